This is an optimization exercise on Yosys and OpenROAD, whose aim is small area and a short achievable clock period, not a production implementation.
At most, simulation tests tie the RTL to the original design; equivalence was not proved.
Order is by start time. A run may have started before the one above it ended, and the first run may already hold edits.
The series may have gaps, and a smaller design here may also do less where the tests do not look.
No functional check of the RTL was part of run 2. No driver is modelled on the clock port, so clocking that relies on it looks cheaper here than on a real chip.

### flow/run.sh
#!/bin/bash
# synth_recipe.tcl (not shown) runs the flow's synth.tcl, then flattens the netlist and writes it again
# the make line also repeats each setting of config.mk as NAME=value (left out here)
make -C /OpenROAD-flow-scripts/flow DESIGN_CONFIG=/design/flow/config.mk WORK_HOME=/design/flow/orfs CLKGATE_MAP_FILE= SYNTH_SCRIPT=/design/flow/synth_recipe.tcl finish
### flow/constraint.sdc
create_clock -name core_clock -period 6.5 [get_ports {clk}]
set_input_delay 1.3000 -clock core_clock [delete_from_list [all_inputs] [get_ports {clk}]]
set_output_delay 1.3000 -clock core_clock [all_outputs]
set_load 0.01 [all_outputs]
### flow/config.mk
export PLATFORM = sky130hd
export DESIGN_NAME = fifo_queue
export DESIGN_NICKNAME = fifo_queue
export VERILOG_FILES = /design/flow/design.v
export SDC_FILE = /design/flow/constraint.sdc
export NUM_CORES = 4
export LEC_CHECK = 0
export CAP_MARGIN = 40
export CORE_MARGIN = 2
export CORE_UTILIZATION = 35
export SLEW_MARGIN = 30
### flow/design.v
`default_nettype none
module fifo_queue #(
    parameter int FIFO_DATA_WIDTH = 16,
    parameter int FIFO_DEPTH = 128
)(
    input wire clk,
    input wire clk_en,
    input wire sync_rst,
    input wire wr_en,
    input wire [FIFO_DATA_WIDTH-1:0] data_in,
    input wire rd_en,
    output reg [FIFO_DATA_WIDTH-1:0] data_out,
    output reg full,
    output reg empty
);
localparam int PTR_WIDTH = $clog2(FIFO_DEPTH);
reg [PTR_WIDTH:0] wr_ptr, rd_ptr;
wire empty_msb_cmp = wr_ptr[PTR_WIDTH] ^ rd_ptr[PTR_WIDTH];
wire low_empty_chk = wr_ptr[PTR_WIDTH-1:0] == rd_ptr[PTR_WIDTH-1:0];
wire full_chk = low_empty_chk && empty_msb_cmp;
wire empty_chk = low_empty_chk && !empty_msb_cmp;
wire wr_ptr_update = sync_rst || (clk_en & wr_en & !full_chk);
wire [PTR_WIDTH:0] wr_ptr_next = sync_rst ? 0 : wr_ptr + 1;
always_ff @(posedge clk) begin : update_wr_ptr
    if (wr_ptr_update) wr_ptr <= wr_ptr_next;
end
logic [FIFO_DEPTH-1:0] wr_dec;
always_comb begin : decode
    wr_dec = 0;
    wr_dec[wr_ptr[PTR_WIDTH-1:0]] = 1'b1;
end
wire [FIFO_DATA_WIDTH-1:0] fifo_read [FIFO_DEPTH];
genvar fifo_idx;
generate
    for (fifo_idx = 0; fifo_idx < FIFO_DEPTH; fifo_idx = fifo_idx + 1) begin : gen_queue
        reg [FIFO_DATA_WIDTH-1:0] fifo_entry;
        wire [FIFO_DATA_WIDTH-1:0] fifo_entry_data = sync_rst ? 0 : data_in;
        wire write_trigger = sync_rst || (clk_en & wr_dec[fifo_idx] & wr_en & !full_chk);
        always_ff @(posedge clk) begin : update_entries
            if (write_trigger) fifo_entry <= fifo_entry_data;
        end
        assign fifo_read[fifo_idx] = fifo_entry;
    end
endgenerate
wire rd_ptr_update = sync_rst || (clk_en & rd_en & !empty_chk);
wire [PTR_WIDTH:0] rd_ptr_next = sync_rst ? 0 : rd_ptr + 1;
always_ff @(posedge clk) begin : read_fifo
    if (rd_ptr_update) begin
        data_out <= fifo_read[rd_ptr[PTR_WIDTH-1:0]];
        rd_ptr <= rd_ptr_next;
    end
end
assign full = full_chk;
assign empty = empty_chk;
endmodule
`default_nettype wire
==> impl_metrics.env, run 1 <==
export IMPL_cp_data_arrival_time_ns=5.91
export IMPL_rsz0062_at_grt="no"
export IMPL_ys_top_cells_by_area="edfxtp_1, a22oi_1, a22o_1, a221oi_1, nand4_1"
export IMPL_cp_top_family="simple AND/OR/NAND/NOR gates"
export IMPL_grt_util_all_layers_pct=41.8
export IMPL_r2r_start="rd_ptr[6]"
export IMPL_hold_buffers=0
export IMPL_synth_edf_count=2080
export IMPL_synth_seq_area_share_pct=80.4
export IMPL_fin_tns_setup_ns=0
export IMPL_cp_max_fo=15
export IMPL_tightest_slew_ns=1.24
export IMPL_startpoint_type="flop"
export IMPL_crit_cells=11
export IMPL_syn_num_nets=4413
export IMPL_cts_root_buf="clkbuf_16"
export IMPL_numPortBuffers=38
export IMPL_wl_per_cell_microns=59.3
export IMPL_drt_iter0_markers=15600
export IMPL_cts_sinks=2080
export IMPL_overflow=0
export IMPL_clock_path_buffers=3
export IMPL_rows=172
export IMPL_hold_depth=1
export IMPL_fp_dieW_microns=475
export IMPL_cts_tree="built"
export IMPL_insertion_delay_ns=0.93
export IMPL_period_needed_ns=5.23
export IMPL_place_hpwl_mm=313
export IMPL_die_y_microns=475
export IMPL_die_area_sq_um=226000
export IMPL_hold_class="flop to flop"
export IMPL_outcome="complete, no violations"
export IMPL_routed_via_density=7.36
export IMPL_initial_core_util_pct=35.3
export IMPL_finalNetCount=4901
export IMPL_clock_fmax_mhz=191
export IMPL_grt_pass1_wl_mm=590
export IMPL_drv_cap=0
export IMPL_cts_clk_slew_worst_paths_ns=0.07
export IMPL_synth_top_cell_area_share_pct=80.4
export IMPL_hold_viol=0
export IMPL_fillers=19300
export IMPL_syn_inst=4384
export IMPL_relSlewSlack_pct=17.1
export IMPL_drive_gt1_share_pct=20.9
export IMPL_yosysWarnings=3
export IMPL_reg2reg_depth=11
export IMPL_cts_htree_levels=4
export IMPL_dr_pass1_iters=7
export IMPL_ys_ff_latch=2080
export IMPL_drc=0
export IMPL_avgSynthCellArea_sq_um=17.7
export IMPL_multiInputGateArea_sq_um=15500
export IMPL_seq_area_sq_um=62500
export IMPL_slew_viol_final=0
export IMPL_cp_required_ns=7.17
export IMPL_area_growth_pct=20.9
export IMPL_path_class="flop to flop"
export IMPL_endpoint_kind="flop"
export IMPL_vias=59600
export IMPL_post_cts_resized=0
export IMPL_postCtsSetupBuffers=0
export IMPL_pin_count=39
export IMPL_antenna_found_initial=99
export IMPL_path_cells="buf_4, buf_4, nand2b_1, nor2_2, buf_4, a22oi_1, nand4_1, nor4_4, buf_4, nand4_1, a2111o_1"
export IMPL_place_congestion=1.10
export IMPL_grt_max_degree=129
export IMPL_min_from="gen_queue[0].fifo_entry[14]"
export IMPL_fin_crit_sh_pct=80.5
export IMPL_ys_types=69
export IMPL_synthFlopType="edfxtp_1"
export IMPL_grt_pass1_vias=50700
export IMPL_cpMaxStageDelayCell="nor4_4"
export IMPL_setup_viol=0
export IMPL_cts_buffers=213
export IMPL_finalWirelength_mm=480
export IMPL_synthArstFlopShare_pct=0
export IMPL_postRouteAntennaNets=0
export IMPL_cpPeakStageDelay_ns=0.89
export IMPL_skew_ns=0.110
export IMPL_startpoint="rd_ptr[6]"
export IMPL_cp_common_cell="buf_4"
export IMPL_syn_area_sq_um=77700
export IMPL_yosys_area_top_type="edfxtp_1"
export IMPL_core_region_area_sq_um=220000
export IMPL_critPathBufInv=4
-- cell type report --
class	instances	area share, %
Antenna cell	89	0.237
Clock buffer	256	5.89
Clock inverter	144	1.65
Inverter	14	0.0559
Multi-Input combinational cell	2047	16.4
Sequential cell	2080	66.4
Tap cell	2958	3.94
Timing Repair Buffer	516	5.34
-- final timing paths --
| kind | to | slack, ns |
|---|---|---|
| max | data_out[2] | 1.27 |
| min | data_out[14] | 0.54 |
| min reg2reg | data_out[14] | 0.54 |
| max reg2reg | data_out[2] | 1.27 |
-- worst register-to-register path, cell delays in order, from the launching register on --
cell	delay, ns
edfxtp_1	0.63
buf_4	0.31
buf_4	0.21
nand2b_1	0.70
nor2_2	0.31
buf_4	0.37
a22oi_1	0.37
nand4_1	0.64
nor4_4	0.90
buf_4	0.22
nand4_1	0.10
a2111o_1	0.30
-- synthesized netlist by cell type (all sizes together), types with 6 or more instances --
master and number:
nand4bb 8, ha 8, or4b 7, a2111o 11, nand3 63, and3 56, nor3 62, nand3b 6
a22oi 652, nand4b 10, o32ai 6, or4 27, a21oi 30, a31o 18, xor2 10, a2111oi 19
o21ai 15, buf 45, a21o 68, nand2b 13, and2 12, nor4bb 7, nand4 124, clkbuf 198
o21bai 43, xnor2 7, a22o 145, mux2i 18, and4 11, or3 7, inv 13, a221oi 122
nor2 151, a221o 6, nand2 150, edfxtp 2080, nor2b 34, nor4 44, a32oi 11, a222oi 7
-- per-layer routing --
metal  wire length, microns  vias up  GRT usage [%]
li1                       -    19500              -
met2                 185000     7746           54.5
met3                  90700     2100           25.3
met4                  48300       70           33.2
met1                 156000    30200           48.9
met5                    675        -          0.426
-- cell families after synthesis --
kind of cell    count (synthesis)  synth area share (%)
flops                        2080                  80.4
compound gates               1192                  12.0
simple gates                  807                  5.61
buf+inv                       257                  1.37
mux                            23                 0.304
xor+xnor                       17                 0.192
fa+ha+maj                       8                 0.129
-- flip-flops by register name (all words and copies together), names as in the netlist --
register and flops:
data_out 16, gen_queue.fifo_entry 2048, rd_ptr 8, wr_ptr 8
-- placed cells by master, fill, tap and decap left out, types with 37 or more instances in the layout --
master	instances
edfxtp_1	2080
a22oi_1	651
buf_4	377
clkbuf_16	215
nand2_1	150
a22o_1	145
nand4_1	124
a221oi_1	121
diode_2	89
nor2_2	74
nand3_1	63
nor2_1	56
and3_1	55
clkinv_1	52
nor3_1	42
clkbuf_1	41
buf_12	41
clkinv_2	39
nor4_1	37
clkdlybuf4s50_1	37
-- per-stage QoR --
step                cell area [sq um]  cells  util (%)  hold slack, ns  setup slack, ns
CTS                             93600   8003      42.5           0.537             1.64
global route                    93800   8023      42.6           0.542             1.48
global placement                85100   7534      38.7           0.516            0.463
detailed placement              86500   7603      39.3           0.527             1.59
finish                          94000   8104      42.7           0.545             1.27
floorplan                       77700   4384         -           0.504            0.853
Power of run 1 is not shown: the default activity estimate is doubtful for this run.
==> run 2, diff against run 1 <==
==> flow/design.v (replaced) <==
`default_nettype none
module fifo_queue #(
    parameter int FIFO_DATA_WIDTH = 16,
    parameter int FIFO_DEPTH = 128
)(
    input wire clk,
    input wire clk_en,
    input wire sync_rst,
    input wire wr_en,
    input wire [FIFO_DATA_WIDTH-1:0] data_in,
    input wire rd_en,
    output reg [FIFO_DATA_WIDTH-1:0] data_out,
    output reg full,
    output reg empty
);
localparam int PTR_WIDTH = $clog2(FIFO_DEPTH);
reg [PTR_WIDTH-1:0] head_idx;
wire shift = clk_en & wr_en & ~full;
wire wr_acc = shift & ~sync_rst;
wire rd_take = clk_en & rd_en & ~empty;
wire rd_acc = rd_take & ~sync_rst;
reg [FIFO_DATA_WIDTH-1:0] mem [FIFO_DEPTH];
always_ff @(posedge clk) begin : update_storage
    if (shift) begin
        mem[0] <= data_in;
        for (int i = 1; i < FIFO_DEPTH; i++) mem[i] <= mem[i-1];
    end
end
always_ff @(posedge clk) begin : read_head
    if (rd_take) data_out <= mem[head_idx];
end
wire head_is_0 = head_idx == 0;
wire head_is_top2 = head_idx == PTR_WIDTH'(FIFO_DEPTH - 2);
always_ff @(posedge clk) begin : update_count
    if (sync_rst) begin
        head_idx <= PTR_WIDTH'(FIFO_DEPTH - 1);
        empty <= 1'b1;
        full <= 1'b0;
    end else if (wr_acc & ~rd_acc) begin
        head_idx <= head_idx + 1'b1;
        empty <= 1'b0;
        full <= head_is_top2;
    end else if (rd_acc & ~wr_acc) begin
        head_idx <= head_idx - 1'b1;
        empty <= head_is_0;
        full <= 1'b0;
    end
end
endmodule
`default_nettype wire
==> run 2 against run 1 <==
Critical endpoint is now data_out[12]; largest cell class unchanged; sequential cell count is 7 lower; core utilization down 1.4 points; first-iteration DRC count shrank 4.6%; synthesized area down 2.4%; critical path type unchanged.
==> impl_metrics.env, run 2 <==
export IMPL_outcome="complete, no violations"
export IMPL_area_growth_pct=17.0
export IMPL_dr_pass1_iters=7
export IMPL_setup_viol=0
export IMPL_cp_max_fo=27
export IMPL_hold_viol=0
export IMPL_post_dp_cell_area_sq_um=81900
export IMPL_cpMaxStageDelayCell="dfxtp_4"
export IMPL_relSlewSlack_pct=29.9
export IMPL_wl_per_cell_microns=47.4
export IMPL_cp_data_arrival_time_ns=5.27
export IMPL_path_cells="buf_4, nand4bb_1, nor2_4, buf_4, nor3_1, nand4_1, nor4_4, buf_4, buf_4, nand3_1, nand4_1"
export IMPL_skew_ns=0.0661
export IMPL_finalNetCount=4390
export IMPL_synth_most_common_cell="edfxtp_1"
export IMPL_period_needed_ns=4.68
export IMPL_yosysWarnings=2
export IMPL_hold_class="flop to flop"
export IMPL_regMostFlops="mem"
export IMPL_cts_buffers=203
export IMPL_cts_root_buf="clkbuf_16"
export IMPL_postRouteAntennaNets=0
export IMPL_avgSynthCellArea_sq_um=18.5
export IMPL_fin_tns_setup_ns=0
export IMPL_insertion_delay_ns=0.89
export IMPL_cts_clk_slew_worst_paths_ns=0.07
export IMPL_pin_count=39
export IMPL_core_region_area_sq_um=215000
export IMPL_yosys_area_top_type="edfxtp_1"
export IMPL_place_congestion=1.02
export IMPL_grt_pass1_vias=46500
export IMPL_rsz0062_at_grt="no"
export IMPL_slew_viol_final=0
export IMPL_hold_buffers=0
export IMPL_synthFlopType="edfxtp_1"
export IMPL_rows=170
export IMPL_drive_gt1_share_pct=14.9
export IMPL_overflow=0
export IMPL_ys_top_cells_by_area="edfxtp_1, a22oi_1, a221oi_1, a22o_1, nand4_1"
export IMPL_reg_largest_list="mem x2048, data_out x16, head_idx x7"
export IMPL_cpPeakStageDelay_ns=0.81
export IMPL_place_hpwl_mm=229
export IMPL_final_cell_mix="edfxtp_1, a22oi_1, clkbuf_16"
export IMPL_synthTopCellsByCount="edfxtp_1, a22oi_1, a221oi_1, nand4_1, a22o_1"
export IMPL_cts_sinks=2073
export IMPL_startpoint_type="flop"
export IMPL_fp_dieW_microns=470
export IMPL_drv_cap=0
export IMPL_synth_seq_area_share_pct=81.9
export IMPL_drt_iter0_markers=14800
export IMPL_ys_ff_latch=2073
export IMPL_drc=0
export IMPL_vias=53000
export IMPL_grt_max_degree=148
export IMPL_grt_util_all_layers_pct=30.8
export IMPL_path_class="flop to flop"
export IMPL_endpoint_kind="flop"
export IMPL_die_y_microns=470
export IMPL_syn_area_sq_um=75900
export IMPL_synth_top_cell_area_share_pct=81.7
export IMPL_clock_path_buffers=3
export IMPL_syn_num_nets=4126
export IMPL_finalWirelength_mm=353
export IMPL_cp_common_cell="buf_4"
export IMPL_final_common_cell="edfxtp_1"
export IMPL_grt_pass1_wl_mm=449
export IMPL_fillers=18900
export IMPL_cts_tree="built"
export IMPL_fin_crit_sh_pct=72.0
export IMPL_numPortBuffers=38
export IMPL_tightest_slew_ns=1.05
export IMPL_routed_via_density=7.12
export IMPL_postCtsSetupBuffers=0
export IMPL_cts_htree_levels=4
export IMPL_syn_inst=4099
export IMPL_die_area_sq_um=221000
export IMPL_post_cts_resized=0
export IMPL_ys_types=76
export IMPL_synth_edf_count=2064
export IMPL_cp_required_ns=7.09
export IMPL_clock_fmax_mhz=214
export IMPL_fin_area_sq_um=88800
export IMPL_largest_reg_flops=2048
export IMPL_initial_core_util_pct=35.3
export IMPL_antenna_found_initial=52
export IMPL_synthArstFlopShare_pct=0
==> run 2: logic make-up (layout without fill, tap and decap cells) <==
logic type / Yosys count / count (layout) / synth area share (%)
other: 0 / 75 / 0
multiplexers: 62 / 62 / 0.833
AO/OA/AOI/OAI: 1010 / 1010 / 10.5
adder cells (fa/ha/maj): 6 / 6 / 0.0989
XOR/XNOR: 7 / 7 / 0.0808
buffers and inverters: 205 / 639 / 1.27
flip-flops: 2073 / 2073 / 81.9
AND/OR/NAND/NOR: 736 / 736 / 5.29
==> run 2: cell type report <==
| type | instances | area, sq um | area share [%] |
|---|---|---|---|
| clock inverters | 129 | 1290 | 1.46 |
| well taps | 2838 | 3550 | 4.00 |
| repair buffers | 257 | 2640 | 2.97 |
| flip-flops and latches | 2073 | 62200 | 70.0 |
| multi-input cells | 1821 | 13600 | 15.4 |
| inverters | 7 | 26.3 | 0.0296 |
| clock buffers | 246 | 5260 | 5.93 |
| diodes | 75 | 188 | 0.211 |
==> run 2: path summary, 6_finish.rpt <==
path	start	end	slack, ns	depth (start not counted)
worst max-delay path	head_idx[2]	data_out[12]	1.82	11
worst min register to register	mem[36][8]	mem[37][8]	0.39	0
worst max register to register	head_idx[2]	data_out[12]	1.82	11
worst min-delay path	mem[36][8]	mem[37][8]	0.39	0
==> run 2: critical path: cells and delay by family, from the launching register on <==
kind,cells,cell delay (ns)
buf+inv,4,1.54
flops,1,0.81
simple gates,7,1.99
==> run 2: metal layers <==
metal,track usage (%),up-vias,routed length [microns]
li1,-,18100,-
met1,39.0,26300,115000
met2,41.3,6875,140000
met3,14.9,1764,67400
met4,20.3,31,30000
met5,1.17,-,301
==> run 2: per-stage QoR <==
stage,setup slack (ns),instances,hold slack [ns],utilization [%]
6_report,1.82,7446,0.394,41.3
5_1_grt,2.03,7374,0.413,41.2
4_1_cts,1.94,7366,0.391,41.1
3_5_place_dp,1.99,6991,0.428,38.1
3_3_place_gp,1.99,6974,0.426,37.9
2_1_floorplan,-25.45,4099,0.417,-
Power of run 2 is not shown: the default activity estimate is doubtful for this run.
==> run 3, diff against run 2 <==
--- a/flow/design.v
+++ b/flow/design.v
@@ -13,8 +13,10 @@
     output reg full,
     output reg empty
 );
-localparam int PTR_WIDTH = $clog2(FIFO_DEPTH);
-reg [PTR_WIDTH-1:0] head_idx;
+localparam int LO = 8;
+localparam int HI = FIFO_DEPTH / LO;
+reg [LO-1:0] head_lo;
+reg [HI-1:0] head_hi;
 wire shift = clk_en & wr_en & ~full;
 wire wr_acc = shift & ~sync_rst;
 wire rd_take = clk_en & rd_en & ~empty;
@@ -26,22 +28,35 @@
         for (int i = 1; i < FIFO_DEPTH; i++) mem[i] <= mem[i-1];
     end
 end
+logic [FIFO_DATA_WIDTH-1:0] head_data;
+always_comb begin : read_mux
+    logic [FIFO_DATA_WIDTH-1:0] grp;
+    head_data = '0;
+    for (int h = 0; h < HI; h++) begin
+        grp = '0;
+        for (int l = 0; l < LO; l++) grp = grp | ({FIFO_DATA_WIDTH{head_lo[l]}} & mem[h*LO+l]);
+        head_data = head_data | ({FIFO_DATA_WIDTH{head_hi[h]}} & grp);
+    end
+end
 always_ff @(posedge clk) begin : read_head
-    if (rd_take) data_out <= mem[head_idx];
+    if (rd_take) data_out <= head_data;
 end
-wire head_is_0 = head_idx == 0;
-wire head_is_top2 = head_idx == PTR_WIDTH'(FIFO_DEPTH - 2);
+wire head_is_0 = head_lo[0] & head_hi[0];
+wire head_is_top2 = head_lo[LO-2] & head_hi[HI-1];
 always_ff @(posedge clk) begin : update_count
     if (sync_rst) begin
-        head_idx <= PTR_WIDTH'(FIFO_DEPTH - 1);
+        head_lo <= LO'(1) << (LO - 1);
+        head_hi <= HI'(1) << (HI - 1);
         empty <= 1'b1;
         full <= 1'b0;
     end else if (wr_acc & ~rd_acc) begin
-        head_idx <= head_idx + 1'b1;
+        head_lo <= {head_lo[LO-2:0], head_lo[LO-1]};
+        if (head_lo[LO-1]) head_hi <= {head_hi[HI-2:0], head_hi[HI-1]};
         empty <= 1'b0;
         full <= head_is_top2;
     end else if (rd_acc & ~wr_acc) begin
-        head_idx <= head_idx - 1'b1;
+        head_lo <= {head_lo[0], head_lo[LO-1:1]};
+        if (head_lo[0]) head_hi <= {head_hi[0], head_hi[HI-1:1]};
         empty <= head_is_0;
         full <= 1'b0;
     end
--- a/flow/config.mk
+++ b/flow/config.mk
@@ -7,5 +7,6 @@
 export LEC_CHECK = 0
 export CAP_MARGIN = 40
 export CORE_MARGIN = 2
-export CORE_UTILIZATION = 35
+export CORE_UTILIZATION = 55
+export SETUP_SLACK_MARGIN = 3.7
 export SLEW_MARGIN = 30
==> run 3 against run 2 <==
Hold slack better by 0.045 ns; register-to-register slack better by 1.9 ns; critical path depth down 10; sequential cell count increased by 17; still clean on timing, DRC and antenna; maximum frequency rose by 60%; die area shrank 37%.
==> impl_metrics.env, run 3 <==
export IMPL_outcome="complete, no violations"
export IMPL_regMostFlops="mem"
export IMPL_startpoint_type="flop"
export IMPL_syn_area_sq_um=75200
export IMPL_path_cells="buf_6"
export IMPL_cts_sinks=2090
export IMPL_reg_largest_list="mem x2048, data_out x16, head_hi x16"
export IMPL_seq_area_sq_um=62500
export IMPL_cpMaxStageDelayCell="edfxtp_1"
export IMPL_skew_ns=0.0209
export IMPL_tightest_slew_ns=0.937
export IMPL_cts_buffers=203
export IMPL_final_common_cell="edfxtp_1"
export IMPL_hold_buffers=0
export IMPL_avgSynthCellArea_sq_um=19.7
export IMPL_grt_pass1_vias=40900
export IMPL_finalWirelength_mm=182
export IMPL_core_region_area_sq_um=136000
export IMPL_diodes=0
export IMPL_crit_path_end="data_out[11]"
export IMPL_drc=0
export IMPL_reg2reg_depth=5
export IMPL_synthArstFlopShare_pct=0
export IMPL_r2r_slack_ns=3.72
export IMPL_finalNetCount=3929
export IMPL_multiInputGateArea_sq_um=11200
export IMPL_largest_reg_flops=2048
export IMPL_drv_cap=0
export IMPL_dr_pass1_iters=6
export IMPL_ys_ff_latch=2090
export IMPL_ys_top_cells_by_area="edfxtp_1, a22oi_1, a41oi_1, buf_6, dfxtp_1"
export IMPL_relSlewSlack_pct=37.5
export IMPL_synth_most_common_cell="edfxtp_1"
export IMPL_routed_via_density=6.98
export IMPL_reg2reg_to="data_out[12]"
export IMPL_synth_edf_count=2064
export IMPL_clock_path_buffers=3
export IMPL_fillers=9306
export IMPL_insertion_delay_ns=0.83
export IMPL_vias=40800
export IMPL_yosysWarnings=2
export IMPL_cp_required_ns=5.20
export IMPL_critPathBufInv=1
export IMPL_antenna_found_initial=7
export IMPL_grt_util_all_layers_pct=25.5
export IMPL_postRouteAntennaNets=0
export IMPL_synthTopCellsByCount="edfxtp_1, a22oi_1, a41oi_1, buf_2, clkbuf_1"
export IMPL_die_y_microns=374
export IMPL_cts_tree="built"
export IMPL_cpPeakStageDelay_ns=0.59
export IMPL_period_needed_ns=2.92
export IMPL_area_growth_pct=11.7
export IMPL_cp_data_arrival_time_ns=1.62
export IMPL_yosys_area_top_type="edfxtp_1"
export IMPL_synth_seq_area_share_pct=83.1
export IMPL_cp_top_family="flip-flops"
export IMPL_setup_viol=0
export IMPL_drt_iter0_markers=5885
export IMPL_die_area_sq_um=140000
export IMPL_drive_gt1_share_pct=10.8
export IMPL_rows=135
export IMPL_crit_cells=1
export IMPL_initial_core_util_pct=55.5
export IMPL_final_cell_mix="edfxtp_1, a22oi_1, clkbuf_16"
export IMPL_hold_viol=0
export IMPL_rsz0062_at_grt="yes"
export IMPL_clock_fmax_mhz=343
export IMPL_grt_max_degree=176
export IMPL_place_hpwl_mm=93.2
export IMPL_wl_per_cell_microns=31.2
export IMPL_grt_pass1_wl_mm=267
export IMPL_fp_dieW_microns=374
export IMPL_synth_top_cell_area_share_pct=82.4
export IMPL_cts_root_buf="clkbuf_16"
export IMPL_numPortBuffers=38
export IMPL_syn_num_nets=3843
export IMPL_syn_inst=3821
export IMPL_cp_max_fo=1
export IMPL_synthFlopType="edfxtp_1"
export IMPL_fin_tns_setup_ns=0
export IMPL_cts_clk_slew_worst_paths_ns=0.06
export IMPL_fin_crit_sh_pct=44.9
export IMPL_endpoint_kind="primary output"
export IMPL_overflow=0
export IMPL_path_class="flop to primary output"
export IMPL_ys_types=28
export IMPL_whs_ns=0.439
export IMPL_place_congestion=0.808
export IMPL_hold_depth=0
export IMPL_slew_viol_final=0
export IMPL_pin_count=39
export IMPL_cts_htree_levels=4
export IMPL_hold_class="flop to flop"
export IMPL_r2r_start="head_lo[1]"
export IMPL_startpoint="data_out[11]"
==> run 3: cell count changes after synthesis, sizes merged, moves of 38 or more <==
cell     change
a22oi      +450
buf        +103
nand2      -130
nand4       -58
nor4        -57
nand3       -81
a2111oi     +53
a41oi      +192
nor2       -109
clkbuf      -38
nor3        -57
a22o       -137
a221oi     -152
==> run 3: cell type report <==
cell class / count / area share [%]
sequential: 2090 / 74.4
multi-input combinational: 1457 / 13.4
clock buffer: 265 / 6.54
tap: 1781 / 2.65
timing repair buffer: 143 / 2.02
clock inverter: 105 / 0.947
inverter: 12 / 0.0581
==> run 3: stage by stage <==
stage	instance area (sq um)	utilization, %	instances	worst slack (ns)
global route	84000	62.0	5853	3.50
global placement	77300	57.0	5466	1.61
detailed placement	77500	57.2	5476	1.83
CTS	83900	61.8	5849	3.53
finish	84000	62.0	5853	3.58
floorplan	75200	-	3821	-25.45
==> run 3: kinds of logic (layout without fill, tap and decap cells) <==
kind of cell               count (synthesis)  count (layout)  share of synthesized area, %
AOI/OAI and AO/OA                       1309            1310                          13.5
adders and majority gates                  1               1                        0.0166
buffers and inverters                    275             525                          2.17
DFF                                     2090            2090                          83.1
muxes                                     22              22                         0.293
and+or+nand+nor                          124             124                         0.900
==> run 3: routing by layer <==
metal	GRT usage (%)	up-vias	part of all wire, %
met1	39.0	21300	42
met3	5.04	317	9.9
met2	37.4	2472	45
li1	-	16800	-
met5	0	-	0.0071
met4	8.01	2	2.6
==> run 3: worst min-delay path by stage <==
stage | start | endpoint | slack, ns
4_1_cts | mem[113][4] | mem[114][4] | 0.44
3_3_place_gp | mem[5][6] | mem[6][6] | 0.43
2_1_floorplan | mem[99][0] | mem[100][0] | 0.43
3_5_place_dp | mem[81][13] | mem[82][13] | 0.43
5_1_grt | mem[84][11] | mem[85][11] | 0.44
6_report | mem[84][11] | mem[85][11] | 0.44
==> run 3: timing repair <==
| item | 4_1_cts | 5_1_grt |
|---|---|---|
| hold endpoints to repair | 0 | 0 |
| endpoints found under the setup margin | 50 | 52 |
| setup buffers | 2 | 2 |
| gates resized for setup | 94 | 35 |
| cloned | 1 | 2 |
| pin swaps | 1 | 4 |
Power of run 3 is not shown: the default activity estimate is doubtful for this run.
==> run 4, diff against run 3 <==
--- a/flow/config.mk
+++ b/flow/config.mk
@@ -7,6 +7,8 @@
 export LEC_CHECK = 0
 export CAP_MARGIN = 40
 export CORE_MARGIN = 2
-export CORE_UTILIZATION = 55
+export CORE_UTILIZATION = 70
+export CTS_CLUSTER_DIAMETER = 100
+export CTS_CLUSTER_SIZE = 30
 export SETUP_SLACK_MARGIN = 3.7
 export SLEW_MARGIN = 30
==> run 4 against run 3 <==
Wire length fell by 5.6%; die area shrank 21%; core utilization grew 12 points; setup slack better by 0.10 ns; critical path depth grew 8; design area is 5.5% lower; global-route usage rose by 4.7 points; maximum frequency grew 3.6%; hold slack better by 0.0056 ns; synthesized cell count is the same.
==> impl_metrics.env, run 4 <==
export IMPL_outcome="complete, no violations"
export IMPL_critPathBufInv=3
export IMPL_setup_viol=0
export IMPL_insertion_delay_ns=0.70
export IMPL_syn_area_sq_um=75200
export IMPL_regMostFlops="mem"
export IMPL_fin_cells=5195
export IMPL_largest_reg_flops=2048
export IMPL_cts_tree="built"
export IMPL_yosys_area_top_type="edfxtp_1"
export IMPL_fin_tns_setup_ns=0
export IMPL_path_cells="clkdlybuf4s15_1, nor3_2, ha_4, buf_8, nand2_2, a21oi_4, buf_12, nor2_1, a211o_1"
export IMPL_post_dp_cell_area_sq_um=76800
export IMPL_ys_top_cells_by_area="edfxtp_1, a22oi_1, a41oi_1, buf_6, dfxtp_1"
export IMPL_ys_types=28
export IMPL_synth_seq_area_share_pct=83.1
export IMPL_drive_gt1_share_pct=5.79
export IMPL_cts_htree_levels=3
export IMPL_finalNetCount=3798
export IMPL_grt_util_all_layers_pct=30.2
export IMPL_fin_area_sq_um=79400
export IMPL_drv_cap=0
export IMPL_cp_max_fo=26
export IMPL_rsz0062_at_grt="yes"
export IMPL_die_y_microns=332
export IMPL_finalWirelength_mm=172
export IMPL_hold_class="flop to flop"
export IMPL_skew_ns=0.0258
export IMPL_place_congestion=0.823
export IMPL_yosysWarnings=2
export IMPL_area_growth_pct=5.56
export IMPL_initial_core_util_pct=70.5
export IMPL_postRouteAntennaNets=0
export IMPL_cts_root_buf="clkbuf_16"
export IMPL_cts_clk_slew_worst_paths_ns=0.11
export IMPL_avgSynthCellArea_sq_um=19.7
export IMPL_synthArstFlopShare_pct=0
export IMPL_path_class="input pin to flop"
export IMPL_ys_ff_latch=2090
export IMPL_reg_largest_list="mem x2048, data_out x16, head_hi x16"
export IMPL_clock_path_buffers=3
export IMPL_wl_per_cell_microns=33.1
export IMPL_vias=39800
export IMPL_grt_pass1_wl_mm=250
export IMPL_tightest_slew_ns=0.980
export IMPL_synthTopCellsByCount="edfxtp_1, a22oi_1, a41oi_1, buf_2, clkbuf_1"
export IMPL_cpMaxStageDelayCell="clkdlybuf4s15_1"
export IMPL_synth_edf_count=2064
export IMPL_pin_count=39
export IMPL_final_cell_mix="edfxtp_1, a22oi_1, a41oi_1"
export IMPL_synthFlopType="edfxtp_1"
export IMPL_syn_num_nets=3843
export IMPL_whs_ns=0.445
export IMPL_drt_iter0_markers=6365
export IMPL_fin_crit_sh_pct=43.3
export IMPL_die_area_sq_um=110000
export IMPL_relSlewSlack_pct=34.7
export IMPL_clock_fmax_mhz=355
export IMPL_fp_dieW_microns=332
export IMPL_antenna_found_initial=5
export IMPL_place_inst=5078
export IMPL_endpoint_kind="flop"
export IMPL_grt_max_degree=210
export IMPL_overflow=0
export IMPL_cp_data_arrival_time_ns=3.42
export IMPL_period_needed_ns=2.82
export IMPL_routed_via_density=7.65
export IMPL_drc=0
export IMPL_place_hpwl_mm=86.4
export IMPL_cp_top_family="buffers and inverters"
export IMPL_rows=120
export IMPL_final_common_cell="edfxtp_1"
export IMPL_hold_viol=0
export IMPL_numPortBuffers=38
export IMPL_startpoint_type="input pin"
export IMPL_dr_pass1_iters=5
export IMPL_cts_buffers=79
export IMPL_cp_required_ns=7.10
export IMPL_grt_pass1_vias=39100
export IMPL_synth_most_common_cell="edfxtp_1"
export IMPL_hold_buffers=0
export IMPL_core_region_area_sq_um=107000
export IMPL_synth_top_cell_area_share_pct=82.4
export IMPL_cpPeakStageDelay_ns=0.46
export IMPL_slew_viol_final=0
export IMPL_cts_sinks=2090
export IMPL_syn_inst=3821
[run 4: cell type report]
class | instances | area [sq um]
timing repair buffer | 136 | 1780
inverter | 12 | 45.0
sequential | 2090 | 62500
fill | 5884 | 27300
tap | 1403 | 1760
multi-input combinational | 1457 | 11200
antenna | 7 | 17.5
clock buffer | 89 | 2060
clock inverter | 1 | 11.3
[run 4: final timing paths]
| path | startpoint | endpoint | slack (ns) | cells after the start |
|---|---|---|---|---|
| setup / recovery | sync_rst | head_hi[15] | 3.68 | 9 |
| hold / removal | mem[77][9] | mem[78][9] | 0.44 | 0 |
| setup reg to reg | head_lo[3] | data_out[5] | 3.70 | 6 |
| hold reg to reg | mem[77][9] | mem[78][9] | 0.44 | 0 |
[run 4: metrics by stage]
stage          utilization (%)  worst slack (ns)
6_report                  74.4              3.68
5_1_grt                   74.4              3.57
4_1_cts                   74.0              3.63
3_5_place_dp              72.0              2.31
3_3_place_gp              71.9              1.83
2_1_floorplan                -            -25.45
[run 4: kinds of logic after synthesis]
| kind of cell | share of synthesized area [%] |
|---|---|
| flip-flops | 83.1 |
| AO/OA/AOI/OAI | 13.5 |
| buffers and inverters | 2.17 |
| AND/OR/NAND/NOR | 0.900 |
| multiplexers | 0.293 |
| adder cells (fa/ha/maj) | 0.0166 |
[run 4: worst reg2reg max path: cells and delay by family, from the launching register on]
family	cells	cell delay [ns]
buffers and inverters	2	0.82
DFF	1	0.57
and+or+nand+nor	1	0.10
AOI/OAI and AO/OA	3	1.04
[run 4: metal layers]
layer / track usage (%) / part of all wire [%] / routed length, microns
met1: 45.5 / 39 / 67100
met2: 46.8 / 47 / 81700
met3: 5.03 / 10 / 17800
met4: 9.02 / 3.2 / 5570
met5: 0 / 0 / 0
[run 4: what timing repair did]
item / in CTS / in global routing
resized for setup: 53 / 18
gates cloned: 1 / 5
endpoints found under the setup margin: 1951 / 243
setup buffers: 5 / 5
pin swaps: 3 / 0
Power of run 4 is not shown: the default activity estimate is doubtful for this run.
==> run 5, diff against run 4 <==
==> flow/design.v (replaced) <==
`default_nettype none
module fifo_queue #(
    parameter int FIFO_DATA_WIDTH = 16,
    parameter int FIFO_DEPTH = 128
)(
    input wire clk,
    input wire clk_en,
    input wire sync_rst,
    input wire wr_en,
    input wire [FIFO_DATA_WIDTH-1:0] data_in,
    input wire rd_en,
    output reg [FIFO_DATA_WIDTH-1:0] data_out,
    output reg full,
    output reg empty
);
localparam int CHAIN = FIFO_DEPTH + 1;
localparam int LO = 8;
localparam int HI = (CHAIN + LO - 1) / LO;
wire wr_acc = clk_en & wr_en & ~full & ~sync_rst;
wire rd_acc = clk_en & rd_en & ~empty & ~sync_rst;
wire rd_take = clk_en & rd_en & ~empty;
reg pending;
reg [FIFO_DATA_WIDTH-1:0] stage;
reg [FIFO_DATA_WIDTH-1:0] mem [FIFO_DEPTH];
always_ff @(posedge clk) begin : update_stage
    pending <= wr_acc;
    if (wr_acc) stage <= data_in;
end
always_ff @(posedge clk) begin : update_storage
    if (pending) begin
        mem[0] <= stage;
        for (int i = 1; i < FIFO_DEPTH; i++) mem[i] <= mem[i-1];
    end
end
reg [LO-1:0] head_lo;
reg [HI-1:0] head_hi;
logic [FIFO_DATA_WIDTH-1:0] head_data;
always_comb begin : read_mux
    logic [FIFO_DATA_WIDTH-1:0] grp;
    logic [FIFO_DATA_WIDTH-1:0] ent;
    head_data = '0;
    for (int l = 0; l < LO; l++) begin
        grp = '0;
        for (int h = 0; h < HI; h++) begin
            if (h * LO + l < CHAIN) begin
                ent = (h * LO + l == 0) ? stage : mem[h * LO + l - 1];
                grp = grp | ({FIFO_DATA_WIDTH{head_hi[h]}} & ent);
            end
        end
        head_data = head_data | ({FIFO_DATA_WIDTH{head_lo[l]}} & grp);
    end
end
reg [FIFO_DATA_WIDTH-1:0] out_hold_n;
always_ff @(posedge clk) begin : read_head
    if (rd_take) out_hold_n <= ~head_data;
    data_out <= rd_take ? head_data : ~out_hold_n;
end
wire [LO-1:0] lo_inc = {head_lo[LO-2:0], head_lo[LO-1]};
wire [LO-1:0] lo_dec = {head_lo[0], head_lo[LO-1:1]};
wire [HI-1:0] hi_inc = head_lo[LO-1] ? {head_hi[HI-2:0], head_hi[HI-1]} : head_hi;
wire [HI-1:0] hi_dec = head_lo[0] ? {head_hi[0], head_hi[HI-1:1]} : head_hi;
wire idx_0 = head_lo[0] & head_hi[0];
wire idx_1 = head_lo[1] & head_hi[0];
wire idx_126 = head_lo[6] & head_hi[15];
wire idx_127 = head_lo[7] & head_hi[15];
wire count_is_1 = pending ? idx_0 : idx_1;
wire count_is_127 = pending ? idx_126 : idx_127;
always_ff @(posedge clk) begin : update_index
    if (sync_rst) begin
        head_lo <= LO'(1);
        head_hi <= HI'(1);
    end else if (pending & ~rd_acc) begin
        head_lo <= lo_inc;
        head_hi <= hi_inc;
    end else if (~pending & rd_acc) begin
        head_lo <= lo_dec;
        head_hi <= hi_dec;
    end
end
always_ff @(posedge clk) begin : update_flags
    if (sync_rst) begin
        empty <= 1'b1;
        full <= 1'b0;
    end else if (wr_acc & ~rd_acc) begin
        empty <= 1'b0;
        full <= count_is_127;
    end else if (rd_acc & ~wr_acc) begin
        empty <= count_is_1;
        full <= 1'b0;
    end
end
endmodule
`default_nettype wire
--- a/flow/config.mk
+++ b/flow/config.mk
@@ -8,7 +8,7 @@
 export CAP_MARGIN = 40
 export CORE_MARGIN = 2
 export CORE_UTILIZATION = 70
-export CTS_CLUSTER_DIAMETER = 100
-export CTS_CLUSTER_SIZE = 30
-export SETUP_SLACK_MARGIN = 3.7
+export CTS_CLUSTER_DIAMETER = 80
+export CTS_CLUSTER_SIZE = 25
+export SETUP_SLACK_MARGIN = 4.0
 export SLEW_MARGIN = 30
==> run 5 against run 4 <==
Clock-buffer cell count rose by 81; synthesized cell count down 0.18%; critical path type unchanged; clock skew is 0.0011 ns lower; sequential cell count grew 34; hold slack worse by 0.017 ns; critical path depth is 1 higher.
==> impl_metrics.env, run 5 <==
export IMPL_vias=41800
export IMPL_grt_pass1_vias=40000
export IMPL_wl_per_cell_microns=37.9
export IMPL_relSlewSlack_pct=39.1
export IMPL_skew_ns=0.0247
export IMPL_synth_most_common_cell="edfxtp_1"
export IMPL_clock_fmax_mhz=385
export IMPL_tightest_slew_ns=0.914
export IMPL_finalWirelength_mm=202
export IMPL_die_y_microns=334
export IMPL_fin_crit_sh_pct=39.9
export IMPL_ys_top_cells_by_area="edfxtp_1, a22o_1, a221oi_1, a22oi_1, dfxtp_1"
export IMPL_rows=121
export IMPL_cts_clk_slew_worst_paths_ns=0.10
export IMPL_drv_cap=0
export IMPL_fin_tns_setup_ns=0
export IMPL_routed_via_density=7.83
export IMPL_syn_num_nets=3837
export IMPL_seq_area_sq_um=63400
export IMPL_final_common_cell="edfxtp_1"
export IMPL_reg_largest_list="mem x2048, head_hi x17"
export IMPL_synthFlopType="edfxtp_1"
export IMPL_cts_tree="built"
export IMPL_yosys_area_top_type="edfxtp_1"
export IMPL_hold_depth=1
export IMPL_core_region_area_sq_um=108000
export IMPL_clock_path_buffers=3
export IMPL_synth_seq_area_share_pct=83.2
export IMPL_cts_root_buf="clkbuf_16"
export IMPL_largest_reg_flops=2048
export IMPL_cp_max_fo=8
export IMPL_finalNetCount=3871
export IMPL_die_area_sq_um=111000
export IMPL_synthArstFlopShare_pct=0
export IMPL_postRouteAntennaNets=0
export IMPL_area_growth_pct=8.69
export IMPL_insertion_delay_ns=0.72
export IMPL_cts_buffers=94
export IMPL_grt_pass1_wl_mm=277
export IMPL_ys_ff_latch=2124
export IMPL_ys_types=39
export IMPL_cts_htree_levels=3
export IMPL_setup_viol=0
export IMPL_place_hpwl_mm=106
export IMPL_cp_data_arrival_time_ns=3.21
export IMPL_final_cell_mix="edfxtp_1, a22o_1, a221oi_1"
export IMPL_slew_viol_final=0
export IMPL_hold_viol=0
export IMPL_syn_area_sq_um=76200
export IMPL_drt_iter0_markers=8063
export IMPL_rsz0062_at_grt="yes"
export IMPL_period_needed_ns=2.60
export IMPL_pin_count=39
export IMPL_dr_pass1_iters=7
export IMPL_syn_inst=3814
export IMPL_r2r_slack_ns=3.97
export IMPL_hold_class="flop to flop"
export IMPL_fillers=5861
export IMPL_yosysWarnings=2
export IMPL_cp_required_ns=7.11
export IMPL_multiInputGateArea_sq_um=11700
export IMPL_grt_max_degree=208
export IMPL_numPortBuffers=38
export IMPL_drive_gt1_share_pct=9.59
export IMPL_antenna_found_initial=5
export IMPL_drc=0
export IMPL_cts_sinks=2124
export IMPL_startpoint_type="input pin"
export IMPL_endpoint_kind="flop"
export IMPL_synth_edf_count=2080
export IMPL_hold_buffers=0
export IMPL_initial_core_util_pct=70.3
export IMPL_regMostFlops="mem"
export IMPL_avgSynthCellArea_sq_um=20.0
export IMPL_path_class="input pin to flop"
export IMPL_reg2reg_depth=9
export IMPL_overflow=0
export IMPL_place_congestion=0.870
export IMPL_grt_util_all_layers_pct=35.0
export IMPL_fp_dieW_microns=334
export IMPL_synthTopCellsByCount="edfxtp_1, a22o_1, a221oi_1, a22oi_1, buf_2"
export IMPL_synth_top_cell_area_share_pct=82.0
export IMPL_outcome="complete, no violations"
[run 5: cell type report]
type / count / area share (%)
Clock buffer: 170 / 3.26
Tap cell: 1414 / 2.14
Antenna cell: 5 / 0.0151
Inverter: 3 / 0.0166
Sequential cell: 2124 / 76.6
Multi-Input combinational cell: 1425 / 14.1
Timing Repair Buffer: 200 / 3.82
[run 5: timing repair]
item | in CTS | in global routing
setup buffers | 42 | 32
pin swaps | 9 | 19
cloned | 17 | 4
gates resized for setup | 183 | 41
endpoints found under the setup margin | 966 | 438
endpoints found under the hold margin | 0 | 0
[run 5: layer usage]
metal  track usage (%)  vias up  part of all wire, %
met2              53.4     3490                   46
met5                 0        -                0.011
met3              7.75      513                   14
met4              13.5        4                  4.1
met1              50.6    21300                   36
li1                  -    16600                    -
[run 5: final timing paths]
kind                   from      endpoint
max                sync_rst    head_hi[1]
min reg2reg  out_hold_n[14]  data_out[14]
min          out_hold_n[14]  data_out[14]
max reg2reg         pending    head_hi[1]
[run 5: logic make-up after synthesis]
logic type               count (synthesis)  synth area share [%]
AND/OR/NAND/NOR                        247                  1.92
AO/OA/AOI/OAI                         1144                  12.7
flip-flops                            2124                  83.2
multiplexers                            31                 0.407
adder cells (fa/ha/maj)                  2                0.0328
buffers and inverters                  266                  1.82
[run 5: critical path: stages]
cell	delay, ns
buf_8	0.10
buf_12	0.12
or3_4	0.39
ha_4	0.19
buf_12	0.12
buf_12	0.12
nand2_1	0.24
a21oi_4	0.17
buf_12	0.18
a211oi_2	0.27
[run 5: metrics by stage]
stage | instances | setup slack (ns) | utilization (%) | hold slack, ns | cell area (sq um)
2_1_floorplan | 3814 | -10.07 | - | 0.404 | 76200
3_3_place_gp | 5056 | 2.21 | 71.6 | 0.414 | 77600
3_5_place_dp | 5069 | 2.12 | 71.9 | 0.414 | 77900
4_1_cts | 5298 | 3.96 | 75.7 | 0.426 | 82100
5_1_grt | 5336 | 3.88 | 76.4 | 0.442 | 82800
6_report | 5341 | 3.90 | 76.4 | 0.428 | 82800
Power of run 5 is not shown: the default activity estimate is doubtful for this run.
==> run 6, diff against run 5 <==
--- a/flow/design.v
+++ b/flow/design.v
@@ -16,15 +16,14 @@
 localparam int CHAIN = FIFO_DEPTH + 1;
 localparam int LO = 8;
 localparam int HI = (CHAIN + LO - 1) / LO;
-wire wr_acc = clk_en & wr_en & ~full & ~sync_rst;
-wire rd_acc = clk_en & rd_en & ~empty & ~sync_rst;
-wire rd_take = clk_en & rd_en & ~empty;
+wire wr_go = clk_en & wr_en & ~full;
+wire rd_go = clk_en & rd_en & ~empty;
 reg pending;
 reg [FIFO_DATA_WIDTH-1:0] stage;
 reg [FIFO_DATA_WIDTH-1:0] mem [FIFO_DEPTH];
 always_ff @(posedge clk) begin : update_stage
-    pending <= wr_acc;
-    if (wr_acc) stage <= data_in;
+    pending <= wr_go & ~sync_rst;
+    if (wr_go) stage <= data_in;
 end
 always_ff @(posedge clk) begin : update_storage
     if (pending) begin
@@ -52,8 +51,8 @@
 end
 reg [FIFO_DATA_WIDTH-1:0] out_hold_n;
 always_ff @(posedge clk) begin : read_head
-    if (rd_take) out_hold_n <= ~head_data;
-    data_out <= rd_take ? head_data : ~out_hold_n;
+    if (rd_go) out_hold_n <= ~head_data;
+    data_out <= rd_go ? head_data : ~out_hold_n;
 end
 wire [LO-1:0] lo_inc = {head_lo[LO-2:0], head_lo[LO-1]};
 wire [LO-1:0] lo_dec = {head_lo[0], head_lo[LO-1:1]};
@@ -65,28 +64,26 @@
 wire idx_127 = head_lo[7] & head_hi[15];
 wire count_is_1 = pending ? idx_0 : idx_1;
 wire count_is_127 = pending ? idx_126 : idx_127;
+wire [LO-1:0] lo_if_rd = pending ? head_lo : lo_dec;
+wire [LO-1:0] lo_if_nrd = pending ? lo_inc : head_lo;
+wire [HI-1:0] hi_if_rd = pending ? head_hi : hi_dec;
+wire [HI-1:0] hi_if_nrd = pending ? hi_inc : head_hi;
 always_ff @(posedge clk) begin : update_index
     if (sync_rst) begin
         head_lo <= LO'(1);
         head_hi <= HI'(1);
-    end else if (pending & ~rd_acc) begin
-        head_lo <= lo_inc;
-        head_hi <= hi_inc;
-    end else if (~pending & rd_acc) begin
-        head_lo <= lo_dec;
-        head_hi <= hi_dec;
+    end else begin
+        head_lo <= rd_go ? lo_if_rd : lo_if_nrd;
+        head_hi <= rd_go ? hi_if_rd : hi_if_nrd;
     end
 end
 always_ff @(posedge clk) begin : update_flags
     if (sync_rst) begin
         empty <= 1'b1;
         full <= 1'b0;
-    end else if (wr_acc & ~rd_acc) begin
-        empty <= 1'b0;
-        full <= count_is_127;
-    end else if (rd_acc & ~wr_acc) begin
-        empty <= count_is_1;
-        full <= 1'b0;
+    end else begin
+        empty <= ~wr_go & (empty | (rd_go & count_is_1));
+        full <= ~rd_go & (full | (wr_go & count_is_127));
     end
 end
 endmodule
==> run 6 against run 5 <==
Clock-buffer cell count is 4 lower; sequential cell count unchanged; die area shrank 0.33%; critical path depth shrank 8; non-clock buffer count is 35 lower; still clean on timing, DRC and antenna; wire length down 1.6%; synthesized area is 0.33% lower; design area down 1.1%.
==> impl_metrics.env, run 6 <==
export IMPL_drive_gt1_share_pct=8.28
export IMPL_drc=0
export IMPL_r2r_slack_ns=3.78
export IMPL_synth_edf_count=2080
export IMPL_wl_per_cell_microns=37.6
export IMPL_place_congestion=0.878
export IMPL_outcome="complete, no violations"
export IMPL_cpMaxStageDelayCell="dfxtp_4"
export IMPL_synth_top_cell_area_share_pct=82.3
export IMPL_ys_top_cells_by_area="edfxtp_1, a22o_1, a221oi_1, a22oi_1, dfxtp_1"
export IMPL_die_area_sq_um=111000
export IMPL_fp_dieW_microns=333
export IMPL_cts_sinks=2124
export IMPL_place_hpwl_mm=105
export IMPL_largest_reg_flops=2048
export IMPL_period_needed_ns=2.72
export IMPL_syn_inst=3824
export IMPL_crit_path_end="mem[10][0]"
export IMPL_tightest_slew_ns=0.998
export IMPL_yosysWarnings=2
export IMPL_dr_pass1_iters=6
export IMPL_grt_util_all_layers_pct=34.5
export IMPL_avgSynthCellArea_sq_um=19.9
export IMPL_initial_core_util_pct=70.7
export IMPL_cp_common_cell="buf_16"
export IMPL_cts_tree="built"
export IMPL_cts_htree_levels=3
export IMPL_setup_viol=0
export IMPL_syn_num_nets=3845
export IMPL_final_common_cell="edfxtp_1"
export IMPL_drv_cap=0
export IMPL_hold_viol=0
export IMPL_fillers=5776
export IMPL_numPortBuffers=38
export IMPL_rsz0062_at_grt="yes"
export IMPL_regMostFlops="mem"
export IMPL_path_class="flop to flop"
export IMPL_reg2reg_depth=2
export IMPL_routed_via_density=7.90
export IMPL_relSlewSlack_pct=33.5
export IMPL_path_cells="buf_16, buf_16"
export IMPL_vias=41900
export IMPL_reg_largest_list="mem x2048, head_hi x17"
export IMPL_cts_clk_slew_worst_paths_ns=0.10
export IMPL_synth_seq_area_share_pct=83.4
export IMPL_startpoint="pending"
export IMPL_cpPeakStageDelay_ns=0.69
export IMPL_grt_pass1_wl_mm=274
export IMPL_whs_ns=0.411
export IMPL_slew_viol_final=0
export IMPL_synthTopCellsByCount="edfxtp_1, a22o_1, a221oi_1, a22oi_1, buf_2"
export IMPL_final_cell_mix="edfxtp_1, a22o_1, a221oi_1"
export IMPL_cp_max_fo=184
export IMPL_cts_root_buf="clkbuf_16"
export IMPL_insertion_delay_ns=0.72
export IMPL_cts_buffers=94
export IMPL_ys_ff_latch=2124
export IMPL_area_growth_pct=7.88
export IMPL_overflow=0
export IMPL_synthArstFlopShare_pct=0
export IMPL_finalNetCount=3837
export IMPL_cp_data_arrival_time_ns=3.06
export IMPL_fin_crit_sh_pct=41.8
export IMPL_core_region_area_sq_um=107000
export IMPL_finalWirelength_mm=199
export IMPL_ys_types=40
export IMPL_syn_area_sq_um=75900
export IMPL_endpoint_kind="flop"
export IMPL_grt_pass1_vias=39700
export IMPL_die_y_microns=333
export IMPL_pin_count=39
export IMPL_fin_tns_setup_ns=0
export IMPL_clock_fmax_mhz=368
export IMPL_clock_path_buffers=3
export IMPL_synthFlopType="edfxtp_1"
export IMPL_grt_max_degree=207
export IMPL_reg2reg_to="mem[10][0]"
export IMPL_postRouteAntennaNets=0
export IMPL_rows=120
export IMPL_yosys_area_top_type="edfxtp_1"
export IMPL_cp_required_ns=6.84
export IMPL_final_util_pct=76.3
export IMPL_r2r_start="pending"
export IMPL_startpoint_type="flop"
export IMPL_skew_ns=0.0238
export IMPL_post_dp_cell_area_sq_um=77700
export IMPL_drt_iter0_markers=8057
export IMPL_synth_most_common_cell="edfxtp_1"
export IMPL_fin_area_sq_um=81900
export IMPL_hold_class="flop to flop"
export IMPL_antenna_found_initial=5
==> run 6: how the worst min path moves through the flow <==
stage | from | endpoint | cells after the start
2_1_floorplan | out_hold_n[0] | data_out[0] | 1
3_3_place_gp | out_hold_n[13] | data_out[13] | 1
3_5_place_dp | out_hold_n[13] | data_out[13] | 1
4_1_cts | out_hold_n[13] | data_out[13] | 1
5_1_grt | out_hold_n[13] | data_out[13] | 1
6_report | out_hold_n[13] | data_out[13] | 1
==> run 6: final cells by class <==
| cell class | count | area [sq um] | area share [%] |
|---|---|---|---|
| clock buffer | 166 | 2640 | 3.23 |
| multi-input combinational | 1429 | 11500 | 14.0 |
| sequential | 2124 | 63500 | 77.5 |
| antenna | 6 | 15.0 | 0.0183 |
| tap | 1403 | 1760 | 2.14 |
| timing repair buffer | 165 | 2520 | 3.08 |
| inverter | 2 | 15.0 | 0.0183 |
| clock inverter | 1 | 8.76 | 0.0107 |
==> run 6: cell families after synthesis <==
group / after synthesis / share of synthesized area, %
DFF: 2124 / 83.4
AOI/OAI and AO/OA: 1148 / 12.8
and+or+nand+nor: 273 / 1.99
buffers and inverters: 271 / 1.69
muxes: 8 / 0.109
==> run 6: worst max-delay path: cells and delay by family, from the launching register on <==
| kind | cells | cell delay, ns |
|---|---|---|
| buffers and inverters | 2 | 1.28 |
| flip-flops | 1 | 0.69 |
==> run 6: routing by layer <==
layer  GRT usage [%]  vias up  part of all wire, %
met1            50.6    21200                   36
met4            13.0        2                  4.0
li1                -    16500                    -
met3            7.30      539                   14
met5               0        -               0.0075
met2            52.5     3608                   47
==> run 6: metrics by stage <==
step | std cells | setup slack, ns
finish | 5296 | 3.78
global route | 5290 | 3.75
CTS | 5252 | 3.81
detailed placement | 5059 | 2.32
global placement | 5048 | 2.23
floorplan | 3824 | -9.49
==> run 6: timing repair <==
| action | in CTS | in global routing |
|---|---|---|
| pin swaps | 1 | 8 |
| setup buffers | 19 | 30 |
| setup endpoints to repair | 1234 | 818 |
| hold buffers | 0 | 0 |
| cloned | 7 | 7 |
| resized for setup | 178 | 38 |
Power of run 6 is not shown: the default activity estimate is doubtful for this run.
==> run 7, diff against run 6 <==
==> flow/flow/run.sh (new file) <==
#!/bin/bash
set -euo pipefail
# synthesis exactly as the standard flow runs it
bash standard.sh synth > synth.log 2>&1
export BUFFER_PORTS_ARGS="-buffer_cell sky130_fd_sc_hd__buf_4"
export CTS_ARGS="-sink_clustering_enable -repair_clock_nets -sink_clustering_size 25 -sink_clustering_max_diameter 80 -dont_use_dummy_load"
bash standard.sh finish > layout.log 2>&1
==> flow/standard.sh (new file) <==
#!/bin/bash
# synth_recipe.tcl (not shown) runs the flow's synth.tcl, then flattens the netlist and writes it again
# the make line also repeats each setting of config.mk as NAME=value (left out here)
make -C /OpenROAD-flow-scripts/flow DESIGN_CONFIG=/design/flow/config.mk WORK_HOME=/design/flow/orfs CLKGATE_MAP_FILE= SYNTH_SCRIPT=/design/flow/synth_recipe.tcl "${@:-finish}"
removed: flow/run.sh
==> run 7 against run 6 <==
Still clean; setup slack gained 0.19 ns; clock-buffer cell count shrank 72; wire length grew 0.28%; non-clock buffer count shrank 19; die area is the same; critical endpoint is now head_hi[4]; largest cell class unchanged.
==> impl_metrics.env, run 7 <==
export IMPL_grt_util_all_layers_pct=34.7
export IMPL_area_growth_pct=7.41
export IMPL_setup_viol=0
export IMPL_rsz0062_at_grt="yes"
export IMPL_synthTopCellsByCount="edfxtp_1, a22o_1, a221oi_1, a22oi_1, buf_2"
export IMPL_final_common_cell="edfxtp_1"
export IMPL_syn_area_sq_um=75900
export IMPL_cpMaxStageDelayCell="buf_4"
export IMPL_relSlewSlack_pct=44.8
export IMPL_hold_class="flop to flop"
export IMPL_cpPeakStageDelay_ns=0.46
export IMPL_rows=120
export IMPL_routed_via_density=7.98
export IMPL_reg_largest_list="mem x2048, head_hi x17"
export IMPL_slew_viol_final=0
export IMPL_antenna_found_initial=2
export IMPL_place_congestion=0.877
export IMPL_clock_fmax_mhz=396
export IMPL_drive_gt1_share_pct=8.83
export IMPL_cts_clk_slew_worst_paths_ns=0.10
export IMPL_endpoint_kind="flop"
export IMPL_cts_htree_levels=3
export IMPL_clock_path_buffers=3
export IMPL_ys_top_cells_by_area="edfxtp_1, a22o_1, a221oi_1, a22oi_1, dfxtp_1"
export IMPL_synth_most_common_cell="edfxtp_1"
export IMPL_insertion_delay_ns=0.72
export IMPL_wl_per_cell_microns=38.4
export IMPL_grt_pass1_wl_mm=275
export IMPL_cts_buffers=94
export IMPL_outcome="complete, no violations"
export IMPL_fp_dieW_microns=333
export IMPL_drc=0
export IMPL_dr_pass1_iters=7
export IMPL_cts_sinks=2124
export IMPL_core_region_area_sq_um=107000
export IMPL_synth_top_cell_area_share_pct=82.3
export IMPL_synthFlopType="edfxtp_1"
export IMPL_whs_ns=0.416
export IMPL_cp_required_ns=7.11
export IMPL_overflow=0
export IMPL_vias=41500
export IMPL_pin_count=39
export IMPL_cts_tree="built"
export IMPL_grt_max_degree=201
export IMPL_final_cell_mix="edfxtp_1, a22o_1, a221oi_1"
export IMPL_drv_cap=0
export IMPL_fin_tns_setup_ns=0
export IMPL_hold_depth=1
export IMPL_syn_num_nets=3845
export IMPL_cp_data_arrival_time_ns=3.13
export IMPL_ys_ff_latch=2124
export IMPL_synthArstFlopShare_pct=0
export IMPL_drt_iter0_markers=7397
export IMPL_synth_edf_count=2080
export IMPL_die_y_microns=333
export IMPL_tightest_slew_ns=0.829
export IMPL_finalNetCount=3818
export IMPL_cp_max_fo=40
export IMPL_finalWirelength_mm=200
export IMPL_ys_types=40
export IMPL_crit_cells=7
export IMPL_place_hpwl_mm=105
export IMPL_path_cells="buf_4, nand3b_1, buf_12, inv_4, buf_4, nand2_1, a311oi_1"
export IMPL_numPortBuffers=38
export IMPL_synth_seq_area_share_pct=83.4
export IMPL_cp_common_cell="buf_4"
export IMPL_cp_top_family="buffers and inverters"
export IMPL_postRouteAntennaNets=0
export IMPL_yosysWarnings=2
export IMPL_yosys_area_top_type="edfxtp_1"
export IMPL_initial_core_util_pct=70.7
export IMPL_startpoint_type="input pin"
export IMPL_largest_reg_flops=2048
export IMPL_regMostFlops="mem"
export IMPL_path_class="input pin to flop"
export IMPL_hold_viol=0
export IMPL_avgSynthCellArea_sq_um=19.9
export IMPL_reg2reg_depth=7
export IMPL_skew_ns=0.0287
export IMPL_critPathBufInv=4
export IMPL_grt_pass1_vias=39500
export IMPL_period_needed_ns=2.53
export IMPL_hold_buffers=0
export IMPL_fin_crit_sh_pct=38.9
export IMPL_die_area_sq_um=111000
export IMPL_syn_inst=3824
export IMPL_cts_root_buf="clkbuf_16"
## run 7: changes by cell type in the layout (fill, tap and decap cells not counted), sizes merged
cell	delta
diode	-3
inv	-1
clkbuf	-72
buf	-3
clkdlybuf4s50	-20
bufbuf	+4
## run 7: path summary, 6_finish.rpt
kind	from	end	slack (ns)
setup / recovery	clk_en	head_hi[4]	3.97
hold reg to reg	out_hold_n[13]	data_out[13]	0.42
setup reg to reg	head_hi[7]	out_hold_n[14]	4.00
hold / removal	out_hold_n[13]	data_out[13]	0.42
## run 7: cell type report
type,instances,area [sq um]
Tap cell,1403,1760
Multi-Input combinational cell,1429,11600
Fill cell,5803,25800
Timing Repair Buffer,146,2400
Antenna cell,3,7.51
Inverter,2,10.0
Clock buffer,94,2350
Sequential cell,2124,63500
## run 7: what timing repair did
| action | CTS | global route |
|---|---|---|
| cloned | 11 | 7 |
| pin swaps | 1 | 4 |
| buffers inserted | 17 | 19 |
| setup endpoints to repair | 1553 | 713 |
| gates resized for setup | 92 | 46 |
## run 7: per-stage QoR
step / instance area [sq um] / setup WS (ns) / utilization [%] / std cells
floorplan: 76000 / -9.49 / - / 3824
global placement: 77300 / 2.60 / 72.0 / 5041
detailed placement: 77600 / 2.81 / 72.2 / 5050
CTS: 80900 / 3.96 / 75.4 / 5172
global route: 81500 / 3.95 / 75.9 / 5198
finish: 81500 / 3.97 / 76.0 / 5201
## run 7: kinds of logic after synthesis
kind of cell,count (synthesis),synth area share (%)
muxes,8,0.109
DFF,2124,83.4
and+or+nand+nor,273,1.99
buffers and inverters,271,1.69
AOI/OAI and AO/OA,1148,12.8
## run 7: routing by layer
metal  vias to the layer above  routed length (microns)  global-route usage, %  part of all wire (%)
met1                     21000                    70600                   50.3                    35
met3                       509                    27800                   7.31                    14
met4                         2                     8820                   14.4                   4.4
met5                         -                       10                      0                0.0050
li1                      16400                        -                      -                     -
met2                      3540                    92300                   52.7                    46
Power of run 7 is not shown: the default activity estimate is doubtful for this run.
==> run 8, diff against run 7 <==
--- a/flow/design.v
+++ b/flow/design.v
@@ -64,6 +64,8 @@
 wire idx_127 = head_lo[7] & head_hi[15];
 wire count_is_1 = pending ? idx_0 : idx_1;
 wire count_is_127 = pending ? idx_126 : idx_127;
+reg not_empty_idx;
+wire rd_go_idx = clk_en & rd_en & not_empty_idx;
 wire [LO-1:0] lo_if_rd = pending ? head_lo : lo_dec;
 wire [LO-1:0] lo_if_nrd = pending ? lo_inc : head_lo;
 wire [HI-1:0] hi_if_rd = pending ? head_hi : hi_dec;
@@ -73,16 +75,18 @@
         head_lo <= LO'(1);
         head_hi <= HI'(1);
     end else begin
-        head_lo <= rd_go ? lo_if_rd : lo_if_nrd;
-        head_hi <= rd_go ? hi_if_rd : hi_if_nrd;
+        head_lo <= rd_go_idx ? lo_if_rd : lo_if_nrd;
+        head_hi <= rd_go_idx ? hi_if_rd : hi_if_nrd;
     end
 end
 always_ff @(posedge clk) begin : update_flags
     if (sync_rst) begin
         empty <= 1'b1;
+        not_empty_idx <= 1'b0;
         full <= 1'b0;
     end else begin
         empty <= ~wr_go & (empty | (rd_go & count_is_1));
+        not_empty_idx <= wr_go | (~empty & ~(rd_go & count_is_1));
         full <= ~rd_go & (full | (wr_go & count_is_127));
     end
 end
==> run 8 against run 7 <==
Still clean; sequential cell count grew 1; design area grew 0.39%; sequential share of layout area fell by 0.29 points; die area grew 0.37%; hold slack better by 0.012 ns; non-clock buffer count increased by 31; maximum frequency increased by 0.44%.
==> impl_metrics.env, run 8 <==
export IMPL_endpoint_kind="primary output"
export IMPL_synthFlopType="edfxtp_1"
export IMPL_finalNetCount=3857
export IMPL_grt_pass1_vias=39800
export IMPL_cp_max_fo=1
export IMPL_drt_iter0_markers=8274
export IMPL_reg2reg_to="data_out[14]"
export IMPL_final_util_pct=75.5
export IMPL_final_cell_mix="edfxtp_1, a22o_1, a221oi_1"
export IMPL_r2r_slack_ns=4.02
export IMPL_core_region_area_sq_um=108000
export IMPL_drive_gt1_share_pct=9.36
export IMPL_place_hpwl_mm=108
export IMPL_largest_reg_flops=2048
export IMPL_slew_viol_final=0
export IMPL_min_from="out_hold_n[0]"
export IMPL_dr_pass1_iters=6
export IMPL_cpMaxStageDelayCell="dfxtp_4"
export IMPL_syn_inst=3828
export IMPL_ys_top_cells_by_area="edfxtp_1, a22o_1, a221oi_1, a22oi_1, dfxtp_1"
export IMPL_finalWirelength_mm=201
export IMPL_relSlewSlack_pct=51.2
export IMPL_numPortBuffers=38
export IMPL_ys_types=40
export IMPL_synth_seq_area_share_pct=83.2
export IMPL_overflow=0
export IMPL_synth_xor_area_share_pct=0
export IMPL_period_needed_ns=2.52
export IMPL_yosys_area_top_type="edfxtp_1"
export IMPL_syn_area_sq_um=76200
export IMPL_grt_util_all_layers_pct=34.5
export IMPL_initial_core_util_pct=70.3
export IMPL_fin_area_sq_um=81900
export IMPL_rsz0062_at_grt="yes"
export IMPL_cts_clk_slew_worst_paths_ns=0.10
export IMPL_clock_fmax_mhz=398
export IMPL_r2r_start="head_hi[3]"
export IMPL_hold_class="flop to flop"
export IMPL_cp_top_family="flip-flops"
export IMPL_synth_most_common_cell="edfxtp_1"
export IMPL_synthArstFlopShare_pct=0
export IMPL_synth_compound_area_share_pct=12.7
export IMPL_syn_num_nets=3849
export IMPL_critPathBufInv=1
export IMPL_grt_pass1_wl_mm=274
export IMPL_hold_depth=1
export IMPL_synth_top_family_by_area="compound AO/OA/AOI/OAI gates"
export IMPL_cpPeakStageDelay_ns=0.38
export IMPL_cts_buffers=95
export IMPL_fin_tns_setup_ns=0
export IMPL_reg2reg_depth=7
export IMPL_yosysWarnings=2
export IMPL_fp_dieW_microns=334
export IMPL_synth_edf_count=2080
export IMPL_postRouteAntennaNets=0
export IMPL_hold_buffers=0
export IMPL_fin_crit_sh_pct=38.7
export IMPL_vias=41900
export IMPL_whs_ns=0.428
export IMPL_setup_viol=0
export IMPL_reg_largest_list="mem x2048, head_hi x17"
export IMPL_path_class="flop to primary output"
export IMPL_die_y_microns=334
export IMPL_synth_simple_area_share_pct=1.98
export IMPL_skew_ns=0.0226
export IMPL_area_growth_pct=7.43
export IMPL_whs_endpoint="data_out[0]"
export IMPL_cts_sinks=2125
export IMPL_regMostFlops="mem"
export IMPL_clock_path_buffers=3
export IMPL_tightest_slew_ns=0.732
export IMPL_cts_root_buf="clkbuf_16"
export IMPL_fillers=5949
export IMPL_final_common_cell="edfxtp_1"
export IMPL_synthTopCellsByCount="edfxtp_1, a22o_1, a221oi_1, a22oi_1, buf_2"
export IMPL_grt_max_degree=153
export IMPL_startpoint_type="flop"
export IMPL_post_dp_cell_area_sq_um=77900
export IMPL_cts_htree_levels=3
export IMPL_cp_data_arrival_time_ns=1.22
export IMPL_outcome="complete, no violations"
export IMPL_synth_top_cell_area_share_pct=82.0
export IMPL_ys_ff_latch=2125
export IMPL_cp_required_ns=5.20
export IMPL_avgSynthCellArea_sq_um=19.9
export IMPL_rows=121
export IMPL_antenna_found_initial=12
export IMPL_path_cells="buf_6"
export IMPL_routed_via_density=7.97
export IMPL_cts_tree="built"
export IMPL_yosys_mux_area_fraction_pct=0.305
export IMPL_die_area_sq_um=112000
export IMPL_hold_viol=0
export IMPL_wl_per_cell_microns=38.2
export IMPL_drv_cap=0
export IMPL_synthAdderAreaFrac_pct=0
export IMPL_place_congestion=0.879
export IMPL_pin_count=39
export IMPL_insertion_delay_ns=0.72
export IMPL_drc=0
-- run 8: cell types whose count changed after synthesis, sizes merged, moves of 8 or more --
cell | before | now
o21ai | 23 | 33
buf | 179 | 197
a22o | 427 | 401
nand2 | 46 | 11
nand4 | 120 | 112
a311oi | 16 | 0
a221oi | 417 | 390
nand3 | 43 | 64
mux2i | 6 | 21
a211oi | 0 | 16
clkbuf | 90 | 69
a22oi | 212 | 269
-- run 8: metal layers --
metal	vias up	global-route usage (%)	part of all wire, %
met4	12	14.5	4.7
li1	16500	-	-
met2	3618	52.7	46
met1	21100	49.8	36
met5	-	0	0.050
met3	605	7.12	13
-- run 8: cell families after synthesis --
family / Yosys count
buffers and inverters: 269
flip-flops: 2125
AND/OR/NAND/NOR: 255
AO/OA/AOI/OAI: 1156
multiplexers: 23
-- run 8: worst register-to-register path: stages (launching register included) --
cell and delay [ns]:
dfxtp_4 0.51, buf_12 0.30, a22o_1 0.33, a221oi_1 0.39
nand4_1 0.18, a222oi_1 0.26, and4_1 0.28, mux2i_1 0.08
-- run 8: final cells by class --
type / instances / area, sq um / area share (%)
Antenna cell: 10 / 25.0 / 0.0306
Clock buffer: 95 / 2380 / 2.90
Inverter: 3 / 11.3 / 0.0138
Multi-Input combinational cell: 1434 / 11500 / 14.1
Sequential cell: 2125 / 63500 / 77.5
Tap cell: 1414 / 1770 / 2.16
Timing Repair Buffer: 177 / 2660 / 3.25
-- run 8: worst max-delay path by stage --
stage | startpoint | end | slack [ns] | cells past startpoint
after floorplan | pending | not_empty_idx | -9.57 | 4
after global placement | clk_en | head_hi[0] | 2.73 | 8
after detailed placement | clk_en | head_hi[1] | 2.95 | 8
after CTS | data_out[4] | data_out[4] | 3.95 | 1
after global routing | head_hi[4] | data_out[15] | 3.94 | 7
final | data_out[11] | data_out[11] | 3.98 | 1
-- run 8: repair_timing --
action                                  4_1_cts  5_1_grt
buffers inserted                             20       31
endpoints found under the setup margin     1312      124
pin swaps                                     2        5
cloned                                        9        8
resized for setup                            73       41
-- run 8: per-stage QoR --
stage / setup WS [ns] / cells
2_1_floorplan: -9.57 / 3828
3_3_place_gp: 2.73 / 5071
3_5_place_dp: 2.95 / 5085
4_1_cts: 3.95 / 5209
5_1_grt: 3.94 / 5248
6_report: 3.98 / 5258
Power of run 8 is not shown: the default activity estimate is doubtful for this run.
==> run 9, diff against run 8 <==
--- a/flow/config.mk
+++ b/flow/config.mk
@@ -10,5 +10,5 @@
 export CORE_UTILIZATION = 70
 export CTS_CLUSTER_DIAMETER = 80
 export CTS_CLUSTER_SIZE = 25
-export SETUP_SLACK_MARGIN = 4.0
+export SETUP_SLACK_MARGIN = 3.9
 export SLEW_MARGIN = 30
==> run 9 against run 8 <==
Die area did not move; maximum frequency fell by 3.2%; global-route usage fell by 1.4 points; sequential share of layout area rose by 0.43 points; sequential cell count did not move; critical path type is now input pin to flop.
==> impl_metrics.env, run 9 <==
export IMPL_pin_count=39
export IMPL_slew_viol_final=0
export IMPL_r2r_start="head_hi[3]"
export IMPL_reg_largest_list="mem x2048, head_hi x17"
export IMPL_regMostFlops="mem"
export IMPL_cts_htree_levels=3
export IMPL_fp_dieW_microns=334
export IMPL_grt_pass1_vias=39200
export IMPL_overflow=0
export IMPL_reg2reg_depth=7
export IMPL_finalNetCount=3830
export IMPL_die_y_microns=334
export IMPL_avgSynthCellArea_sq_um=19.9
export IMPL_syn_num_nets=3849
export IMPL_cts_root_buf="clkbuf_16"
export IMPL_synthFlopType="edfxtp_1"
export IMPL_synth_most_common_cell="edfxtp_1"
export IMPL_hold_viol=0
export IMPL_yosys_area_top_type="edfxtp_1"
export IMPL_routed_via_density=7.92
export IMPL_core_region_area_sq_um=108000
export IMPL_yosysWarnings=2
export IMPL_cts_clk_slew_worst_paths_ns=0.10
export IMPL_cp_data_arrival_time_ns=3.18
export IMPL_rows=121
export IMPL_largest_reg_flops=2048
export IMPL_grt_max_degree=208
export IMPL_clock_path_buffers=3
export IMPL_antenna_found_initial=9
export IMPL_insertion_delay_ns=0.72
export IMPL_synth_top_cell_area_share_pct=82.0
export IMPL_fin_tns_setup_ns=0
export IMPL_relSlewSlack_pct=47.8
export IMPL_r2r_slack_ns=3.94
export IMPL_syn_inst=3828
export IMPL_postRouteAntennaNets=0
export IMPL_startpoint_type="input pin"
export IMPL_grt_pass1_wl_mm=266
export IMPL_synth_top_family_by_area="compound AO/OA/AOI/OAI gates"
export IMPL_setup_viol=0
export IMPL_place_hpwl_mm=108
export IMPL_whs_endpoint="data_out[0]"
export IMPL_synth_simple_area_share_pct=1.98
export IMPL_place_congestion=0.879
export IMPL_grt_util_all_layers_pct=33.2
export IMPL_drt_iter0_markers=7687
export IMPL_cp_required_ns=7.08
export IMPL_synth_edf_count=2080
export IMPL_hold_depth=1
export IMPL_ys_types=40
export IMPL_synthAdderAreaFrac_pct=0
export IMPL_cp_max_fo=24
export IMPL_endpoint_kind="flop"
export IMPL_path_class="input pin to flop"
export IMPL_synthArstFlopShare_pct=0
export IMPL_ys_top_cells_by_area="edfxtp_1, a22o_1, a221oi_1, a22oi_1, dfxtp_1"
export IMPL_synthTopCellsByCount="edfxtp_1, a22o_1, a221oi_1, a22oi_1, buf_2"
export IMPL_reg2reg_to="data_out[14]"
export IMPL_ys_ff_latch=2125
export IMPL_syn_area_sq_um=76200
export IMPL_dr_pass1_iters=8
export IMPL_yosys_mux_area_fraction_pct=0.305
export IMPL_cts_sinks=2125
export IMPL_final_setup_worst_slack_ns=3.90
export IMPL_synth_xor_area_share_pct=0
export IMPL_initial_core_util_pct=70.3
export IMPL_period_needed_ns=2.60
export IMPL_skew_ns=0.0218
export IMPL_drive_gt1_share_pct=8.20
export IMPL_die_area_sq_um=112000
export IMPL_synth_seq_area_share_pct=83.2
export IMPL_outcome="complete, no violations"
export IMPL_wl_per_cell_microns=37.6
export IMPL_fin_crit_sh_pct=40.0
export IMPL_dp_slack_ns=2.95
export IMPL_final_cell_mix="edfxtp_1, a22o_1, a221oi_1"
export IMPL_cts_buffers=95
export IMPL_hold_class="flop to flop"
export IMPL_min_from="out_hold_n[0]"
export IMPL_final_common_cell="edfxtp_1"
export IMPL_area_growth_pct=6.79
export IMPL_numPortBuffers=38
export IMPL_finalWirelength_mm=197
export IMPL_clock_fmax_mhz=385
export IMPL_synth_compound_area_share_pct=12.7
export IMPL_drv_cap=0
export IMPL_tightest_slew_ns=0.783
export IMPL_rsz0062_at_grt="no"
export IMPL_fillers=6017
export IMPL_vias=41400
export IMPL_cts_tree="built"
export IMPL_drc=0
run 9: cell counts after synthesis:
No cell type changed its count.
run 9: kinds of logic (layout without fill, tap and decap cells):
kind of cell / count (synthesis) / after routing
DFF: 2125 / 2125
AOI/OAI and AO/OA: 1156 / 1156
buffers and inverters: 269 / 248
and+or+nand+nor: 255 / 255
muxes: 23 / 23
other: 0 / 7
run 9: area by class of cell:
| type | count | area, sq um | area share, % |
|---|---|---|---|
| multi-input combinational | 1434 | 11500 | 14.1 |
| tap | 1414 | 1770 | 2.17 |
| clock buffer | 95 | 2380 | 2.92 |
| timing repair buffer | 150 | 2250 | 2.77 |
| antenna | 7 | 17.5 | 0.0215 |
| sequential | 2125 | 63400 | 78.0 |
| inverter | 3 | 11.3 | 0.0138 |
run 9: how the worst max path moves through the flow:
stage / slack [ns] / start / depth (start not counted) / to
after floorplan: -9.57 / pending / 4 / not_empty_idx
after global placement: 2.73 / clk_en / 8 / head_hi[0]
after detailed placement: 2.95 / clk_en / 8 / head_hi[1]
after CTS: 3.85 / head_hi[12] / 8 / data_out[6]
after global routing: 3.90 / head_hi[4] / 8 / out_hold_n[13]
final: 3.90 / clk_en / 8 / data_out[1]
run 9: what timing repair did:
item                                   in CTS  in global routing
setup buffers                               6                 19
setup endpoints to repair                1291               1018
resized for setup                          24                 35
pin swaps                                   0                  5
endpoints found under the hold margin       0                  0
cloned                                      1                 13
hold buffers                                0                  0
run 9: metal layers:
metal  GRT usage [%]  share of wire, %  wire (microns)
met2            51.1                47           92100
met3            6.96                13           26300
met5               0             0.028              55
met4            11.9               4.2            8320
met1            48.2                35           69800
run 9: metrics by stage:
| step | std cells | instance area [sq um] | utilization [%] | hold WS, ns |
|---|---|---|---|---|
| 3_5_place_dp | 5085 | 77900 | 71.9 | 0.421 |
| 3_3_place_gp | 5071 | 77500 | 71.5 | 0.412 |
| 5_1_grt | 5221 | 81400 | 75.1 | 0.453 |
| 4_1_cts | 5187 | 80500 | 74.3 | 0.430 |
| 6_report | 5228 | 81400 | 75.1 | 0.435 |
| 2_1_floorplan | 3828 | 76200 | - | 0.404 |
run 9: worst max-delay path: stages:
cell     delay, ns
buf_4         0.10
nand2_1       0.04
or2_2         0.28
buf_4         0.34
inv_2         0.14
buf_4         0.57
and4b_1       0.29
a22oi_1       0.08
Power of run 9 is not shown: the default activity estimate is doubtful for this run.
==> run 10, diff against run 9 <==
--- a/flow/config.mk
+++ b/flow/config.mk
@@ -7,8 +7,8 @@
 export LEC_CHECK = 0
 export CAP_MARGIN = 40
 export CORE_MARGIN = 2
-export CORE_UTILIZATION = 70
+export CORE_UTILIZATION = 78
 export CTS_CLUSTER_DIAMETER = 80
 export CTS_CLUSTER_SIZE = 25
-export SETUP_SLACK_MARGIN = 3.9
+export SETUP_SLACK_MARGIN = 4.0
 export SLEW_MARGIN = 30
==> run 10 against run 9 <==
Still clean; wire length up 1.9%; global-route usage up 5.5 points; first-iteration DRC count up 17%; clock skew up 0.017 ns; critical endpoint is now out_hold_n[11].
==> impl_metrics.env, run 10 <==
export IMPL_outcome="complete, no violations"
export IMPL_ys_top_cells_by_area="edfxtp_1, a22o_1, a221oi_1, a22oi_1, dfxtp_1"
export IMPL_area_growth_pct=6.91
export IMPL_fin_cells=5093
export IMPL_min_from="out_hold_n[0]"
export IMPL_cts_root_buf="clkbuf_16"
export IMPL_final_util_pct=84.2
export IMPL_grt_max_degree=212
export IMPL_slew_viol_final=0
export IMPL_finalWirelength_mm=200
export IMPL_ys_ff_latch=2125
export IMPL_wl_per_cell_microns=39.3
export IMPL_whs_endpoint="data_out[0]"
export IMPL_reg2reg_to="out_hold_n[11]"
export IMPL_yosysWarnings=2
export IMPL_cpPeakStageDelay_ns=0.45
export IMPL_use_met1_pct=54.6
export IMPL_finalNetCount=3827
export IMPL_cts_sinks=2125
export IMPL_place_inst=4940
export IMPL_pin_count=39
export IMPL_cts_tree="built"
export IMPL_clock_path_buffers=3
export IMPL_largest_reg_flops=2048
export IMPL_initial_core_util_pct=78.8
export IMPL_postRouteAntennaNets=0
export IMPL_die_y_microns=317
export IMPL_cpMaxStageDelayCell="dfxtp_4"
export IMPL_cts_clk_slew_worst_paths_ns=0.10
export IMPL_hold_buffers=0
export IMPL_setup_viol=0
export IMPL_synthTopCellsByCount="edfxtp_1, a22o_1, a221oi_1, a22oi_1, buf_2"
export IMPL_synth_edf_count=2080
export IMPL_drive_gt1_share_pct=8.60
export IMPL_rows=114
export IMPL_hold_depth=1
export IMPL_endpoint_kind="flop"
export IMPL_grt_util_all_layers_pct=38.7
export IMPL_grt_busiest_layer="met2"
export IMPL_fin_tns_setup_ns=0
export IMPL_critPathBufInv=2
export IMPL_rsz0062_at_grt="yes"
export IMPL_place_congestion=0.910
export IMPL_cts_buffers=94
export IMPL_regMostFlops="mem"
export IMPL_syn_area_sq_um=76200
export IMPL_hold_class="flop to flop"
export IMPL_relSlewSlack_pct=36.4
export IMPL_cp_data_arrival_time_ns=3.08
export IMPL_die_area_sq_um=100000
export IMPL_crit_cells=8
export IMPL_skew_ns=0.0385
export IMPL_clock_fmax_mhz=394
export IMPL_hold_viol=0
export IMPL_synth_seq_area_share_pct=83.2
export IMPL_vias=42800
export IMPL_place_hpwl_mm=107
export IMPL_path_cells="buf_6, buf_16, a22o_1, a221oi_1, nand4_1, a22oi_2, and4_1, nor3b_2"
export IMPL_path_class="flop to flop"
export IMPL_reg_largest_list="mem x2048, head_hi x17"
export IMPL_fin_crit_sh_pct=39.1
export IMPL_dr_pass1_iters=8
export IMPL_ys_types=40
export IMPL_tightest_slew_ns=0.953
export IMPL_synthArstFlopShare_pct=0
export IMPL_cp_required_ns=7.04
export IMPL_grt_pass1_vias=40600
export IMPL_final_cell_mix="edfxtp_1, a22o_1, a221oi_1"
export IMPL_cp_top_family="compound AO/OA/AOI/OAI gates"
export IMPL_cp_max_fo=41
export IMPL_syn_num_nets=3849
export IMPL_drt_iter0_markers=8977
export IMPL_overflow=0
export IMPL_grt_pass1_wl_mm=273
export IMPL_synthFlopType="edfxtp_1"
export IMPL_synth_most_common_cell="edfxtp_1"
export IMPL_core_region_area_sq_um=96700
export IMPL_avgSynthCellArea_sq_um=19.9
export IMPL_met3_usage_pct=10.9
export IMPL_numPortBuffers=38
export IMPL_period_needed_ns=2.54
export IMPL_reg2reg_depth=8
export IMPL_fp_dieW_microns=317
export IMPL_final_common_cell="edfxtp_1"
export IMPL_syn_inst=3828
export IMPL_antenna_found_initial=3
export IMPL_routed_via_density=8.40
export IMPL_drc=0
export IMPL_drv_cap=0
export IMPL_yosys_area_top_type="edfxtp_1"
export IMPL_r2r_start="head_hi[15]"
export IMPL_startpoint_type="flop"
export IMPL_grtUsageMet2_pct=57.6
export IMPL_insertion_delay_ns=0.72
export IMPL_cts_htree_levels=3
export IMPL_synth_top_cell_area_share_pct=82.0
export IMPL_r2r_slack_ns=3.96
==> run 10: worst max path at each step <==
| stage | startpoint | to | slack, ns |
|---|---|---|---|
| 3_5_place_dp | clk_en | head_hi[8] | 2.91 |
| 3_3_place_gp | clk_en | head_hi[0] | 2.87 |
| 4_1_cts | data_out[4] | data_out[4] | 3.95 |
| 2_1_floorplan | pending | not_empty_idx | -9.57 |
| 5_1_grt | head_hi[10] | data_out[4] | 3.94 |
| 6_report | head_hi[15] | out_hold_n[11] | 3.96 |
==> run 10: layer usage <==
| metal | vias up | part of all wire [%] |
|---|---|---|
| met4 | 2 | 5.7 |
| met2 | 4458 | 46 |
| li1 | 16400 | - |
| met1 | 21000 | 32 |
| met3 | 850 | 16 |
| met5 | - | 0.0085 |
==> run 10: area by class of cell <==
type,instances,area (sq um)
sequential,2125,63500
fill,4000,15200
multi-input combinational,1434,11600
timing repair buffer,148,2440
clock buffer,94,2350
tap,1276,1600
antenna,13,32.5
inverter,3,16.3
==> run 10: metrics by stage <==
stage / hold WS, ns / instance area, sq um / setup slack, ns
4_1_cts: 0.430 / 80800 / 3.95
6_report: 0.433 / 81500 / 3.96
2_1_floorplan: 0.404 / 76200 / -9.57
3_3_place_gp: 0.414 / 77300 / 2.87
5_1_grt: 0.438 / 81400 / 3.94
3_5_place_dp: 0.417 / 77700 / 2.91
==> run 10: kinds of logic after synthesis <==
logic type      share of synthesized area, %
flops                                   83.2
compound gates                          12.7
buf+inv                                 1.85
simple gates                            1.98
mux                                    0.305
==> run 10: timing repair <==
action,4_1_cts,5_1_grt
pin swaps,1,3
gates resized for setup,78,38
endpoints found under the setup margin,1273,886
gates cloned,6,9
setup buffers,17,11
==> run 10: worst register-to-register path, stage by stage, from the launching register on <==
cell	delay, ns
dfxtp_4	0.45
buf_6	0.24
buf_16	0.25
a22o_1	0.31
a221oi_1	0.29
nand4_1	0.19
a22oi_2	0.17
and4_1	0.28
nor3b_2	0.19
Power of run 10 is not shown: the default activity estimate is doubtful for this run.
==> run 11, diff against run 10 <==
==> flow/flow/run.sh (replaced) <==
#!/bin/bash
set -euo pipefail
# synthesis exactly as the standard flow runs it
bash standard.sh synth > synth.log 2>&1
export BUFFER_PORTS_ARGS="-buffer_cell sky130_fd_sc_hd__buf_4"
export CTS_ARGS="-sink_clustering_enable -repair_clock_nets -sink_clustering_size 30 -sink_clustering_max_diameter 100 -dont_use_dummy_load"
bash standard.sh finish > layout.log 2>&1
--- a/flow/config.mk
+++ b/flow/config.mk
@@ -7,8 +7,8 @@
 export LEC_CHECK = 0
 export CAP_MARGIN = 40
 export CORE_MARGIN = 2
-export CORE_UTILIZATION = 78
-export CTS_CLUSTER_DIAMETER = 80
-export CTS_CLUSTER_SIZE = 25
+export CORE_UTILIZATION = 70
+export CTS_CLUSTER_DIAMETER = 100
+export CTS_CLUSTER_SIZE = 30
 export SETUP_SLACK_MARGIN = 4.0
 export SLEW_MARGIN = 30
==> run 11 against run 10 <==
Critical endpoint is now out_hold_n[3]; clock-buffer cell count shrank 14; non-clock buffer count grew 7; maximum frequency shrank 0.47%; final cell count grew 2.4%; die area grew 11%; wire length shrank 1.2%; first-iteration DRC count shrank 12%; register-to-register slack is essentially flat; design area shrank 0.35%.
==> impl_metrics.env, run 11 <==
export IMPL_outcome="complete, no violations"
export IMPL_relSlewSlack_pct=52.3
export IMPL_numPortBuffers=38
export IMPL_area_growth_pct=6.53
export IMPL_dp_slack_ns=2.95
export IMPL_synth_top_cell_area_share_pct=82.0
export IMPL_synthFlopType="edfxtp_1"
export IMPL_synth_seq_area_share_pct=83.2
export IMPL_cts_sinks=2125
export IMPL_avgSynthCellArea_sq_um=19.9
export IMPL_cts_htree_levels=3
export IMPL_wl_per_cell_microns=37.9
export IMPL_cts_root_buf="clkbuf_16"
export IMPL_place_congestion=0.879
export IMPL_synth_edf_count=2080
export IMPL_rsz0062_at_grt="yes"
export IMPL_rows=121
export IMPL_insertion_delay_ns=0.72
export IMPL_path_cells="buf_16, a22o_1, a221oi_1, nand4_1, a22oi_1, and4_1, nor3b_2"
export IMPL_routed_via_density=7.92
export IMPL_hold_buffers=0
export IMPL_regMostFlops="mem"
export IMPL_drt_iter0_markers=7920
export IMPL_cp_required_ns=7.05
export IMPL_die_area_sq_um=112000
export IMPL_syn_area_sq_um=76200
export IMPL_cp_data_arrival_time_ns=3.10
export IMPL_cts_tree="built"
export IMPL_whs_ns=0.424
export IMPL_dr_pass1_iters=10
export IMPL_final_cell_mix="edfxtp_1, a22o_1, a221oi_1"
export IMPL_final_common_cell="edfxtp_1"
export IMPL_drv_cap=0
export IMPL_finalNetCount=3820
export IMPL_ys_ff_latch=2125
export IMPL_setup_viol=0
export IMPL_endpoint_kind="flop"
export IMPL_cts_clk_slew_worst_paths_ns=0.11
export IMPL_initial_core_util_pct=70.3
export IMPL_syn_inst=3828
export IMPL_place_hpwl_mm=108
export IMPL_post_dp_cell_area_sq_um=77900
export IMPL_slew_viol_final=0
export IMPL_cts_buffers=80
export IMPL_grt_util_all_layers_pct=34.1
export IMPL_vias=41300
export IMPL_cp_max_fo=48
export IMPL_fin_area_sq_um=81200
export IMPL_final_setup_worst_slack_ns=3.95
export IMPL_die_y_microns=334
export IMPL_hold_viol=0
export IMPL_clock_path_buffers=3
export IMPL_drive_gt1_share_pct=8.27
export IMPL_syn_num_nets=3849
export IMPL_hold_class="flop to flop"
export IMPL_fp_dieW_microns=334
export IMPL_core_region_area_sq_um=108000
export IMPL_synthTopCellsByCount="edfxtp_1, a22o_1, a221oi_1, a22oi_1, buf_2"
export IMPL_postRouteAntennaNets=0
export IMPL_drc=0
export IMPL_cpMaxStageDelayCell="dfxtp_4"
export IMPL_antenna_found_initial=5
export IMPL_path_class="flop to flop"
export IMPL_pin_count=39
export IMPL_startpoint_type="flop"
export IMPL_clock_fmax_mhz=392
export IMPL_synthArstFlopShare_pct=0
export IMPL_grt_max_degree=153
export IMPL_synth_most_common_cell="edfxtp_1"
export IMPL_cpPeakStageDelay_ns=0.51
export IMPL_period_needed_ns=2.55
export IMPL_fin_tns_setup_ns=0
export IMPL_yosysWarnings=2
export IMPL_ys_types=40
export IMPL_grt_pass1_vias=39600
export IMPL_yosys_area_top_type="edfxtp_1"
export IMPL_largest_reg_flops=2048
export IMPL_finalWirelength_mm=198
export IMPL_overflow=0
export IMPL_grt_pass1_wl_mm=272
export IMPL_skew_ns=0.0407
export IMPL_ys_top_cells_by_area="edfxtp_1, a22o_1, a221oi_1, a22oi_1, dfxtp_1"
export IMPL_reg_largest_list="mem x2048, head_hi x17"
export IMPL_tightest_slew_ns=0.715
export IMPL_fin_crit_sh_pct=39.3
[run 11: changes by cell type in the layout (fill, tap and decap cells not counted), sizes merged]
cell    previous run  this run
buf              132       141
bufbuf             5         9
clkbuf           105        85
diode             13         3
[run 11: stage by stage]
stage,utilization [%],std cells
after floorplan,-,3828
after global placement,71.5,5071
after detailed placement,71.9,5085
after CTS,74.4,5188
after global routing,74.9,5211
final,74.9,5214
[run 11: path summary, 6_finish.rpt]
path | start | endpoint | slack (ns) | depth (start not counted)
worst max register to register | head_hi[7] | out_hold_n[3] | 3.95 | 7
worst max-delay path | head_hi[7] | out_hold_n[3] | 3.95 | 7
worst min-delay path | out_hold_n[14] | data_out[14] | 0.42 | 1
worst min register to register | out_hold_n[14] | data_out[14] | 0.42 | 1
[run 11: critical path: cells and delay by family, from the launching register on]
family                 cells  cell delay, ns
AO/OA/AOI/OAI              3            0.97
AND/OR/NAND/NOR            3            0.57
flip-flops                 1            0.51
buffers and inverters      1            0.27
[run 11: cell families (layout without fill, tap and decap cells)]
group	count (synthesis)	after routing	share of synthesized area, %
simple gates	255	255	1.98
compound gates	1156	1156	12.7
buf+inv	269	238	1.85
flops	2125	2125	83.2
other cells	0	3	0
mux	23	23	0.305
[run 11: cell type report]
cell class / instances / area, sq um
inverter: 3 / 11.3
clock buffer: 80 / 2000
sequential: 2125 / 63500
multi-input combinational: 1434 / 11500
tap: 1414 / 1770
fill: 6031 / 27200
antenna: 3 / 7.51
timing repair buffer: 155 / 2410
[run 11: layer usage]
layer	vias to the layer above	GRT usage [%]	share of wire, %
met5	-	0	0
met4	0	12.9	4.2
met3	549	7.32	13
met2	3429	52.8	47
met1	20900	48.9	36
li1	16400	-	-
[run 11: what timing repair did]
item	4_1_cts	5_1_grt
setup endpoints to repair	1338	98
setup buffers	14	18
gates resized for setup	72	24
gates cloned	9	5
pin swaps	2	2
Power of run 11 is not shown: the default activity estimate is doubtful for this run.

==> afterwards: timing with drivers on the ports <==
How much do the figures lean on ideal ports? The routed layouts below were timed once more, with nothing changed but the port constraints.
Step 1 sets driving cells, clkbuf_16 on the clock port and buf_2 on the other inputs (assumed; they add their load-dependent delay and slew).
Step 2 moves the port delays by t, midway between the first and last clock arrival at a register: inputs arrive t later, outputs are due t later. That takes back most of the time a late clock gives input paths.
Slacks: ideal / step 1 / step 2; pairs: ideal / step 1.
| run | t (ns) | setup slack, ns | hold slack, ns | worst setup path at the end | slew at the worst register clock pin (ns) |
|---|---|---|---|---|---|
| run 1 | 0.972 | 1.266 / 1.266 / 1.266 | 0.545 / 0.545 / 0.545 | register to register | 0.07 / 0.07 |
| run 2 | 0.949 | 1.817 / 1.817 / 1.817 | 0.394 / 0.394 / 0.394 | register to register | 0.07 / 0.07 |
| run 3 | 0.888 | 3.581 / 3.502 / 2.898 | 0.439 / 0.439 / 0.439 | input to register | 0.06 / 0.06 |
| run 4 | 0.760 | 3.683 / 3.687 / 2.969 | 0.445 / 0.445 / 0.445 | input to register | 0.12 / 0.12 |
| run 5 | 0.792 | 3.905 / 3.911 / 3.144 | 0.428 / 0.428 / 0.428 | input to register | 0.11 / 0.11 |
| run 6 | 0.786 | 3.782 / 3.782 / 3.221 | 0.411 / 0.411 / 0.411 | input to register | 0.10 / 0.10 |
| run 7 | 0.782 | 3.973 / 3.924 / 3.233 | 0.416 / 0.416 / 0.416 | input to register | 0.10 / 0.10 |
| run 8 | 0.776 | 3.984 / 3.914 / 3.295 | 0.428 / 0.428 / 0.428 | input to register | 0.10 / 0.10 |
| run 9 | 0.778 | 3.902 / 3.884 / 3.161 | 0.435 / 0.435 / 0.435 | input to register | 0.10 / 0.10 |
| run 10 | 0.774 | 3.959 / 3.908 / 3.269 | 0.433 / 0.433 / 0.433 | input to register | 0.10 / 0.10 |
| run 11 | 0.774 | 3.947 / 3.907 / 3.335 | 0.424 / 0.424 / 0.424 | input to register | 0.12 / 0.12 |
After both steps every run listed still meets setup and hold. The setup slack of run 5, which loses most, moves by +0.006 ns with the drivers and by -0.761 ns with both steps.
